Background: an optimization exercise with open tools, aiming at small area. Do not read the settings as production practice.
RTL that was checked went through simulation tests only; none was proved equivalent to the original.
The runs stand in the order in which they began. Some may have run side by side, so a run need not build on the results above it, and the first need not be the original design.
Some runs may be left out. An edit can pass the tests and still lose a function that they never use.
For runs 1, 3 and 4, only the layout was checked, not whether the RTL still works.
Power and IR drop assume default switching activity.

[design/flow/run.sh]
#!/bin/bash
# synth_recipe.tcl (not shown) runs the flow's synth.tcl, then flattens the netlist and writes it again
# the make line also repeats each setting of config.mk as NAME=value (left out here)
make -C /OpenROAD-flow-scripts/flow DESIGN_CONFIG=/design/flow/config.mk WORK_HOME=/design/flow/orfs CLKGATE_MAP_FILE= SYNTH_SCRIPT=/design/flow/synth_recipe.tcl finish
[design/flow/config.mk]
export PLATFORM = sky130hd
export DESIGN_NAME = queue_non_fsm
export DESIGN_NICKNAME = queue_non_fsm
export VERILOG_FILES = /design/flow/design.v
export SDC_FILE = /design/flow/constraint.sdc
export NUM_CORES = 4
export LEC_CHECK = 0
export CAP_MARGIN = 20
export CORE_MARGIN = 2
export CORE_UTILIZATION = 40
export SLEW_MARGIN = 20
[design/flow/constraint.sdc]
create_clock -name core_clock -period 5.0 [get_ports {clk}]
set_input_delay 1.0000 -clock core_clock [delete_from_list [all_inputs] [get_ports {clk}]]
set_output_delay 1.0000 -clock core_clock [all_outputs]
set_load 0.01 [all_outputs]
[design/flow/design.v]
`timescale 1ns / 1ps
module queue_non_fsm(
    clk,              
    reset,            
    data_in,          
    write_to_stack,   
    read_from_stack,  
    stack_full,       
    stack_empty,      
    data_out          
    );
    parameter num_of_words  = 32;  
    parameter word_length   = 8;   
    parameter pointer_width = 5;   
    input [word_length - 1:0] data_in;
    input       clk,
                reset,
                write_to_stack,
                read_from_stack;
    output stack_full,
           stack_empty;
    output [word_length - 1:0] data_out;
    reg    [word_length - 1:0] data_out;
    reg [word_length - 1:0] queue_8_32 [0:num_of_words - 1];  
    reg [pointer_width:0]     pointer_difference;
    reg [pointer_width - 1:0] read_pointer,
                              write_pointer;
    assign stack_full  = pointer_difference == num_of_words;
    assign stack_empty = pointer_difference == 0;
    integer i;
    always @ (posedge clk or 
              posedge reset
              ) begin
        if (reset) begin
           for (i = 0; i < num_of_words; i = i + 1) queue_8_32[i] <= 8'b0000_0000;           
           data_out           <= 8'b0000_0000;
           pointer_difference <= 0;
           read_pointer       <= 0; 
           write_pointer      <= 0;
        end        
        else if (write_to_stack && (!stack_full)) begin
            queue_8_32[write_pointer] <= data_in;
            write_pointer             <= write_pointer + 1;
            pointer_difference        <= pointer_difference + 1;
        end
        else if (read_from_stack && (!stack_empty)) begin
            data_out           <= queue_8_32[read_pointer];
            read_pointer       = read_pointer + 1;
            pointer_difference <= pointer_difference - 1;
        end        
    end
endmodule
==> flow_summary.toml, run 1 <==
[finish]
fill_cells = 3108
final_area_um2 = 14900
num-nets-final = 1093
syn_to_final_growth_pct = 11.4
diodes = 0
drive_gt1_share_pct = 33.9

[clock_network]
clock-sinks = 280
clkSlewWorstSetupHoldPaths_ns = 0.06
root_buffer = "clkbuf_16"
cts_tree = "yes"
cts_resized = 0
htree_num_levels = 1
cts.path.max_buffers = 3
cts_inserted_buffers = 30
insertion_delay_ns = 0.55
cts_setup_buffers = 0
cts_hold_buf = 0

[setup_path]
r2r_start = "read_pointer[4]"
cp-start-kind = "flop"
cp-end-kind = "flop"
critical_path_class = "reg -> reg"
crit_start = "read_pointer[4]"
worstPathRequired_ns = 5.40
critical_path_arrival_ns = 3.90
cp_max_fo = 34

[floorplan]
rows = 67
initial_core_util_pct = 40.2
die_w_um = 187
ios = 22
dieArea_um2 = 35000
fp.coreArea_um2 = 33300
die_h_um = 187

[pwr]
p_per_area_nw_per_um2 = 638
combPwrFrac_pct = 36.5
power_mw = 9.53
sw_frac_of_total_pct = 36.6
switching_power_mw = 3.48
internal-power_mw = 6.04
p_clk_share_pct = 22.4
p_seq_share_pct = 41.2
cellLeakagePower_nw = 6.57
max-vdd-ir-drop_uv = 332

[logic_synthesis]
netlist_area_um2 = 13400
yosysUniqueCellTypes = 70
avgSynthCellArea_um2 = 12.5
netlist_instances = 1068
postSynth.asyncResetShare_pct = 100
ys_warn_count = 2
ys_ff_latch = 280
synth_flop_cell = "dfrtp_1"
ys_seq_area_share_pct = 52.3
synth-edff-count = 0

[grt]
first_global_vias = 9230
antenna_found_initial = 0
grt_start_max_net_pins = 84
grt_use_total_pct = 23.1
grt_pass1_wl_mm = 61.2
overflow = 0

[sta]
slew_headroom_pct = 21.2
max_freq_ghz = 0.286
setup_viol = 0
clock_skew_ns = 0.00617
tns_ns = 0
fin_ws_ns = 1.51
period_share_pct = 69.9
rsz0062_at_grt = "false"
drv_slew = 0
period_needed_ns = 3.49
tightestPinTransition_ns = 1.18
hold_viol_final = 0

[routing]
wire_per_inst_um = 26.2
routed_wl_mm = 40.1
drc_errors = 0
vias_per_cell = 5.96
route.antenna.remaining_nets = 0
dr.pass1.iters = 5
vias = 9113
drt-initial-drc-count = 1012

[placement]
hpwlAfterDp_mm = 26.4
numPortBuffers = 21
gp_congestion = 0.888
place_area_um2 = 14000
detailedPlace.worstSlack_ns = 1.52

[min_path]
min_from = "data_out[3]"
min_path_type = "reg -> reg"

[status]
outcome = "timing/DRC/antenna clean"

[run]
timing.max_cap.violations = 0
==> flip-flops by register name, summed over array words and instances, names as in the netlist <==
register	flops
write_pointer	5
read_pointer	5
data_out	8
queue_8_32	256
pointer_difference	6
==> power by group through the flow <==
| stage | registers (mW) | logic [mW] | clock network (mW) |
|---|---|---|---|
| floorplan | 3.65 | 2.53 | 0 |
| finish | 3.92 | 3.47 | 2.13 |
| global route | 4.05 | 3.71 | 2.24 |
| detailed placement | 3.94 | 3.43 | 0 |
| global placement | 3.91 | 3.38 | 0 |
| CTS | 3.90 | 3.44 | 2.15 |
==> cells in the mapped netlist (5+ instances only) <==
library cell | number | area, um2
mux2_2 | 265 | 2980
a22oi_1 | 37 | 278
inv_1 | 12 | 45.0
a211oi_1 | 7 | 52.6
nand2_1 | 59 | 221
a21oi_1 | 16 | 80.1
buf_2 | 22 | 110
a32oi_1 | 5 | 43.8
nor3_1 | 6 | 30.0
a22o_1 | 10 | 87.6
a32o_1 | 9 | 90.1
nor2_1 | 37 | 139
dfrtp_1 | 280 | 7010
nand3_1 | 26 | 130
a221oi_1 | 8 | 70.1
mux2_4 | 8 | 120
mux2i_1 | 23 | 230
and3_1 | 5 | 31.3
nand4_1 | 14 | 87.6
nor2b_1 | 14 | 87.6
ha_1 | 16 | 200
buf_1 | 5 | 18.8
nor2_2 | 11 | 68.8
o22ai_1 | 9 | 56.3
o21ai_0 | 19 | 95.1
nand2b_1 | 7 | 43.8
or3_1 | 6 | 37.5
xnor2_1 | 9 | 78.8
clkbuf_1 | 44 | 165
o2111ai_1 | 5 | 43.8
==> metrics by stage <==
stage | instances | util (%) | hold slack (ns)
6_report | 1528 | 44.9 | 0.476
5_1_grt | 1528 | 44.9 | 0.493
4_1_cts | 1528 | 44.8 | 0.486
3_5_place_dp | 1480 | 42.1 | 0.473
3_3_place_gp | 1480 | 42.1 | 0.466
2_1_floorplan | 1068 | - | 0.471
==> final timing paths <==
kind | end | cells after the start | slack [ns]
max | data_out[7] | 7 | 1.51
min reg2reg | data_out[3] | 2 | 0.48
min in group asynchronous | queue_8_32[22][2] | 2 | 0.90
max in group asynchronous | queue_8_32[21][1] | 3 | 3.13
max reg2reg | data_out[7] | 7 | 1.51
min | data_out[3] | 2 | 0.48
==> final cells by class <==
cell class / instances / area [um2] / area share (%)
inverters: 13 / 52.6 / 0.352
well taps: 448 / 561 / 3.75
repair buffers: 43 / 393 / 2.63
multi-input cells: 696 / 5990 / 40.1
clock buffers: 45 / 908 / 6.08
clock inverters: 3 / 15.0 / 0.101
flip-flops and latches: 280 / 7010 / 47.0
==> cell families (layout without fill, tap and decap cells) <==
logic type	after synthesis	count (layout)	synth area share (%)
muxes	297	297	25.1
DFF	280	280	52.3
and+or+nand+nor	214	214	8.41
AOI/OAI and AO/OA	157	157	8.79
buffers and inverters	92	104	3.07
adders and majority gates	17	17	1.64
xor gates and xnor gates	11	11	0.719
==> layer usage <==
metal / part of all wire, % / up-vias / routed length, um / track usage [%]
li1: - / 3905 / - / -
met1: 46 / 4781 / 18300 / 34.0
met2: 44 / 353 / 17700 / 35.0
met3: 7.1 / 74 / 2850 / 4.05
met4: 3.1 / 0 / 1260 / 6.78
met5: 0 / - / 0 / 0
==> layout by cell type, fill, tap and decap left out, types with 6 or more instances in the layout <==
cell type and n:
o21ai_0 19, or3_1 6, clkdlybuf4s50_1 17, buf_4 19
clkbuf_16 31, a221oi_1 8, mux2_4 8, nand3_1 26
nand2_1 59, a32o_1 9, nor2_2 12, a21oi_1 16
mux2_2 265, dfrtp_1 277, o22ai_1 9, nor2_1 36
nand4_1 14, clkbuf_1 6, nand2b_1 7, mux2i_1 23
nor2b_1 14, nor3_1 6, inv_1 11, a22oi_1 37
a211oi_1 7, xnor2_1 9, a22o_1 10, clkbuf_8 8
ha_1 16
==> critical path, stage by stage, from the launching register on <==
cell      delay [ns]
dfrtp_2         0.74
buf_4           0.52
nor2_2          0.35
a22oi_1         0.57
o22ai_1         0.21
a2111o_1        0.39
nor4_1          0.40
o31ai_1         0.12
==> inputs of run 2 (changes only) <==
==> design/flow/design.v (replaced) <==
`timescale 1ns / 1ps
module queue_non_fsm(
    clk,
    reset,
    data_in,
    write_to_stack,
    read_from_stack,
    stack_full,
    stack_empty,
    data_out
    );
    input  [7:0] data_in;
    input        clk,
                 reset,
                 write_to_stack,
                 read_from_stack;
    output       stack_full,
                 stack_empty;
    output [7:0] data_out;
    reg    [7:0] data_out;
    reg [7:0] mem [0:31];
    reg [5:0] c;
    assign stack_empty = c[5];
    assign stack_full  = ~c[5] & (&c[4:0]);
    wire wr = write_to_stack & ~stack_full;
    wire rd = read_from_stack & ~stack_empty & ~wr;
    integer i;
    always @(posedge clk) begin
        if (wr) begin
            mem[0] <= data_in;
            for (i = 1; i < 32; i = i + 1) mem[i] <= mem[i-1];
        end
    end
    always @(posedge clk or posedge reset) begin
        if (reset) begin
            c        <= 6'b111111;
            data_out <= 8'b0;
        end else begin
            if (wr)      c <= c + 6'd1;
            else if (rd) c <= c - 6'd1;
            if (rd) data_out <= mem[c[4:0]];
        end
    end
endmodule
==> run 2 against run 1 <==
Largest cell class unchanged; area after synthesis is 19% lower; sequential cell count is 10 lower; synthesized cell count is 37% lower; register-to-register slack better by 0.06 ns; clock power is 8% lower; critical endpoint is now stack_full; via count is 26% lower; still clean.
==> flow_summary.toml, run 2 <==
[finish]
syn_to_final_growth_pct = 12.8
regMostFlops = "mem"
num-nets-final = 722
diodes = 0
drive_gt1_share_pct = 10.8
final_area_um2 = 12200
largestRegisters = "mem (256), data_out (8), c (6)"
fin_cells = 1066
layout_common_cells = "edfxtp_1 (256), nor2_1 (42), a22oi_1 (36)"
largest_reg_flops = 256
final_common_cell = "edfxtp_1"

[setup_path]
cp_max_fo = 38
r2r_start = "c[1]"
worstPathRequired_ns = 4.00
cp-end-kind = "primary output"
rrSetupSlack_ns = 1.57
critical_path_class = "reg -> out"
r2r-end = "data_out[5]"
r2r_cells = 6
cp-start-kind = "flop"
critical_path_arrival_ns = 2.73
crit_path_end = "stack_full"
crit_start = "c[1]"

[routing]
vias_per_cell = 6.29
routed_wl_mm = 29.3
wire_per_inst_um = 27.5
route.antenna.remaining_nets = 0
dr.pass1.iters = 6
vias = 6706
drc_errors = 0
drt-initial-drc-count = 1022

[pwr]
p_per_area_nw_per_um2 = 572
cellLeakagePower_nw = 4.11
max-vdd-ir-drop_uv = 400

[grt]
antenna_found_initial = 0
grt_pass1_wl_mm = 43.2
grt_start_max_net_pins = 75
grt_use_total_pct = 20.4
first_global_vias = 6621
overflow = 0

[sta]
rsz0062_at_grt = "false"
period_needed_ns = 3.73
tns_ns = 0
fin_ws_ns = 1.27
slew_headroom_pct = 29.0
period_share_pct = 74.6
hold_viol_final = 0
drv_slew = 0
tightestPinTransition_ns = 1.06
max_freq_ghz = 0.268
clock_skew_ns = 0.0127
setup_viol = 0

[floorplan]
die_w_um = 168
fp.coreArea_um2 = 26700
dieArea_um2 = 28400
ios = 22
die_h_um = 168
initial_core_util_pct = 40.5
rows = 60

[logic_synthesis]
netlist_area_um2 = 10800
synth-edff-count = 256
synthTopCellsByArea = "edfxtp_1 (71%), a22oi_1 (2.5%), dfrtp_1 (1.9%), dfstp_2 (1.5%), nor2_1 (1.5%)"
yosys.area.top_type = "edfxtp_1"
ys_warn_count = 2
synth_top_cell_area_share_pct = 71.1
postSynth.asyncResetShare_pct = 5.19
yosysUniqueCellTypes = 75
post-synth-top-count-cell = "edfxtp_1"
synthTopCellsByCount = "edfxtp_1 (256), nor2_1 (42), a22oi_1 (36)"
ys_seq_area_share_pct = 74.4
avgSynthCellArea_um2 = 16.0
netlist_instances = 678
ys_ff_latch = 270
synth_flop_cell = "edfxtp_1"

[status]
outcome = "timing/DRC/antenna clean"

[clock_network]
clock-sinks = 270
cts.path.max_buffers = 3
htree_num_levels = 1
cts_inserted_buffers = 27
root_buffer = "clkbuf_16"
cts_hold_buf = 0
cts_tree = "yes"
clkSlewWorstSetupHoldPaths_ns = 0.07
cts_resized = 0
cts_setup_buffers = 0
insertion_delay_ns = 0.54

[placement]
detailedPlace.worstSlack_ns = 1.38
dp_cells = 1017
place_area_um2 = 11400
hpwlAfterDp_mm = 19.0
numPortBuffers = 21
gp_congestion = 0.912

[run]
timing.max_cap.violations = 0

[min_path]
min_path_type = "reg -> reg"
==> run 2: final cells by class <==
cell class / count / area (um2)
fill: 2334 / 14500
sequential: 270 / 8050
multi-input combinational: 364 / 2540
clock buffer: 31 / 691
tap: 341 / 427
timing repair buffer: 34 / 308
clock inverter: 18 / 156
inverter: 8 / 33.8
==> run 2: where the power goes <==
part | switching, mW | total [mW] | internal [mW]
clock network | 0.837 | 1.97 | 1.14
logic | 1.15 | 1.79 | 0.641
registers | 0.383 | 3.22 | 2.83
total | 2.37 | 6.98 | 4.61
==> run 2: worst min-delay path by stage <==
stage | startpoint | endpoint | slack, ns | cells after the start
after floorplan | mem[16][6] | mem[17][6] | 0.42 | 0
after global placement | mem[27][1] | mem[28][1] | 0.43 | 0
after detailed placement | mem[26][0] | mem[27][0] | 0.43 | 0
after CTS | mem[1][3] | mem[2][3] | 0.45 | 0
after global routing | mem[10][7] | mem[11][7] | 0.45 | 0
final | mem[27][5] | mem[28][5] | 0.44 | 0
==> run 2: cell families (layout without fill, tap and decap cells) <==
group	count (synthesis)	in the layout	synth area share [%]
AOI/OAI and AO/OA	156	156	11.2
xor gates and xnor gates	4	4	0.324
adders and majority gates	5	5	0.648
buffers and inverters	44	91	2.37
DFF	270	270	74.4
muxes	26	26	2.57
and+or+nand+nor	173	173	8.55
==> run 2: critical path, cell delays in order, from the launching register on <==
cell and delay (ns):
dfstp_2 1.15, and2_0 0.32, nand2_4 0.08, nor2_1 0.09
clkdlybuf4s50_1 0.54
==> run 2: metrics by stage <==
stage	util (%)	hold slack (ns)	power (mW)
floorplan	-	0.417	4.32
global placement	42.5	0.428	4.97
detailed placement	42.5	0.430	5.00
CTS	45.7	0.447	6.95
global route	45.7	0.454	7.20
finish	45.7	0.442	6.98
==> run 2: per-layer routing <==
metal / track usage (%) / vias up / share of wire [%]
li1: - / 2807 / -
met1: 27.8 / 3373 / 39
met2: 33.2 / 455 / 47
met3: 3.65 / 71 / 9.9
met4: 7.50 / 0 / 3.4
met5: 0 / - / 0
==> inputs of run 3 (changes only) <==
--- a/design/flow/design.v
+++ b/design/flow/design.v
@@ -24,6 +24,32 @@
     assign stack_full  = ~c[5] & (&c[4:0]);
     wire wr = write_to_stack & ~stack_full;
     wire rd = read_from_stack & ~stack_empty & ~wr;
+    wire [32:0] sel;
+    genvar g;
+    generate for (g = 0; g < 32; g = g + 1) begin : dec
+        assign sel[g] = rd & (c[4:0] == g);
+    end endgenerate
+    assign sel[32] = ~rd;
+    wire [7:0] rd_next;
+    generate for (g = 0; g < 8; g = g + 1) begin : rbit
+        wire [32:0] d;
+        genvar k;
+        for (k = 0; k < 32; k = k + 1) begin : dk
+            assign d[k] = mem[k][g];
+        end
+        assign d[32] = data_out[g];
+        wire [10:0] y;
+        for (k = 0; k < 11; k = k + 1) begin : t
+            aoi222 u (.a1(sel[3*k]),   .a2(d[3*k]),
+                      .b1(sel[3*k+1]), .b2(d[3*k+1]),
+                      .c1(sel[3*k+2]), .c2(d[3*k+2]), .y(y[k]));
+        end
+        wire p0, p1, p2;
+        nand4 n0 (.a(y[0]), .b(y[1]), .c(y[2]),  .d(y[3]), .y(p0));
+        nand4 n1 (.a(y[4]), .b(y[5]), .c(y[6]),  .d(y[7]), .y(p1));
+        nand3 n2 (.a(y[8]), .b(y[9]), .c(y[10]),            .y(p2));
+        assign rd_next[g] = p0 | p1 | p2;
+    end endgenerate
     integer i;
     always @(posedge clk) begin
         if (wr) begin
@@ -38,7 +64,16 @@
         end else begin
             if (wr)      c <= c + 6'd1;
             else if (rd) c <= c - 6'd1;
-            if (rd) data_out <= mem[c[4:0]];
+            data_out <= rd_next;
         end
     end
 endmodule
+module aoi222(input a1, a2, b1, b2, c1, c2, output y);
+    assign y = ~((a1 & a2) | (b1 & b2) | (c1 & c2));
+endmodule
+module nand4(input a, b, c, d, output y);
+    assign y = ~(a & b & c & d);
+endmodule
+module nand3(input a, b, c, output y);
+    assign y = ~(a & b & c);
+endmodule
--- a/design/flow/config.mk
+++ b/design/flow/config.mk
@@ -9,3 +9,5 @@
 export CORE_MARGIN = 2
 export CORE_UTILIZATION = 40
 export SLEW_MARGIN = 20
+export SYNTH_HIERARCHICAL = 1
+export SYNTH_MINIMUM_KEEP_SIZE = 0
==> run 3 against run 2 <==
Still clean on timing, DRC and antenna; worst hold slack better by 0.0053 ns; combinational power is 67% lower; clock power is 3% higher; core utilization is 1.9 points higher; clock-buffer cell count is 3 higher; global-route usage is 4.1 points lower; critical path type is now in -> reg.
==> flow_summary.toml, run 3 <==
[status]
outcome = "timing/DRC/antenna clean"

[grt]
gr-usage-met2_pct = 26.1
grt_pass1_wl_mm = 32.2
antenna_found_initial = 1
met1_usage_pct = 21.8
grt_start_max_net_pins = 200
grt.busiest_layer = "met2"
grt.met3_usage_pct = 3.65
overflow = 0
grt_use_total_pct = 16.3
first_global_vias = 5262

[floorplan]
die_h_um = 159
rows = 56
initial_core_util_pct = 41.0
ios = 22
fp.coreArea_um2 = 23500
die_w_um = 159
dieArea_um2 = 25400

[sta]
tightestPinTransition_ns = 1.07
setup_viol = 0
slew_headroom_pct = 28.6
period_share_pct = 64.5
rsz0062_at_grt = "false"
max_freq_ghz = 0.310
hold_viol_final = 0
clock_skew_ns = 0.0133
tns_ns = 0
drv_slew = 0
period_needed_ns = 3.22

[placement]
hpwlAfterDp_mm = 13.5
gp_congestion = 0.818
numPortBuffers = 21

[setup_path]
cp_max_fo = 8
cp-start-kind = "input port"
critical_path_arrival_ns = 3.70
cp-end-kind = "flop"
critical_path_class = "in -> reg"
worstPathRequired_ns = 5.47

[routing]
routed_wl_mm = 21.2
dr.pass1.iters = 10
vias = 5351
drc_errors = 0
vias_per_cell = 6.12
route.antenna.remaining_nets = 0
drt-initial-drc-count = 1106
wire_per_inst_um = 24.3

[clock_network]
cts.path.max_buffers = 3
clock-sinks = 270
htree_num_levels = 1
root_buffer = "clkbuf_16"
cts_inserted_buffers = 27
cts_tree = "yes"
cts_setup_buffers = 0
insertion_delay_ns = 0.53
clkSlewWorstSetupHoldPaths_ns = 0.06
cts_hold_buf = 0
cts_resized = 0

[finish]
largest_reg_flops = 256
regMostFlops = "mem"
drive_gt1_share_pct = 9.91
syn_to_final_growth_pct = 15.9
num-nets-final = 552
diodes = 0
largestRegisters = "mem (256), data_out (8), c (6)"
register_area_um2 = 8050
layout_common_cells = "edfxtp_1 (256), a222oi_1 (88), nor2_1 (32)"
fin_util_pct = 47.5
multi_input_area_um2 = 1580
fill_cells = 1990
final_common_cell = "edfxtp_1"

[logic_synthesis]
ys_seq_area_share_pct = 83.4
synth-edff-count = 256
yosys.area.top_type = "edfxtp_1"
post-synth-top-count-cell = "edfxtp_1"
synthTopCellsByCount = "edfxtp_1 (256), a222oi_1 (88), nor2_1 (32)"
ys_ff_latch = 270
yosysUniqueCellTypes = 33
netlist_instances = 483
synthTopCellsByArea = "edfxtp_1 (80%), a222oi_1 (9.1%), dfrtp_1 (2.1%), dfstp_2 (1.6%), nor2_1 (1.2%)"
netlist_area_um2 = 9650
synth_top_cell_area_share_pct = 79.7
synth_flop_cell = "edfxtp_1"
ys_warn_count = 8
postSynth.asyncResetShare_pct = 5.19
avgSynthCellArea_um2 = 20.0

[pwr]
cellLeakagePower_nw = 3.67
max-vdd-ir-drop_uv = 209
p_per_area_nw_per_um2 = 498

[run]
timing.max_cap.violations = 0

[min_path]
min_path_type = "reg -> reg"
## run 3: cell families (layout without fill, tap and decap cells)
group | count (synthesis) | in the layout | share of synthesized area, %
AND/OR/NAND/NOR | 95 | 95 | 4.97
XOR/XNOR | 3 | 3 | 0.272
adder cells (fa/ha/maj) | 6 | 6 | 0.856
AO/OA/AOI/OAI | 102 | 102 | 10.2
flip-flops | 270 | 270 | 83.4
buffers and inverters | 7 | 79 | 0.272
## run 3: worst max-delay path, cell delays in order
cell	delay, ns
clkdlybuf4s50_1	0.52
nand2b_1	0.20
nor3b_1	0.40
nand2_1	0.21
nor2_1	0.74
a222oi_1	0.23
nand4_1	0.23
or3_1	0.15
## run 3: area by class of cell
type | count | area share, %
Clock buffer | 34 | 6.28
Timing Repair Buffer | 23 | 2.13
Multi-Input combinational cell | 206 | 14.1
Sequential cell | 270 | 71.9
Inverter | 6 | 0.235
Clock inverter | 16 | 1.73
Tap cell | 319 | 3.57
## run 3: path summary, 6_finish.rpt
kind,from,cells past startpoint,slack [ns],endpoint
setup / recovery,read_from_stack,8,1.78,data_out[0]
hold / removal,mem[4][1],0,0.45,mem[5][1]
setup reg to reg,c[0],6,1.98,data_out[7]
hold reg to reg,mem[4][1],0,0.45,mem[5][1]
max in group asynchronous,reset,2,3.74,data_out[1]
min in group asynchronous,reset,2,0.85,data_out[0]
## run 3: stage by stage
stage          power, mW  hold slack (ns)  cell area [um2]  std cells  worst slack, ns
3_3_place_gp        3.55            0.429            10300        824             1.35
5_1_grt             5.77            0.452            11200        874             1.63
2_1_floorplan       3.27            0.425             9660        483            -1.57
4_1_cts             5.60            0.448            11200        874             1.84
3_5_place_dp        3.57            0.433            10300        824             1.29
6_report            5.57            0.447            11200        874             1.78
## run 3: where the power goes
group / total, mW / internal, mW / switching (mW)
Sequential: 2.95 / 2.76 / 0.186
Combinational: 0.590 / 0.226 / 0.364
Clock: 2.03 / 1.21 / 0.825
## run 3: per-module statistics from Yosys (local to each module, per instance)
module	cells inside	times used	flip-flops and latches	cell area [um2]
nand4	1	16	0	6.26
aoi222	1	88	0	10.0
queue_non_fsm	371	1	270	8630
nand3	1	8	0	5.00
## run 3: per-layer routing
| metal | part of all wire [%] | wire length, um |
|---|---|---|
| met3 | 9.8 | 2080 |
| met5 | 0.061 | 13 |
| met1 | 39 | 8380 |
| met4 | 3.6 | 767 |
| met2 | 47 | 9990 |
==> inputs of run 4 (changes only) <==
--- a/design/flow/config.mk
+++ b/design/flow/config.mk
@@ -7,7 +7,8 @@
 export LEC_CHECK = 0
 export CAP_MARGIN = 20
 export CORE_MARGIN = 2
-export CORE_UTILIZATION = 40
+export CORE_UTILIZATION = 65
+export CTS_BUF_LIST = sky130_fd_sc_hd__clkbuf_4
 export SLEW_MARGIN = 20
 export SYNTH_HIERARCHICAL = 1
 export SYNTH_MINIMUM_KEEP_SIZE = 0
==> run 4 against run 3 <==
Global-route usage grew 12 points; routed wire length grew 0.74%; via count is 5.3% higher; highest routed layer is now met4; worst hold slack got worse by 0.025 ns; area after synthesis is the same; still clean.
==> flow_summary.toml, run 4 <==
[status]
outcome = "timing/DRC/antenna clean"

[pwr]
p_seq_share_pct = 55.6
max-vdd-ir-drop_uv = 313
internal-power_mw = 3.92
sw_frac_of_total_pct = 26.2
switching_power_mw = 1.39
cellLeakagePower_nw = 3.74
combPwrFrac_pct = 10.7
power_mw = 5.31
p_per_area_nw_per_um2 = 484
p_clk_share_pct = 33.7

[finish]
fin_cells = 804
syn_to_final_growth_pct = 13.6
largestRegisters = "mem (256), data_out (8), c (6)"
register_area_um2 = 8050
fill_cells = 882
regMostFlops = "mem"
fin_util_pct = 75.4
final_common_cell = "edfxtp_1"
final_area_um2 = 11000
layout_common_cells = "edfxtp_1 (256), clkbuf_4 (96), a222oi_1 (88)"
drive_gt1_share_pct = 18.9
largest_reg_flops = 256
num-nets-final = 593
multi_input_area_um2 = 1580

[setup_path]
slowest_delay_ns = 0.76
worstPathRequired_ns = 5.60
critical-path-top-delay-family = "simple AND/OR/NAND/NOR gates"
cp-end-kind = "flop"
critical_path_arrival_ns = 3.86
critical_path_class = "in -> reg"
cp-start-kind = "input port"
worst_path_max_delay_cell = "nor2_1"
critical_path.cell_chain = "clkdlybuf4s50_1 > nand2b_1 > nor3b_1 > nand2_1 > nor2_1 > a222oi_1 > nand4_1 > or3_1"
cp_max_fo = 8
path_buf_inv = 1

[sta]
tightestPinTransition_ns = 0.946
period_needed_ns = 3.26
slew_headroom_pct = 36.7
fin_ws_ns = 1.74
setup_viol = 0
holdWs_ns = 0.421
tns_ns = 0
max_freq_ghz = 0.307
drv_slew = 0
clock_skew_ns = 0.0460
rsz0062_at_grt = "false"
period_share_pct = 65.2
hold_viol_final = 0

[logic_synthesis]
synth-edff-count = 256
netlist_area_um2 = 9650
avgSynthCellArea_um2 = 20.0
synthTopCellsByCount = "edfxtp_1 (256), a222oi_1 (88), nor2_1 (32)"
post-synth-top-count-cell = "edfxtp_1"
synth_flop_cell = "edfxtp_1"
synth_top_cell_area_share_pct = 79.7
ys_seq_area_share_pct = 83.4
synthTopCellsByArea = "edfxtp_1 (80%), a222oi_1 (9.1%), dfrtp_1 (2.1%), dfstp_2 (1.6%), nor2_1 (1.2%)"
postSynth.asyncResetShare_pct = 5.19
ys_ff_latch = 270
yosysUniqueCellTypes = 33
yosys.area.top_type = "edfxtp_1"
netlist_instances = 483
ys_warn_count = 8

[placement]
dp_cells = 689
detailedPlace.worstSlack_ns = 1.27
numPortBuffers = 21
hpwlAfterDp_mm = 12.8
place_area_um2 = 10100
gp_congestion = 0.817

[run]
timing.max_cap.violations = 0

[clock_network]
htree_num_levels = 3
cts_setup_buffers = 0
insertion_delay_ns = 0.66
clock-sinks = 270
cts_resized = 0
cts_hold_buf = 0
cts_inserted_buffers = 67
cts_tree = "yes"
clkSlewWorstSetupHoldPaths_ns = 0.07
cts.path.max_buffers = 3
root_buffer = "clkbuf_4"

[floorplan]
initial_core_util_pct = 66.4
ios = 22
die_w_um = 126
fp.coreArea_um2 = 14500
rows = 44
dieArea_um2 = 15800
die_h_um = 126

[routing]
routed_wl_mm = 21.4
dr.pass1.iters = 9
wire_per_inst_um = 26.6
drt-initial-drc-count = 1158
route.antenna.remaining_nets = 0
drc_errors = 0
vias = 5636
vias_per_cell = 7.01

[min_path]
min_path_type = "reg -> reg"

[grt]
overflow = 0
grt_start_max_net_pins = 220
grt_use_total_pct = 27.9
grt_pass1_wl_mm = 32.9
first_global_vias = 5502
antenna_found_initial = 1
## run 4: area by class of cell
type / instances / area share (%)
repair buffers: 24 / 2.42
clock inverters: 16 / 0.822
inverters: 6 / 0.240
diodes: 2 / 0.0456
multi-input cells: 206 / 14.4
well taps: 184 / 2.10
clock buffers: 96 / 6.57
flip-flops and latches: 270 / 73.4
## run 4: cells by family after synthesis
kind of cell | after synthesis | synth area share [%]
AOI/OAI and AO/OA | 102 | 10.2
and+or+nand+nor | 95 | 4.97
buffers and inverters | 7 | 0.272
adders and majority gates | 6 | 0.856
xor gates and xnor gates | 3 | 0.272
DFF | 270 | 83.4
## run 4: per-layer routing
metal  track usage, %  wire [um]  vias to the layer above
li1                 -          -                     2395
met1             41.7       8410                     2778
met2             41.2      10000                      408
met3             6.80       2400                       55
met4             10.1        536                        0
met5                0          0                        -
## run 4: per-module statistics from Yosys, one instance, submodules excluded
module	flip-flops and latches	times used
aoi222	0	88
nand4	0	16
queue_non_fsm	270	1
nand3	0	8
## run 4: power by group through the flow
stage          Combinational (mW)  Clock [mW]  Sequential (mW)
2_1_floorplan               0.330           0             2.94
3_3_place_gp                0.549           0             2.98
3_5_place_dp                0.562           0             2.99
4_1_cts                     0.564        1.83             2.95
5_1_grt                     0.623        1.96             2.98
6_report                    0.569        1.79             2.95
## run 4: final timing paths
path	slack, ns	endpoint	depth (start not counted)	from
setup / recovery	1.74	data_out[7]	8	read_from_stack
hold / removal	0.42	mem[28][0]	0	mem[27][0]
setup reg to reg	2.06	data_out[6]	6	c[0]
hold reg to reg	0.42	mem[28][0]	0	mem[27][0]
max in group asynchronous	3.83	data_out[3]	2	reset
min in group asynchronous	0.72	data_out[7]	2	reset
==> inputs of run 5 (changes only) <==
--- a/design/flow/design.v
+++ b/design/flow/design.v
@@ -19,7 +19,8 @@
     output [7:0] data_out;
     reg    [7:0] data_out;
     reg [7:0] mem [0:31];
-    reg [5:0] c;
+    reg  [5:0] cn;
+    wire [5:0] c = ~cn;
     assign stack_empty = c[5];
     assign stack_full  = ~c[5] & (&c[4:0]);
     wire wr = write_to_stack & ~stack_full;
@@ -59,11 +60,11 @@
     end
     always @(posedge clk or posedge reset) begin
         if (reset) begin
-            c        <= 6'b111111;
+            cn       <= 6'b000000;
             data_out <= 8'b0;
         end else begin
-            if (wr)      c <= c + 6'd1;
-            else if (rd) c <= c - 6'd1;
+            if (wr)      cn <= cn - 6'd1;
+            else if (rd) cn <= cn + 6'd1;
             data_out <= rd_next;
         end
     end
==> design/flow/flow/run.sh (new file) <==
#!/bin/bash
# The standard ORFS layout (standard.sh, unchanged synthesis), with three
# changes to what it builds around the design:
#  - port buffers are the smallest buffer, buf_1;
#  - clock tree synthesis uses small clock buffers and inserts no dummy
#    loads (the tree is still built by CTS; no register gets a skew of
#    its own);
# Each tool's full output is in the ORFS logs under orfs/logs, and make's
# own output in flow_make.log.
set -euo pipefail
export BUFFER_PORTS_ARGS="-buffer_cell sky130_fd_sc_hd__buf_1"
export CTS_ARGS="-sink_clustering_enable -repair_clock_nets -dont_use_dummy_load -buf_list sky130_fd_sc_hd__clkbuf_8 -sink_clustering_size 20 -sink_clustering_max_diameter 50"
bash standard.sh > flow_make.log 2>&1
==> design/flow/standard.sh (new file) <==
#!/bin/bash
# synth_recipe.tcl (not shown) runs the flow's synth.tcl, then flattens the netlist and writes it again
# the make line also repeats each setting of config.mk as NAME=value (left out here)
make -C /OpenROAD-flow-scripts/flow DESIGN_CONFIG=/design/flow/config.mk WORK_HOME=/design/flow/orfs CLKGATE_MAP_FILE= SYNTH_SCRIPT=/design/flow/synth_recipe.tcl "${@:-finish}"
--- a/design/flow/config.mk
+++ b/design/flow/config.mk
@@ -7,8 +7,7 @@
 export LEC_CHECK = 0
 export CAP_MARGIN = 20
 export CORE_MARGIN = 2
-export CORE_UTILIZATION = 65
-export CTS_BUF_LIST = sky130_fd_sc_hd__clkbuf_4
+export CORE_UTILIZATION = 40
 export SLEW_MARGIN = 20
 export SYNTH_HIERARCHICAL = 1
 export SYNTH_MINIMUM_KEEP_SIZE = 0
removed: design/flow/run.sh
==> run 5 against run 4 <==
Worst setup slack improved by 0.35 ns; clock-buffer cell count fell by 74; worst hold slack got worse by 0.027 ns; largest power group unchanged.
==> flow_summary.toml, run 5 <==
[clock_network]
htree_num_levels = 1
root_buffer = "clkbuf_8"
cts_hold_buf = 0
clkSlewWorstSetupHoldPaths_ns = 0.11
clock-sinks = 270
cts_inserted_buffers = 22
cts_tree = "yes"
insertion_delay_ns = 0.54
cts_resized = 0
cts.path.max_buffers = 3
cts_setup_buffers = 0

[routing]
drc_errors = 0
routed_wl_mm = 18.6
dr.pass1.iters = 8
wire_per_inst_um = 22.1
vias = 5117
route.antenna.remaining_nets = 0
vias_per_cell = 6.06
drt-initial-drc-count = 1128

[min_path]
min_path_type = "reg -> reg"

[pwr]
max-vdd-ir-drop_uv = 241
p_per_area_nw_per_um2 = 445
cellLeakagePower_nw = 3.38
power_mw = 4.65

[finish]
num-nets-final = 544
largestRegisters = "mem (256), data_out (8), cn (6)"
register_area_um2 = 8040
final_common_cell = "edfxtp_1"
layout_common_cells = "edfxtp_1 (256), a222oi_1 (88), nor2_1 (33)"
diodes = 0
drive_gt1_share_pct = 6.29
regMostFlops = "mem"
fin_cells = 844
largest_reg_flops = 256
fill_cells = 2063
syn_to_final_growth_pct = 8.34
multi_input_area_um2 = 1580

[floorplan]
die_w_um = 159
fp.coreArea_um2 = 23500
ios = 22
initial_core_util_pct = 40.9
die_h_um = 159
dieArea_um2 = 25300
rows = 56

[logic_synthesis]
netlist_instances = 480
avgSynthCellArea_um2 = 20.1
yosys.area.top_type = "edfxtp_1"
ys_warn_count = 8
postSynth.asyncResetShare_pct = 5.19
synthTopCellsByArea = "edfxtp_1 (80%), a222oi_1 (9.1%), dfrtp_1 (3.6%), nor2_1 (1.3%), nand4_1 (1.1%)"
netlist_area_um2 = 9640
synth_top_cell_area_share_pct = 79.8
synth-edff-count = 256
synth_flop_cell = "edfxtp_1"
post-synth-top-count-cell = "edfxtp_1"
synthTopCellsByCount = "edfxtp_1 (256), a222oi_1 (88), nor2_1 (33)"
ys_ff_latch = 270
ys_seq_area_share_pct = 83.4
yosysUniqueCellTypes = 35

[sta]
tightestPinTransition_ns = 1.11
holdWs_ns = 0.394
max_freq_ghz = 0.344
clock_skew_ns = 0.0625
period_share_pct = 58.2
drv_slew = 0
tns_ns = 0
period_needed_ns = 2.91
slew_headroom_pct = 26.2
rsz0062_at_grt = "false"
setup_viol = 0
hold_viol_final = 0
fin_ws_ns = 2.09

[setup_path]
critical_path.cell_chain = "buf_1 > inv_1 > a31o_4 > inv_8 > buf_4"
critical-path-top-delay-family = "buffers and inverters"
path_buf_inv = 4
slowest_delay_ns = 0.90
cp-end-kind = "flop"
critical_path_arrival_ns = 3.02
cp-start-kind = "input port"
critical_path_class = "in -> reg"
worstPathRequired_ns = 5.11
cp_max_fo = 88
worst_path_max_delay_cell = "buf_4"

[grt]
grt_start_max_net_pins = 89
antenna_found_initial = 1
grt_use_total_pct = 14.3
overflow = 0
first_global_vias = 4952
grt_pass1_wl_mm = 29.1

[placement]
numPortBuffers = 21
hpwlAfterDp_mm = 12.2
detailedPlace.worstSlack_ns = 1.54
gp_congestion = 0.823
dp_cells = 822

[status]
outcome = "timing/DRC/antenna clean"

[run]
timing.max_cap.violations = 0
## run 5: cell count changes in the layout (fill, tap and decap cells not counted), moves of 3 or more
cell | previous run | this run
buf_1 | 0 | 21
clkbuf_4 | 96 | 0
clkbuf_8 | 0 | 22
clkdlybuf4s50_1 | 21 | 0
clkinv_1 | 11 | 0
dfrtp_1 | 8 | 14
dfstp_2 | 6 | 0
inv_2 | 3 | 0
## run 5: per-layer routing
metal | GRT usage (%) | wire length, um | vias up
met5 | 0 | 0 | -
met4 | 3.06 | 320 | 0
met3 | 2.53 | 1160 | 26
met2 | 22.7 | 8640 | 188
met1 | 21.0 | 8490 | 2679
li1 | - | - | 2224
## run 5: cells by family after synthesis
kind of cell	after synthesis	synth area share (%)
adders and majority gates	5	0.727
muxes	2	0.221
AOI/OAI and AO/OA	99	10.1
and+or+nand+nor	95	5.04
xor gates and xnor gates	3	0.273
buffers and inverters	6	0.234
DFF	270	83.4
## run 5: path summary, 6_finish.rpt
check / cells past startpoint / slack (ns) / startpoint / to
max in group asynchronous: 2 / 4.04 / reset / cn[2]
max reg2reg: 4 / 2.22 / cn[0] / mem[17][0]
min in group asynchronous: 2 / 0.49 / reset / data_out[6]
max: 5 / 2.09 / write_to_stack / mem[17][0]
min reg2reg: 0 / 0.39 / mem[17][0] / mem[18][0]
min: 0 / 0.39 / mem[17][0] / mem[18][0]
## run 5: worst reg2reg max path: cells and delay by family, from the launching register on
family	cells	cell delay, ns
compound gates	1	0.30
buf+inv	2	1.41
flops	1	0.47
simple gates	1	0.11
## run 5: layout make-up
| type | instances | area share (%) |
|---|---|---|
| Clock buffer | 22 | 2.90 |
| Inverter | 6 | 0.288 |
| Multi-Input combinational cell | 204 | 15.1 |
| Sequential cell | 270 | 77.0 |
| Tap cell | 319 | 3.82 |
| Timing Repair Buffer | 23 | 0.899 |
## run 5: per-module statistics from Yosys, one instance, submodules excluded
module | copies in the design | cell area (um2) | cells
queue_non_fsm | 1 | 8620 | 368
aoi222 | 88 | 10.0 | 1
nand4 | 16 | 6.26 | 1
nand3 | 8 | 5.00 | 1
## run 5: stage by stage
stage	util [%]	cell area, um2
after floorplan	-	9640
after global placement	43.1	10100
after detailed placement	43.1	10100
after CTS	44.3	10400
after global routing	44.3	10400
final	44.3	10400
## run 5: report_power, final
group / switching [mW] / internal [mW] / total (mW) / leakage, nW
sequential: 0.183 / 2.86 / 3.04 / 2.67
clock: 0.638 / 0.396 / 1.03 / 0.158
combinational: 0.375 / 0.199 / 0.574 / 0.545
==> inputs of run 6 (changes only) <==
==> design/flow/run.sh (new file) <==
#!/bin/bash
# synth_recipe.tcl (not shown) runs the flow's synth.tcl, then flattens the netlist and writes it again
# the make line also repeats each setting of config.mk as NAME=value (left out here)
make -C /OpenROAD-flow-scripts/flow DESIGN_CONFIG=/design/flow/config.mk WORK_HOME=/design/flow/orfs CLKGATE_MAP_FILE= SYNTH_SCRIPT=/design/flow/synth_recipe.tcl finish
--- a/design/flow/config.mk
+++ b/design/flow/config.mk
@@ -7,7 +7,10 @@
 export LEC_CHECK = 0
 export CAP_MARGIN = 20
 export CORE_MARGIN = 2
-export CORE_UTILIZATION = 40
+export CORE_UTILIZATION = 60
+export CTS_BUF_LIST = sky130_fd_sc_hd__clkbuf_8
+export CTS_CLUSTER_DIAMETER = 50
+export CTS_CLUSTER_SIZE = 20
 export SLEW_MARGIN = 20
 export SYNTH_HIERARCHICAL = 1
 export SYNTH_MINIMUM_KEEP_SIZE = 0
removed: design/flow/flow/run.sh
removed: design/flow/standard.sh
==> run 6 against run 5 <==
Area after synthesis unchanged; non-clock buffer count unchanged; critical path depth decreased by 2; clock power increased by 27%; sequential power about the same; worst hold slack improved by 0.040 ns; synthesized cell count unchanged; fmax decreased by 6.0%; design area increased by 2.2%; sequential share of layout area decreased by 1.7 points; worst setup slack got worse by 0.19 ns; critical endpoint is now stack_full.
==> flow_summary.toml, run 6 <==
[logic_synthesis]
synth_top_family_by_area = "compound AO/OA/AOI/OAI gates"
ys_seq_area_share_pct = 83.4
synth-compound-area-share_pct = 10.1
synthTopCellsByArea = "edfxtp_1 (80%), a222oi_1 (9.1%), dfrtp_1 (3.6%), nor2_1 (1.3%), nand4_1 (1.1%)"
synth_mux_area_share_pct = 0.221
synth_fa_ha_area_share_pct = 0.727
synth_top_cell_area_share_pct = 79.8
synth_flop_cell = "edfxtp_1"
postSynth.asyncResetShare_pct = 5.19
synthTopCellsByCount = "edfxtp_1 (256), a222oi_1 (88), nor2_1 (33)"
yosysUniqueCellTypes = 35
ys_warn_count = 8
yosys.area_share.simple_pct = 5.04
netlist_instances = 480
synth_xor_area_share_pct = 0.273
yosys.area.top_type = "edfxtp_1"
post-synth-top-count-cell = "edfxtp_1"
ys_ff_latch = 270
netlist_area_um2 = 9640
synth-edff-count = 256
avgSynthCellArea_um2 = 20.1

[routing]
drt-initial-drc-count = 825
vias_per_cell = 6.81
wire_per_inst_um = 25.0
vias = 5185
route.antenna.remaining_nets = 0
dr.pass1.iters = 9
drc_errors = 0
routed_wl_mm = 19.0

[pwr]
max-vdd-ir-drop_uv = 293
p_per_area_nw_per_um2 = 469
cellLeakagePower_nw = 3.53

[grt]
overflow = 0
grt.met3_usage_pct = 5.09
first_global_vias = 4892
grt_start_max_net_pins = 231
met1_usage_pct = 33.4
antenna_found_initial = 2
grt_use_total_pct = 22.3
gr-usage-met2_pct = 34.5
grt_pass1_wl_mm = 28.3
grt.busiest_layer = "met2"

[floorplan]
ios = 22
rows = 46
die_w_um = 131
fp.coreArea_um2 = 15800
dieArea_um2 = 17100
initial_core_util_pct = 61.1
die_h_um = 131

[setup_path]
cp-start-kind = "flop"
r2r_cells = 7
cp-end-kind = "primary output"
worst_path_max_delay_cell = "clkdlybuf4s50_1"
slowest_delay_ns = 0.53
cp_max_fo = 8
critical_path.cell_chain = "nor3_2 > and3_1 > clkdlybuf4s50_1"
worstPathRequired_ns = 4.00
critical_path_class = "reg -> out"
critical_path_arrival_ns = 2.09

[sta]
period_share_pct = 61.9
fin_ws_ns = 1.91
tns_ns = 0
hold_viol_final = 0
tightestPinTransition_ns = 0.935
slew_headroom_pct = 37.4
max_freq_ghz = 0.323
drv_slew = 0
period_needed_ns = 3.09
rsz0062_at_grt = "false"
clock_skew_ns = 0.0305
setup_viol = 0

[min_path]
whs_path_depth = 0
min_path_type = "reg -> reg"

[clock_network]
root_buffer = "clkbuf_8"
htree_num_levels = 1
cts_resized = 0
cts_inserted_buffers = 23
cts_setup_buffers = 0
insertion_delay_ns = 0.56
cts_tree = "yes"
cts_hold_buf = 0
cts.path.max_buffers = 3
clkSlewWorstSetupHoldPaths_ns = 0.12
clock-sinks = 270

[placement]
hpwlAfterDp_mm = 12.2
detailedPlace.worstSlack_ns = 1.47
gp_congestion = 0.844
place_area_um2 = 10100
numPortBuffers = 21

[finish]
final_area_um2 = 10700
syn_to_final_growth_pct = 10.7
largestRegisters = "mem (256), data_out (8), cn (6)"
num-nets-final = 545
layout_common_cells = "edfxtp_1 (256), a222oi_1 (88), nor2_1 (33)"
regMostFlops = "mem"
diodes = 0
drive_gt1_share_pct = 9.54
final_common_cell = "edfxtp_1"
largest_reg_flops = 256

[status]
outcome = "timing/DRC/antenna clean"

[run]
timing.max_cap.violations = 0
## run 6: cells by family after synthesis
logic type	Yosys count
XOR/XNOR	3
flip-flops	270
AO/OA/AOI/OAI	99
adder cells (fa/ha/maj)	5
buffers and inverters	6
AND/OR/NAND/NOR	95
multiplexers	2
## run 6: metal layers
layer | share of wire [%] | up-vias
li1 | - | 2249
met1 | 43 | 2652
met2 | 47 | 262
met3 | 8.6 | 20
met4 | 1.1 | 2
met5 | 0.042 | -
## run 6: per-stage QoR
step	total power [mW]	util, %	hold WS (ns)	std cells
2_1_floorplan	3.43	-	0.425	480
3_3_place_gp	3.71	64.3	0.429	718
3_5_place_dp	3.73	64.3	0.433	718
4_1_cts	5.02	67.5	0.426	760
5_1_grt	5.20	67.7	0.450	761
6_report	5.00	67.7	0.435	761
## run 6: power by group
group / switching, mW / leakage [nW] / total [mW] / internal (mW)
clock network: 0.781 / 0.249 / 1.31 / 0.532
logic: 0.378 / 0.613 / 0.629 / 0.251
registers: 0.209 / 2.67 / 3.06 / 2.85
total: 1.37 / 3.53 / 5.00 / 3.63
## run 6: worst paths after layout
| path | startpoint | endpoint | slack (ns) |
|---|---|---|---|
| worst max-delay path | cn[3] | stack_full | 1.91 |
| worst min-delay path | mem[28][7] | mem[29][7] | 0.43 |
| worst max register to register | cn[3] | cn[5] | 2.37 |
| worst min register to register | mem[28][7] | mem[29][7] | 0.43 |
| max in group asynchronous | reset | cn[1] | 3.72 |
| min in group asynchronous | reset | cn[3] | 0.83 |
## run 6: cell type report
| type | count | area [um2] |
|---|---|---|
| clock buffers | 23 | 317 |
| clock inverters | 19 | 181 |
| fillers | 1102 | 5100 |
| inverters | 6 | 30.0 |
| multi-input cells | 204 | 1580 |
| flip-flops and latches | 270 | 8040 |
| well taps | 216 | 270 |
| repair buffers | 23 | 258 |
## run 6: critical path, delay by kind of cell (launching register included)
kind | cells | cell delay [ns]
buffers and inverters | 1 | 0.53
AND/OR/NAND/NOR | 2 | 0.50
flip-flops | 1 | 0.50
## run 6: Yosys stat by module, one instance, submodules excluded
module / cell area, um2 / times used
queue_non_fsm: 8620 / 1
nand3: 5.00 / 8
nand4: 6.26 / 16
aoi222: 10.0 / 88
==> inputs of run 7 (changes only) <==
==> design/flow/flow/run.sh (new file) <==
#!/bin/bash
# The standard ORFS layout (standard.sh, with its synthesis unchanged), with
# two changes to what it builds around the design:
#  - the port buffers are the smallest buffer, buf_1;
#  - clock tree synthesis uses clkbuf_8 only, clusters of up to 20 sinks,
#    and inserts no dummy loads. The tree is still built by CTS; no
#    register is given a skew of its own.
# Each tool's full output is in the ORFS logs under orfs/logs; make's own
# output is in flow_make.log.
set -euo pipefail
export BUFFER_PORTS_ARGS="-buffer_cell sky130_fd_sc_hd__buf_1"
export CTS_ARGS="-sink_clustering_enable -repair_clock_nets -dont_use_dummy_load -buf_list sky130_fd_sc_hd__clkbuf_8 -sink_clustering_size 20 -sink_clustering_max_diameter 50"
bash standard.sh > flow_make.log 2>&1
==> design/flow/standard.sh (new file) <==
#!/bin/bash
# synth_recipe.tcl (not shown) runs the flow's synth.tcl, then flattens the netlist and writes it again
# the make line also repeats each setting of config.mk as NAME=value (left out here)
make -C /OpenROAD-flow-scripts/flow DESIGN_CONFIG=/design/flow/config.mk WORK_HOME=/design/flow/orfs CLKGATE_MAP_FILE= SYNTH_SCRIPT=/design/flow/synth_recipe.tcl "${@:-finish}"
--- a/design/flow/config.mk
+++ b/design/flow/config.mk
@@ -8,9 +8,6 @@
 export CAP_MARGIN = 20
 export CORE_MARGIN = 2
 export CORE_UTILIZATION = 60
-export CTS_BUF_LIST = sky130_fd_sc_hd__clkbuf_8
-export CTS_CLUSTER_DIAMETER = 50
-export CTS_CLUSTER_SIZE = 20
 export SLEW_MARGIN = 20
 export SYNTH_HIERARCHICAL = 1
 export SYNTH_MINIMUM_KEEP_SIZE = 0
removed: design/flow/run.sh
==> run 7 against run 6 <==
Synthesized cell count did not move; die area did not move; final cell count fell by 2.5%; via count fell by 3.8%; first-iteration DRC count fell by 11%; routed wire length fell by 6.2%; clock skew rose by 0.019 ns; sequential cell count did not move; core utilization fell by 2.0 points; worst hold slack got worse by 0.0014 ns; combinational power fell by 7.6%; critical path depth rose by 5.
==> flow_summary.toml, run 7 <==
[pwr]
max-vdd-ir-drop_uv = 267
combPwrFrac_pct = 12.4
p_per_area_nw_per_um2 = 451
p_clk_share_pct = 22.3
cellLeakagePower_nw = 3.40
power_mw = 4.67
internal-power_mw = 3.47
sw_frac_of_total_pct = 25.7
switching_power_mw = 1.20
p_seq_share_pct = 65.3

[setup_path]
cp_max_fo = 54
critical_path_class = "in -> reg"
cp-start-kind = "input port"
critical_path_arrival_ns = 3.13
worstPathRequired_ns = 5.40
cp-end-kind = "flop"

[clock_network]
htree_num_levels = 1
cts_tree = "yes"
cts_resized = 0
cts_inserted_buffers = 23
clock-sinks = 270
root_buffer = "clkbuf_8"
cts_hold_buf = 0
cts_setup_buffers = 0
clkSlewWorstSetupHoldPaths_ns = 0.09
insertion_delay_ns = 0.53
cts.path.max_buffers = 3

[routing]
dr.pass1.iters = 6
routed_wl_mm = 17.8
vias = 4986
vias_per_cell = 6.72
drc_errors = 0
drt-initial-drc-count = 731
route.antenna.remaining_nets = 0
wire_per_inst_um = 24.0

[finish]
layout_common_cells = "edfxtp_1 (256), a222oi_1 (88), nor2_1 (33)"
final_common_cell = "edfxtp_1"
regMostFlops = "mem"
largest_reg_flops = 256
syn_to_final_growth_pct = 7.48
num-nets-final = 545
largestRegisters = "mem (256), data_out (8), cn (6)"
fin_cells = 742
fill_cells = 1100
drive_gt1_share_pct = 6.46
diodes = 0

[logic_synthesis]
avgSynthCellArea_um2 = 20.1
yosys.area.top_type = "edfxtp_1"
synthTopCellsByCount = "edfxtp_1 (256), a222oi_1 (88), nor2_1 (33)"
synth_top_cell_area_share_pct = 79.8
post-synth-top-count-cell = "edfxtp_1"
ys_ff_latch = 270
synth_flop_cell = "edfxtp_1"
synth-edff-count = 256
synthTopCellsByArea = "edfxtp_1 (80%), a222oi_1 (9.1%), dfrtp_1 (3.6%), nor2_1 (1.3%), nand4_1 (1.1%)"
netlist_instances = 480
netlist_area_um2 = 9640
ys_seq_area_share_pct = 83.4
yosysUniqueCellTypes = 35
postSynth.asyncResetShare_pct = 5.19
ys_warn_count = 8

[status]
outcome = "timing/DRC/antenna clean"

[placement]
numPortBuffers = 21
hpwlAfterDp_mm = 11.6
detailedPlace.worstSlack_ns = 1.75
dp_cells = 718
gp_congestion = 0.777

[sta]
period_needed_ns = 2.73
drv_slew = 0
rsz0062_at_grt = "false"
clock_skew_ns = 0.0491
slew_headroom_pct = 44.0
period_share_pct = 54.7
setup_viol = 0
tns_ns = 0
hold_viol_final = 0
max_freq_ghz = 0.366
holdWs_ns = 0.433
tightestPinTransition_ns = 0.840
fin_ws_ns = 2.27

[floorplan]
fp.coreArea_um2 = 15800
die_h_um = 131
initial_core_util_pct = 61.1
ios = 22
rows = 46
dieArea_um2 = 17100
die_w_um = 131

[min_path]
min_path_type = "reg -> reg"

[grt]
grt_use_total_pct = 21.4
antenna_found_initial = 0
overflow = 0
grt_start_max_net_pins = 209
grt_pass1_wl_mm = 27.5
first_global_vias = 4873

[run]
timing.max_cap.violations = 0
-- run 7: cell type report --
type                            instances  area, um2  area share, %
Clock buffer                           23        317           3.06
Inverter                                6       30.0          0.290
Multi-Input combinational cell        204       1580           15.2
Sequential cell                       270       8040           77.6
Tap cell                              216        270           2.61
Timing Repair Buffer                   23        126           1.22
-- run 7: power by group through the flow --
stage,registers (mW),clock network [mW],logic (mW)
2_1_floorplan,3.04,0,0.382
3_3_place_gp,3.08,0,0.547
6_report,3.05,1.04,0.581
5_1_grt,3.08,1.16,0.642
3_5_place_dp,3.09,0,0.573
4_1_cts,3.05,1.09,0.574
-- run 7: cells by family after synthesis --
family	synth area share [%]
simple gates	5.04
mux	0.221
fa+ha+maj	0.727
flops	83.4
compound gates	10.1
xor+xnor	0.273
buf+inv	0.234
-- run 7: path summary, 6_finish.rpt --
check	from	to	slack (ns)	cells past startpoint
setup / recovery	write_to_stack	cn[5]	2.27	8
hold / removal	mem[30][5]	mem[31][5]	0.43	0
setup reg to reg	cn[3]	cn[5]	2.33	7
hold reg to reg	mem[30][5]	mem[31][5]	0.43	0
max in group asynchronous	reset	data_out[4]	4.03	2
min in group asynchronous	reset	data_out[5]	0.52	2
-- run 7: per-stage QoR --
step                      utilization (%)  cell area, um2
after floorplan                         -            9640
after global placement               63.5           10000
after detailed placement             63.5           10000
after CTS                            65.5           10300
after global routing                 65.7           10400
final                                65.7           10400
-- run 7: Yosys stat by module (local to each module, per instance) --
module / cells / copies in the design
queue_non_fsm: 368 / 1
aoi222: 1 / 88
nand4: 1 / 16
nand3: 1 / 8
-- run 7: critical path: stages --
cell and delay [ns]:
buf_1 0.14, inv_1 0.11, a31o_4 0.27, inv_8 0.30, ha_1 0.36, and3_4 0.20
a2111o_1 0.44, o311a_1 0.29
-- run 7: per-layer routing --
layer,wire [um],track usage [%],share of wire [%]
met1,7640,31.2,43
met3,1160,3.50,6.5
met5,0,0,0
met2,8730,34.7,49
met4,286,5.07,1.6
==> inputs of run 8 (changes only) <==
--- a/design/flow/design.v
+++ b/design/flow/design.v
@@ -52,11 +52,17 @@
         assign rd_next[g] = p0 | p1 | p2;
     end endgenerate
     integer i;
+    wire wrn = ~wr;
+    wire [7:0] mem_d [0:31];
+    generate for (g = 0; g < 32; g = g + 1) begin : word
+        genvar b;
+        for (b = 0; b < 8; b = b + 1) begin : bits
+            ao22 u (.a1(wr),  .a2(g == 0 ? data_in[b] : mem[g == 0 ? 0 : g-1][b]),
+                    .b1(wrn), .b2(mem[g][b]), .y(mem_d[g][b]));
+        end
+    end endgenerate
     always @(posedge clk) begin
-        if (wr) begin
-            mem[0] <= data_in;
-            for (i = 1; i < 32; i = i + 1) mem[i] <= mem[i-1];
-        end
+        for (i = 0; i < 32; i = i + 1) mem[i] <= mem_d[i];
     end
     always @(posedge clk or posedge reset) begin
         if (reset) begin
@@ -72,6 +78,9 @@
 module aoi222(input a1, a2, b1, b2, c1, c2, output y);
     assign y = ~((a1 & a2) | (b1 & b2) | (c1 & c2));
 endmodule
+module ao22(input a1, a2, b1, b2, output y);
+    assign y = (a1 & a2) | (b1 & b2);
+endmodule
 module nand4(input a, b, c, d, output y);
     assign y = ~(a & b & c & d);
 endmodule
==> run 8 against run 7 <==
Highest routed layer unchanged; still clean; clock-buffer cell count fell by 2; sequential cell count is the same; clock skew fell by 0.0045 ns; die area fell by 3.1%; sequential power increased by 16%; first-iteration DRC count grew 49%.
==> flow_summary.toml, run 8 <==
[grt]
grt_pass1_wl_mm = 35.5
grt_use_total_pct = 26.9
antenna_found_initial = 0
grt_start_max_net_pins = 113
overflow = 0
first_global_vias = 6526

[placement]
dp_cells = 950
hpwlAfterDp_mm = 14.1
gp_congestion = 0.859
numPortBuffers = 21

[sta]
tightestPinTransition_ns = 1.07
drv_slew = 0
setup_viol = 0
slew_headroom_pct = 28.6
period_needed_ns = 3.40
tns_ns = 0
max_freq_ghz = 0.294
rsz0062_at_grt = "false"
clock_skew_ns = 0.0446
hold_viol_final = 0
period_share_pct = 68.1

[logic_synthesis]
ys_seq_area_share_pct = 58.7
avgSynthCellArea_um2 = 12.6
synth_top_cell_area_share_pct = 54.9
synth-edff-count = 0
postSynth.asyncResetShare_pct = 5.19
yosysUniqueCellTypes = 33
netlist_instances = 738
ys_ff_latch = 270
synth_flop_cell = "dfxtp_1"
synthTopCellsByArea = "dfxtp_1 (55%), a22o_1 (24%), a222oi_1 (9.4%), dfrtp_1 (3.8%), nor2_1 (1.3%)"
netlist_area_um2 = 9330
synthTopCellsByCount = "a22o_1 (256), dfxtp_1 (256), a222oi_1 (88)"
ys_warn_count = 9
yosys.area.top_type = "dfxtp_1"

[floorplan]
die_w_um = 129
ios = 22
rows = 45
die_h_um = 129
fp.coreArea_um2 = 15200
dieArea_um2 = 16600
initial_core_util_pct = 61.4

[routing]
vias = 7252
route.antenna.remaining_nets = 0
drt-initial-drc-count = 1091
wire_per_inst_um = 23.5
vias_per_cell = 7.47
routed_wl_mm = 22.8
dr.pass1.iters = 6
drc_errors = 0

[status]
outcome = "timing/DRC/antenna clean"

[clock_network]
cts_hold_buf = 0
cts.path.max_buffers = 3
root_buffer = "clkbuf_8"
htree_num_levels = 1
cts_tree = "yes"
clkSlewWorstSetupHoldPaths_ns = 0.11
cts_setup_buffers = 0
clock-sinks = 270
insertion_delay_ns = 0.55
cts_inserted_buffers = 21
cts_resized = 0

[min_path]
whs_path_depth = 1
min_path_type = "reg -> reg"

[setup_path]
cp-end-kind = "flop"
cp_max_fo = 66
r2r_cells = 7
critical_path_arrival_ns = 3.81
critical_path_class = "reg -> reg"
cp-start-kind = "flop"
worstPathRequired_ns = 5.40

[finish]
register_area_um2 = 5480
diodes = 0
largestRegisters = "mem (256), data_out (8), cn (6)"
largest_reg_flops = 256
syn_to_final_growth_pct = 7.08
fin_cells = 971
multi_input_area_um2 = 3830
num-nets-final = 802
regMostFlops = "mem"
layout_common_cells = "a22o_1 (256), dfxtp_1 (256), a222oi_1 (88)"
fill_cells = 1178
drive_gt1_share_pct = 4.73

[run]
timing.max_cap.violations = 0

[pwr]
cellLeakagePower_nw = 3.85
max-vdd-ir-drop_uv = 352
p_per_area_nw_per_um2 = 581
power_mw = 5.80
[run 8: cell types whose count changed after synthesis, sizes merged, moves of 2 or more]
cell | previous run | this run
a22o | 0 | 256
and2b | 0 | 2
buf | 0 | 2
edfxtp | 256 | 0
nor2b | 3 | 1
dfxtp | 0 | 256
[run 8: cells by family after synthesis]
family	count (synthesis)	synth area share, %
fa+ha+maj	5	0.751
mux	1	0.107
compound gates	355	34.5
xor+xnor	3	0.282
simple gates	96	5.20
flops	270	58.7
buf+inv	8	0.483
[run 8: area by class of cell]
type                    instances  area share, %
well taps                     188           2.35
flip-flops and latches        270           54.8
clock buffers                  21           2.89
inverters                       6          0.388
multi-input cells             460           38.4
repair buffers                 26           1.20
[run 8: critical path, cell delays in order (launching register included)]
cell	delay, ns
dfrtp_1	0.49
nor3_2	0.26
a31o_4	0.70
clkinvlp_4	0.37
ha_1	0.42
and3_1	0.21
a2111o_1	0.45
o311a_4	0.38
[run 8: Yosys stat by module, one instance, submodules excluded]
module | cell area, um2 | flops+latches | copies in the design
ao22 | 8.76 | 0 | 256
aoi222 | 10.0 | 0 | 88
nand3 | 5.00 | 0 | 8
nand4 | 6.26 | 0 | 16
queue_non_fsm | 6070 | 270 | 1
[run 8: where the power goes]
group	internal [mW]	switching [mW]
logic	0.673	0.568
clock network	0.378	0.631
registers	2.91	0.645
[run 8: worst paths after layout]
kind	from	end	slack (ns)
max	cn[3]	cn[5]	1.60
min	mem[10][0]	mem[11][0]	0.47
min in group asynchronous	reset	data_out[3]	0.51
max reg2reg	cn[3]	cn[5]	1.60
min reg2reg	mem[10][0]	mem[11][0]	0.47
max in group asynchronous	reset	data_out[0]	4.05
[run 8: per-layer routing]
layer / track usage, % / part of all wire [%] / vias to the layer above
met5: 0 / 0 / -
met4: 10.5 / 3.4 / 0
met3: 3.99 / 6.8 / 48
met2: 40.0 / 46 / 277
met1: 39.8 / 44 / 3654
li1: - / - / 3273
[run 8: through the flow]
| stage | util (%) | instance area, um2 | hold WS (ns) | worst slack [ns] |
|---|---|---|---|---|
| after floorplan | - | 9390 | 0.440 | -1.29 |
| after global placement | 63.8 | 9700 | 0.455 | 1.33 |
| after detailed placement | 63.8 | 9700 | 0.460 | 1.18 |
| final | 65.7 | 9990 | 0.467 | 1.60 |
| after global routing | 65.7 | 9990 | 0.514 | 1.40 |
| after CTS | 65.7 | 9990 | 0.470 | 1.62 |
==> inputs of run 9 (changes only) <==
==> design/flow/flow/run.sh (replaced) <==
#!/bin/bash
# The standard ORFS layout (standard.sh, with its synthesis unchanged), with
# these changes to what it builds around the design:
#  - the port buffers are the smallest buffer, buf_1;
#  - clock tree synthesis drives the registers from clkbuf_4 in clusters of
#    up to 10 sinks, with clkbuf_2 above them in the tree, and inserts no
#    dummy loads. The tree is still built by CTS; no register is given a
#    skew of its own;
#  - the buffers ABC inserted are removed at floorplan (repair_design then
#    buffers what needs it), and after global routing repair_timing
#    downsizes gates on paths with slack to spare (RECOVER_POWER).
# Each tool's full output is in the ORFS logs under orfs/logs; make's own
# output is in flow_make.log.
set -euo pipefail
export BUFFER_PORTS_ARGS="-buffer_cell sky130_fd_sc_hd__buf_1"
export CTS_ARGS="-sink_clustering_enable -repair_clock_nets -dont_use_dummy_load -buf_list sky130_fd_sc_hd__clkbuf_4 -root_buf sky130_fd_sc_hd__clkbuf_2 -tree_buf sky130_fd_sc_hd__clkbuf_2 -sink_clustering_size 10 -sink_clustering_max_diameter 40"
export REMOVE_ABC_BUFFERS=1
export RECOVER_POWER=100
bash standard.sh > flow_make.log 2>&1
==> run 9 against run 8 <==
Worst hold slack got worse by 0.21 ns; non-clock buffer count fell by 1; design area fell by 0.70%; via count down 0.14%; worst setup slack got worse by 0.59 ns; core utilization shrank 0.46 points; clock-buffer cell count up 15; clock skew increased by 0.058 ns; critical path type unchanged; critical endpoint unchanged.
==> flow_summary.toml, run 9 <==
[status]
outcome = "timing/DRC/antenna clean"

[logic_synthesis]
netlist_area_um2 = 9330
synth_top_family_by_area = "compound AO/OA/AOI/OAI gates"
ys_ff_latch = 270
yosys.area.top_type = "dfxtp_1"
synthTopCellsByCount = "a22o_1 (256), dfxtp_1 (256), a222oi_1 (88)"
synth-compound-area-share_pct = 34.5
ys_seq_area_share_pct = 58.7
netlist_instances = 738
synth_xor_area_share_pct = 0.282
synth-edff-count = 0
yosysUniqueCellTypes = 33
synthTopCellsByArea = "dfxtp_1 (55%), a22o_1 (24%), a222oi_1 (9.4%), dfrtp_1 (3.8%), nor2_1 (1.3%)"
synth_top_cell_area_share_pct = 54.9
yosys.area_share.simple_pct = 5.20
synth_fa_ha_area_share_pct = 0.751
synth_flop_cell = "dfxtp_1"
ys_warn_count = 9
postSynth.asyncResetShare_pct = 5.19
synth_mux_area_share_pct = 0.107
avgSynthCellArea_um2 = 12.6

[grt]
grt_start_max_net_pins = 125
grt_use_total_pct = 28.4
grt_pass1_wl_mm = 37.3
first_global_vias = 6954
overflow = 0
antenna_found_initial = 1

[pwr]
p_seq_share_pct = 62.1
switching_power_mw = 1.88
p_clk_share_pct = 16.8
combPwrFrac_pct = 21.1
cellLeakagePower_nw = 3.86
power_mw = 5.76
max-vdd-ir-drop_uv = 323
internal-power_mw = 3.88
p_per_area_nw_per_um2 = 580
sw_frac_of_total_pct = 32.7

[finish]
regMostFlops = "mem"
largestRegisters = "mem (256), data_out (8), cn (6)"
fill_cells = 1179
syn_to_final_growth_pct = 6.33
drive_gt1_share_pct = 5.90
num-nets-final = 816
layout_common_cells = "a22o_1 (256), dfxtp_1 (256), a222oi_1 (88)"
largest_reg_flops = 256

[placement]
hpwlAfterDp_mm = 14.6
gp_congestion = 0.795
numPortBuffers = 21

[clock_network]
cts.path.max_buffers = 3
clkSlewWorstSetupHoldPaths_ns = 0.10
root_buffer = "clkbuf_2"
cts_hold_buf = 0
insertion_delay_ns = 0.77
cts_tree = "yes"
cts_resized = 0
htree_num_levels = 2
cts_setup_buffers = 0
clock-sinks = 270
cts_inserted_buffers = 36

[routing]
wl_met2_mm = 11.2
route.antenna.remaining_nets = 0
vias_per_cell = 7.34
met3WireLength_mm = 1.54
highest_layer = "met4"
vias = 7242
drt-initial-drc-count = 989
wire_per_inst_um = 23.4
routed_wl_mm = 23.0
wl_met1_mm = 9.88
dr.pass1.iters = 9
drc_errors = 0

[sta]
max_freq_ghz = 0.251
tns_ns = 0
setup_viol = 0
clock_skew_ns = 0.103
hold_viol_final = 0
rsz0062_at_grt = "false"
period_needed_ns = 3.99
tightestPinTransition_ns = 1.26
drv_slew = 0
period_share_pct = 79.8
slew_headroom_pct = 15.8

[run]
timing.max_cap.violations = 0

[setup_path]
r2r_start = "cn[3]"
r2r_cells = 7
cp-start-kind = "flop"
r2r-end = "cn[5]"
worstPathRequired_ns = 5.55
critical_path_class = "reg -> reg"
cp_max_fo = 112
rrSetupSlack_ns = 1.01
critical_path_arrival_ns = 4.55
cp-end-kind = "flop"

[floorplan]
dieArea_um2 = 16600
die_h_um = 129
initial_core_util_pct = 61.4
rows = 45
fp.coreArea_um2 = 15200
die_w_um = 129
ios = 22

[min_path]
min_path_type = "in -> async"
## run 9: routing by layer
metal | global-route usage (%) | up-vias
met5 | 0 | -
met4 | 8.38 | 0
met3 | 4.70 | 39
met2 | 46.4 | 267
met1 | 39.1 | 3612
li1 | - | 3324
## run 9: per-stage QoR
| stage | util [%] | setup slack [ns] | hold WS [ns] | std cells | area (um2) |
|---|---|---|---|---|---|
| after global routing | 65.3 | 0.762 | 0.225 | 986 | 9920 |
| final | 65.3 | 1.01 | 0.259 | 986 | 9920 |
| after CTS | 65.3 | 1.76 | 0.211 | 985 | 9930 |
| after floorplan | - | -9.11 | 0.440 | 736 | 9310 |
| after global placement | 63.6 | 1.49 | 0.455 | 949 | 9670 |
| after detailed placement | 63.6 | 1.41 | 0.453 | 949 | 9670 |
## run 9: how the worst max path moves through the flow
| stage | start | end | slack (ns) | cells past startpoint |
|---|---|---|---|---|
| 6_report | cn[3] | cn[5] | 1.01 | 7 |
| 5_1_grt | cn[3] | cn[5] | 0.76 | 8 |
| 4_1_cts | cn[3] | cn[4] | 1.76 | 8 |
| 3_5_place_dp | write_to_stack | cn[5] | 1.41 | 8 |
| 3_3_place_gp | write_to_stack | cn[4] | 1.49 | 9 |
| 2_1_floorplan | write_to_stack | cn[5] | -9.11 | 7 |
## run 9: cell families after synthesis
group           Yosys count
simple gates             96
compound gates          355
fa+ha+maj                 5
buf+inv                   8
xor+xnor                  3
flops                   270
mux                       1
## run 9: power groups by stage
| stage | sequential (mW) | clock, mW | combinational [mW] |
|---|---|---|---|
| after floorplan | 3.39 | 0 | 0.967 |
| after global placement | 3.57 | 0 | 1.17 |
| after detailed placement | 3.60 | 0 | 1.22 |
| after CTS | 3.56 | 0.996 | 1.22 |
| after global routing | 3.67 | 1.09 | 1.34 |
| final | 3.57 | 0.967 | 1.22 |
## run 9: critical path, cell delays in order (launching register included)
cell and delay (ns):
dfrtp_1 0.50, nor3_2 0.27, a31o_1 1.03, inv_8 0.47, ha_1 0.50, and3_1 0.21, a2111o_1 0.47, o311a_2 0.35
## run 9: modules after synthesis (local to each module, per instance)
module	times used	flip-flops and latches	area, um2	cells
nand3	8	0	5.00	1
aoi222	88	0	10.0	1
ao22	256	0	8.76	1
queue_non_fsm	1	270	6070	370
nand4	16	0	6.26	1
## run 9: cell type report
class / instances / area, um2 / area share [%]
multi-input combinational: 460 / 3810 / 38.4
timing repair buffer: 25 / 113 / 1.14
tap: 188 / 235 / 2.37
sequential: 270 / 5480 / 55.2
clock buffer: 36 / 258 / 2.60
inverter: 6 / 30.0 / 0.303
antenna: 1 / 2.50 / 0.0252
==> inputs of run 10 (changes only) <==
==> design/flow/run.sh (new file) <==
#!/bin/bash
# synth_recipe.tcl (not shown) runs the flow's synth.tcl, then flattens the netlist and writes it again
# the make line also repeats each setting of config.mk as NAME=value (left out here)
make -C /OpenROAD-flow-scripts/flow DESIGN_CONFIG=/design/flow/config.mk WORK_HOME=/design/flow/orfs CLKGATE_MAP_FILE= SYNTH_SCRIPT=/design/flow/synth_recipe.tcl finish
--- a/design/flow/config.mk
+++ b/design/flow/config.mk
@@ -8,6 +8,9 @@
 export CAP_MARGIN = 20
 export CORE_MARGIN = 2
 export CORE_UTILIZATION = 60
+export CTS_BUF_LIST = sky130_fd_sc_hd__clkbuf_8
+export CTS_CLUSTER_DIAMETER = 50
+export CTS_CLUSTER_SIZE = 20
 export SLEW_MARGIN = 20
 export SYNTH_HIERARCHICAL = 1
 export SYNTH_MINIMUM_KEEP_SIZE = 0
removed: design/flow/flow/run.sh
removed: design/flow/standard.sh
==> run 10 against run 9 <==
Still clean; largest cell class unchanged; non-clock buffer count unchanged; worst hold slack improved by 0.23 ns; sequential cell count is the same; critical path type is now in -> reg; die area stayed put; clock skew shrank 0.080 ns; power up 8.1%; clock-buffer cell count fell by 12; final cell count rose by 0.10%; design area is 4.5% higher; fmax grew 11%.
==> flow_summary.toml, run 10 <==
[status]
outcome = "timing/DRC/antenna clean"

[floorplan]
rows = 45
die_w_um = 129
fp.coreArea_um2 = 15200
die_h_um = 129
initial_core_util_pct = 61.4
dieArea_um2 = 16600
ios = 22

[logic_synthesis]
synth-edff-count = 0
synth_flop_cell = "dfxtp_1"
synthTopCellsByArea = "dfxtp_1 (55%), a22o_1 (24%), a222oi_1 (9.4%), dfrtp_1 (3.8%), nor2_1 (1.3%)"
synth_fa_ha_area_share_pct = 0.751
ys_seq_area_share_pct = 58.7
synth_top_family_by_area = "compound AO/OA/AOI/OAI gates"
ys_warn_count = 9
yosys.area.top_type = "dfxtp_1"
ys_ff_latch = 270
postSynth.asyncResetShare_pct = 5.19
netlist_area_um2 = 9330
synth-compound-area-share_pct = 34.5
avgSynthCellArea_um2 = 12.6
synthTopCellsByCount = "a22o_1 (256), dfxtp_1 (256), a222oi_1 (88)"
synth_xor_area_share_pct = 0.282
yosysUniqueCellTypes = 33
yosys.area_share.simple_pct = 5.20
netlist_instances = 738
synth_mux_area_share_pct = 0.107
synth_top_cell_area_share_pct = 54.9

[grt]
grt_start_max_net_pins = 221
grt_use_total_pct = 27.3
antenna_found_initial = 0
grt_pass1_wl_mm = 36.4
first_global_vias = 6731
overflow = 0

[routing]
route.antenna.remaining_nets = 0
wire_per_inst_um = 23.0
drc_errors = 0
vias = 7233
vias_per_cell = 7.33
dr.pass1.iters = 9
routed_wl_mm = 22.7
drt-initial-drc-count = 1133

[sta]
period_needed_ns = 3.59
period_share_pct = 71.8
clock_skew_ns = 0.0228
setup_viol = 0
drv_slew = 0
max_freq_ghz = 0.279
tightestPinTransition_ns = 0.961
rsz0062_at_grt = "false"
slew_headroom_pct = 35.9
hold_viol_final = 0

[setup_path]
worstPathRequired_ns = 5.44
critical_path_arrival_ns = 4.03
cp_max_fo = 46
critical_path_class = "in -> reg"
cp-end-kind = "flop"
cp-start-kind = "input port"

[min_path]
min_path_type = "reg -> reg"

[finish]
regMostFlops = "mem"
largestRegisters = "mem (256), data_out (8), cn (6)"
syn_to_final_growth_pct = 11.1
register_area_um2 = 5480
fin_util_pct = 68.2
diodes = 0
fill_cells = 1163
largest_reg_flops = 256
multi_input_area_um2 = 3830
drive_gt1_share_pct = 6.38
final_area_um2 = 10400
num-nets-final = 801
layout_common_cells = "a22o_1 (256), dfxtp_1 (256), a222oi_1 (88)"
fin_cells = 987

[placement]
hpwlAfterDp_mm = 14.2
gp_congestion = 0.924
dp_cells = 949
place_area_um2 = 9830
numPortBuffers = 21

[clock_network]
insertion_delay_ns = 0.55
clock-sinks = 270
cts_resized = 0
cts_setup_buffers = 0
cts_hold_buf = 0
htree_num_levels = 1
cts_tree = "yes"
cts.path.max_buffers = 3
cts_inserted_buffers = 21
clkSlewWorstSetupHoldPaths_ns = 0.12
root_buffer = "clkbuf_8"

[pwr]
max-vdd-ir-drop_uv = 366
cellLeakagePower_nw = 4.03
p_per_area_nw_per_um2 = 601
power_mw = 6.22

[run]
timing.max_cap.violations = 0
-- run 10: cell counts after synthesis --
No cell type changed its count.
-- run 10: per-module statistics from Yosys (local to each module, per instance) --
module,times used,flops+latches
queue_non_fsm,1,270
aoi222,88,0
ao22,256,0
nand4,16,0
nand3,8,0
-- run 10: where the power goes --
part | switching [mW] | internal (mW)
clock network | 0.754 | 0.633
logic | 0.558 | 0.727
registers | 0.646 | 2.91
total | 1.96 | 4.27
-- run 10: critical path, stage by stage --
cell	delay, ns
clkdlybuf4s50_1	0.58
inv_12	0.12
a31o_4	0.44
clkinvlp_4	0.42
ha_1	0.44
and3_1	0.20
a2111o_1	0.44
o311a_4	0.39
-- run 10: cell type report --
| class | count | area share [%] |
|---|---|---|
| clock buffer | 24 | 3.19 |
| clock inverter | 14 | 1.90 |
| inverter | 6 | 0.374 |
| multi-input combinational | 460 | 37.0 |
| sequential | 270 | 52.8 |
| tap | 188 | 2.27 |
| timing repair buffer | 25 | 2.47 |
-- run 10: layer usage --
| metal | track usage (%) | routed length (um) | up-vias |
|---|---|---|---|
| met5 | 0 | 0 | - |
| met4 | 8.82 | 679 | 0 |
| met3 | 3.62 | 1450 | 47 |
| met2 | 42.6 | 10500 | 267 |
| met1 | 39.4 | 10100 | 3625 |
| li1 | - | - | 3294 |
-- run 10: cell families (layout without fill, tap and decap cells) --
kind of cell | Yosys count | after routing
compound gates | 355 | 355
flops | 270 | 270
xor+xnor | 3 | 3
buf+inv | 8 | 69
fa+ha+maj | 5 | 5
mux | 1 | 1
simple gates | 96 | 96
-- run 10: through the flow --
step | hold WS (ns) | setup WS, ns | TNS (ns)
4_1_cts | 0.488 | 1.44 | 0
5_1_grt | 0.513 | 1.29 | 0
6_report | 0.487 | 1.41 | 0
2_1_floorplan | 0.440 | -1.29 | -20.08
3_5_place_dp | 0.459 | 0.863 | 0
3_3_place_gp | 0.453 | 0.986 | 0
-- run 10: final timing paths --
path	from	end	slack (ns)	cells after the start
max	write_to_stack	cn[5]	1.41	8
min	mem[31][2]	mem[31][2]	0.49	1
max reg2reg	cn[3]	cn[5]	1.70	7
min reg2reg	mem[31][2]	mem[31][2]	0.49	1
max in group asynchronous	reset	data_out[4]	3.73	2
min in group asynchronous	reset	cn[5]	0.85	2
==> inputs of run 11 (changes only) <==
==> design/flow/flow/run.sh (new file) <==
#!/bin/bash
# The standard ORFS layout (standard.sh, with its synthesis unchanged), with
# these changes to what it builds around the design:
#  - the port buffers are the smallest buffer, buf_1;
#  - clock tree synthesis drives the registers from clkbuf_4 in clusters of
#    up to 10 sinks, with clkbuf_2 above them in the tree, and inserts no
#    dummy loads. The tree is still built by CTS; no register is given a
#    skew of its own;
#  - the buffers ABC inserted are removed at floorplan (repair_design then
#    buffers what needs it), and after global routing repair_timing
#    downsizes gates on paths with slack to spare (RECOVER_POWER).
# Each tool's full output is in the ORFS logs under orfs/logs; make's own
# output is in flow_make.log.
set -euo pipefail
export BUFFER_PORTS_ARGS="-buffer_cell sky130_fd_sc_hd__buf_1"
export CTS_ARGS="-sink_clustering_enable -repair_clock_nets -dont_use_dummy_load -buf_list sky130_fd_sc_hd__clkbuf_4 -root_buf sky130_fd_sc_hd__clkbuf_2 -tree_buf sky130_fd_sc_hd__clkbuf_2 -sink_clustering_size 10 -sink_clustering_max_diameter 40"
export REMOVE_ABC_BUFFERS=1
export RECOVER_POWER=100
bash standard.sh > flow_make.log 2>&1
==> design/flow/standard.sh (new file) <==
#!/bin/bash
# synth_recipe.tcl (not shown) runs the flow's synth.tcl, then flattens the netlist and writes it again
# the make line also repeats each setting of config.mk as NAME=value (left out here)
make -C /OpenROAD-flow-scripts/flow DESIGN_CONFIG=/design/flow/config.mk WORK_HOME=/design/flow/orfs CLKGATE_MAP_FILE= SYNTH_SCRIPT=/design/flow/synth_recipe.tcl "${@:-finish}"
==> design/flow/config.mk (replaced) <==
export PLATFORM = sky130hd
export DESIGN_NAME = queue_non_fsm
export DESIGN_NICKNAME = queue_non_fsm
export VERILOG_FILES = /design/flow/design.v
export SDC_FILE = /design/flow/constraint.sdc
export NUM_CORES = 4
export LEC_CHECK = 0
export CAP_MARGIN = 20
export CORE_MARGIN = 2
export CORE_UTILIZATION = 70
export PLACE_DENSITY = 0.85
export SLEW_MARGIN = 20
export SYNTH_HIERARCHICAL = 1
export SYNTH_MINIMUM_KEEP_SIZE = 0
removed: design/flow/run.sh
==> run 11 against run 10 <==
Non-clock buffer count fell by 1; largest cell class unchanged; critical endpoint is now data_out[1]; now fails the layout checks on max-capacitance violations, max-slew violations; combinational power fell by 5%; sequential power barely moved; core utilization rose by 6.9 points; final cell count fell by 2.0%; worst setup slack improved by 0.20 ns; power fell by 8.5%; critical path depth fell by 1; sequential share of layout area rose by 2.7 points; via count rose by 2.2%.
==> flow_summary.toml, run 11 <==
[status]
outcome = "complete, but fails checks"
violations = "max-capacitance violations, max-slew violations"

[logic_synthesis]
synth_flop_cell = "dfxtp_1"
synth_mux_area_share_pct = 0.107
synth_top_cell_area_share_pct = 54.9
netlist_instances = 738
yosysUniqueCellTypes = 33
synth_fa_ha_area_share_pct = 0.751
synthTopCellsByCount = "a22o_1 (256), dfxtp_1 (256), a222oi_1 (88)"
synthTopCellsByArea = "dfxtp_1 (55%), a22o_1 (24%), a222oi_1 (9.4%), dfrtp_1 (3.8%), nor2_1 (1.3%)"
ys_warn_count = 9
synth_top_family_by_area = "compound AO/OA/AOI/OAI gates"
ys_ff_latch = 270
ys_seq_area_share_pct = 58.7
synth-edff-count = 0
synth_xor_area_share_pct = 0.282
yosys.area_share.simple_pct = 5.20
yosys.area.top_type = "dfxtp_1"
netlist_area_um2 = 9330
synth-compound-area-share_pct = 34.5
postSynth.asyncResetShare_pct = 5.19
avgSynthCellArea_um2 = 12.6

[sta]
max_freq_ghz = 0.295
clock_skew_ns = 0.0265
tightestPinTransition_ns = 1.89
setup_viol = 0
hold_viol_final = 0
holdWs_ns = 0.200
period_needed_ns = 3.39
rsz0062_at_grt = "false"
period_share_pct = 67.8
slew_headroom_pct = -26.1
drv_slew = 185
fin_ws_ns = 1.61

[finish]
num-nets-final = 810
drive_gt1_share_pct = 5.18
regMostFlops = "mem"
final_area_um2 = 9870
largestRegisters = "mem (256), data_out (8), cn (6)"
largest_reg_flops = 256
syn_to_final_growth_pct = 5.77
fin_util_pct = 75.1
layout_common_cells = "a22o_1 (256), dfxtp_1 (256), a222oi_1 (88)"
diodes = 0

[clock_network]
cts_setup_buffers = 0
cts_tree = "yes"
cts_inserted_buffers = 31
cts_resized = 0
clock-sinks = 270
insertion_delay_ns = 0.82
root_buffer = "clkbuf_2"
cts.path.max_buffers = 3
htree_num_levels = 1
cts_hold_buf = 0
clkSlewWorstSetupHoldPaths_ns = 0.11

[routing]
drc_errors = 0
dr.pass1.iters = 6
vias = 7389
drt-initial-drc-count = 1161
route.antenna.remaining_nets = 0
routed_wl_mm = 22.5
wire_per_inst_um = 23.2
vias_per_cell = 7.64

[pwr]
p_per_area_nw_per_um2 = 577
max-vdd-ir-drop_uv = 317
cellLeakagePower_nw = 3.83

[placement]
gp_congestion = 0.877
detailedPlace.worstSlack_ns = 1.35
numPortBuffers = 21
place_area_um2 = 9660
hpwlAfterDp_mm = 14.2

[floorplan]
ios = 22
fp.coreArea_um2 = 13100
die_h_um = 119
initial_core_util_pct = 71.0
rows = 42
dieArea_um2 = 14300
die_w_um = 119

[grt]
grt_use_total_pct = 30.8
grt_start_max_net_pins = 265
overflow = 0
antenna_found_initial = 0
first_global_vias = 6822
grt_pass1_wl_mm = 35.6

[setup_path]
worstPathRequired_ns = 5.71
path_common_cell = "nand3_1"
slowest_delay_ns = 0.69
cp_max_fo = 264
worst_path_max_delay_cell = "buf_12"
cp-end-kind = "flop"
critical_path_class = "reg -> reg"
cp-start-kind = "flop"
critical_path_arrival_ns = 4.10
critical_path.cell_chain = "nor3_1 > a31o_4 > buf_12 > nand3_1 > a222oi_1 > nand3_1 > or3_1"

[min_path]
min_path_type = "in -> async"

[run]
timing.max_cap.violations = 2
-- run 11: cell types whose count changed in the layout (fill, tap and decap cells not counted), sizes merged --
cell and delta:
clkinvlp -2, bufinv -3, buf +18, clkinv -5
clkbuf +9, clkdlybuf4s50 -21, inv -4
-- run 11: worst max-delay path: cells and delay by family, from the launching register on --
family	cells	cell delay, ns
flip-flops	1	0.49
AO/OA/AOI/OAI	2	0.74
AND/OR/NAND/NOR	4	1.38
buffers and inverters	1	0.69
-- run 11: routing by layer --
metal	vias up	routed length (um)	global-route usage, %	part of all wire, %
li1	3309	-	-	-
met1	3651	9170	42.0	41
met2	371	10800	49.0	48
met3	58	1650	4.84	7.3
met4	0	880	13.2	3.9
met5	-	0	0	0
-- run 11: where the power goes --
part,internal (mW),leakage [nW],switching [mW]
Combinational,0.663,1.41,0.565
Sequential,2.91,2.28,0.654
Clock,0.270,0.141,0.638
-- run 11: path summary, 6_finish.rpt --
check	start	end	slack [ns]	cells past startpoint
setup / recovery	cn[3]	data_out[1]	1.61	7
hold / removal	reset	data_out[6]	0.20	2
setup reg to reg	cn[3]	data_out[1]	1.61	7
hold reg to reg	mem[31][7]	mem[31][7]	0.49	1
max in group asynchronous	reset	data_out[4]	4.38	2
min in group core_clock	data_in[4]	mem[0][4]	0.39	2
-- run 11: logic make-up (layout without fill, tap and decap cells) --
family          after synthesis  count (layout)
simple gates                 96              96
fa+ha+maj                     5               5
compound gates              355             355
xor+xnor                      3               3
buf+inv                       8              61
mux                           1               1
flops                       270             270
-- run 11: per-stage QoR --
step                      setup TNS (ns)  power, mW  cells
after floorplan                 -2100.82       4.36    736
after global placement                 0       4.68    936
after detailed placement               0       4.80    936
after CTS                              0       5.69    967
after global routing                   0       5.99    967
final                                  0       5.70    967
-- run 11: cell type report --
class                           count  area [um2]
Fill cell                         917        3270
Multi-Input combinational cell    460        3810
Inverter                            6        27.5
Clock buffer                       31         225
Sequential cell                   270        5480
Timing Repair Buffer               24         109
Tap cell                          176         220
-- run 11: per-module statistics from Yosys (local to each module, per instance) --
module | cells inside | cell area [um2] | flops+latches | copies in the design
nand3 | 1 | 5.00 | 0 | 8
nand4 | 1 | 6.26 | 0 | 16
queue_non_fsm | 370 | 6070 | 270 | 1
ao22 | 1 | 8.76 | 0 | 256
aoi222 | 1 | 10.0 | 0 | 88
==> inputs of run 12 (changes only) <==
--- a/design/flow/design.v
+++ b/design/flow/design.v
@@ -26,9 +26,18 @@
     wire wr = write_to_stack & ~stack_full;
     wire rd = read_from_stack & ~stack_empty & ~wr;
     wire [32:0] sel;
+    wire [4:0]  ci = ~c[4:0];
+    wire [3:0]  lo_n;
+    wire [7:0]  hi_n;
     genvar g;
-    generate for (g = 0; g < 32; g = g + 1) begin : dec
-        assign sel[g] = rd & (c[4:0] == g);
+    generate for (g = 0; g < 4; g = g + 1) begin : plo
+        nand3 u (.a(rd), .b(g & 1 ? c[0] : ci[0]), .c(g & 2 ? c[1] : ci[1]), .y(lo_n[g]));
+    end
+    for (g = 0; g < 8; g = g + 1) begin : phi
+        nand3 u (.a(g & 1 ? c[2] : ci[2]), .b(g & 2 ? c[3] : ci[3]), .c(g & 4 ? c[4] : ci[4]), .y(hi_n[g]));
+    end
+    for (g = 0; g < 32; g = g + 1) begin : dec
+        nor2 u (.a(lo_n[g % 4]), .b(hi_n[g / 4]), .y(sel[g]));
     end endgenerate
     assign sel[32] = ~rd;
     wire [7:0] rd_next;
@@ -87,3 +96,6 @@
 module nand3(input a, b, c, output y);
     assign y = ~(a & b & c);
 endmodule
+module nor2(input a, b, output y);
+    assign y = ~(a | b);
+endmodule
==> design/flow/flow/run.sh (replaced) <==
#!/bin/bash
# The standard ORFS layout (standard.sh, with its synthesis unchanged), with
# these changes to what it builds around the design:
#  - the port buffers are the smallest buffer, buf_1;
#  - clock tree synthesis drives the registers from clkbuf_4 in clusters of
#    up to 10 sinks, with clkbuf_2 above them in the tree, and inserts no
#    dummy loads. The tree is still built by CTS; no register is given a
#    skew of its own;
#  - the buffers ABC inserted are removed at floorplan; repair_design then
#    buffers what needs it.
# Each tool's full output is in the ORFS logs under orfs/logs; make's own
# output is in flow_make.log.
set -euo pipefail
export BUFFER_PORTS_ARGS="-buffer_cell sky130_fd_sc_hd__buf_1"
export CTS_ARGS="-sink_clustering_enable -repair_clock_nets -dont_use_dummy_load -buf_list sky130_fd_sc_hd__clkbuf_4 -root_buf sky130_fd_sc_hd__clkbuf_2 -tree_buf sky130_fd_sc_hd__clkbuf_2 -sink_clustering_size 10 -sink_clustering_max_diameter 60"
export REMOVE_ABC_BUFFERS=1
bash standard.sh > flow_make.log 2>&1
--- a/design/flow/config.mk
+++ b/design/flow/config.mk
@@ -7,8 +7,7 @@
 export LEC_CHECK = 0
 export CAP_MARGIN = 20
 export CORE_MARGIN = 2
-export CORE_UTILIZATION = 70
-export PLACE_DENSITY = 0.85
+export CORE_UTILIZATION = 60
 export SLEW_MARGIN = 20
 export SYNTH_HIERARCHICAL = 1
 export SYNTH_MINIMUM_KEEP_SIZE = 0
==> run 12 against run 11 <==
Register-to-register slack got worse by 0.35 ns; clock skew grew 0.041 ns; combinational power shrank 12%; now clean on timing, DRC and antenna; via count is essentially flat; clock-buffer cell count is 1 lower; largest power group unchanged; critical path type unchanged.
==> flow_summary.toml, run 12 <==
[setup_path]
cp-end-kind = "flop"
worstPathRequired_ns = 5.76
r2r_cells = 9
worst_path_max_delay_cell = "nor2_1"
path_common_cell = "nand3_1"
critical_path_arrival_ns = 4.50
path_buf_inv = 1
r2r_start = "cn[4]"
critical-path-top-delay-family = "simple AND/OR/NAND/NOR gates"
cp_max_fo = 9
r2r-end = "data_out[4]"
slowest_delay_ns = 0.72
rrSetupSlack_ns = 1.26
critical_path.cell_chain = "or4b_4 > o31ai_4 > nand3_1 > inv_1 > nand3_1 > nor2_1 > a222oi_1 > nand4_1 > or3_1"
cp-start-kind = "flop"
critical_path_class = "reg -> reg"

[logic_synthesis]
post-synth-top-count-cell = "a22o_1"
ys_ff_latch = 270
ys_warn_count = 9
yosys.area.top_type = "dfxtp_1"
synth_top_cell_area_share_pct = 55.1
netlist_instances = 734
netlist_area_um2 = 9300
synthTopCellsByCount = "a22o_1 (257), dfxtp_1 (256), a222oi_1 (88)"
synth-edff-count = 0
postSynth.asyncResetShare_pct = 5.19
ys_seq_area_share_pct = 58.9
avgSynthCellArea_um2 = 12.7
yosysUniqueCellTypes = 29
synthTopCellsByArea = "dfxtp_1 (55%), a22o_1 (24%), a222oi_1 (9.5%), dfrtp_1 (3.8%), nor2_1 (1.3%)"
synth_flop_cell = "dfxtp_1"

[pwr]
p_per_area_nw_per_um2 = 551
power_mw = 5.45
max-vdd-ir-drop_uv = 296
cellLeakagePower_nw = 3.83

[routing]
wire_per_inst_um = 24.2
vias = 7390
routed_wl_mm = 23.7
route.antenna.remaining_nets = 0
vias_per_cell = 7.55
drc_errors = 0
drt-initial-drc-count = 1382
dr.pass1.iters = 6

[sta]
slew_headroom_pct = 30.1
setup_viol = 0
period_needed_ns = 3.74
period_share_pct = 74.8
clock_skew_ns = 0.0674
tns_ns = 0
tightestPinTransition_ns = 1.05
max_freq_ghz = 0.267
hold_viol_final = 0
rsz0062_at_grt = "false"
drv_slew = 0

[grt]
first_global_vias = 6799
grt_start_max_net_pins = 158
grt_use_total_pct = 28.4
antenna_found_initial = 1
grt_pass1_wl_mm = 37.6
overflow = 0

[clock_network]
root_buffer = "clkbuf_2"
cts_tree = "yes"
htree_num_levels = 1
cts.path.max_buffers = 3
clock-sinks = 270
insertion_delay_ns = 0.86
clkSlewWorstSetupHoldPaths_ns = 0.12
cts_resized = 0
cts_setup_buffers = 0
cts_inserted_buffers = 30
cts_hold_buf = 0

[floorplan]
die_h_um = 128
ios = 22
fp.coreArea_um2 = 15100
die_w_um = 128
rows = 45
dieArea_um2 = 16500
initial_core_util_pct = 61.4

[finish]
final_common_cell = "a22o_1"
syn_to_final_growth_pct = 6.45
regMostFlops = "mem"
drive_gt1_share_pct = 5.06
largest_reg_flops = 256
largestRegisters = "mem (256), data_out (8), cn (6)"
num-nets-final = 809
layout_common_cells = "a22o_1 (257), dfxtp_1 (256), a222oi_1 (88)"
fill_cells = 1171

[placement]
gp_congestion = 0.836
numPortBuffers = 21
hpwlAfterDp_mm = 14.6

[min_path]
min_path_type = "in -> async"

[run]
timing.max_cap.violations = 0

[status]
outcome = "timing/DRC/antenna clean"
-- run 12: kinds of logic after synthesis --
group | after synthesis | share of synthesized area, %
buffers and inverters | 11 | 0.444
adder cells (fa/ha/maj) | 5 | 0.754
AO/OA/AOI/OAI | 355 | 34.6
multiplexers | 2 | 0.215
AND/OR/NAND/NOR | 88 | 4.84
XOR/XNOR | 3 | 0.283
flip-flops | 270 | 58.9
-- run 12: area by class of cell --
type	instances	area, um2	share of cell area, %
antenna	1	2.50	0.0253
clock buffer	30	218	2.20
sequential	270	5480	55.3
timing repair buffer	26	136	1.38
inverter	11	48.8	0.493
multi-input combinational	453	3780	38.2
tap	188	235	2.38
-- run 12: modules after synthesis, one instance, submodules excluded --
module,cells inside,copies in the design,area (um2)
queue_non_fsm,322,1,5860
nand4,1,16,6.26
nand3,1,20,5.00
nor2,1,32,3.75
aoi222,1,88,10.0
ao22,1,256,8.76
-- run 12: through the flow --
step           worst slack (ns)  utilization, %  cell area [um2]  cells  hold WS, ns
3_3_place_gp               1.33            63.7             9650    947        0.454
6_report                   1.26            65.4             9900    979        0.213
2_1_floorplan             -9.52               -             9300    734        0.440
5_1_grt                   0.986            65.4             9900    979        0.219
3_5_place_dp               1.29            63.7             9650    947        0.457
4_1_cts                    1.35            65.2             9870    977        0.140
-- run 12: how the worst max path moves through the flow --
stage | from | to | slack (ns) | cells past startpoint
floorplan | cn[1] | cn[5] | -9.52 | 8
global placement | write_to_stack | data_out[3] | 1.33 | 9
detailed placement | write_to_stack | data_out[3] | 1.29 | 9
CTS | cn[4] | data_out[1] | 1.35 | 9
global route | cn[4] | data_out[4] | 0.99 | 9
finish | cn[4] | data_out[4] | 1.26 | 9
-- run 12: power breakdown --
group          internal [mW]  switching (mW)  leakage, nW
logic                  0.590           0.495         1.41
registers               2.83           0.636         2.28
clock network          0.261           0.645        0.137
total                   3.68            1.78         3.83
-- run 12: layer usage --
| metal | wire (um) | track usage (%) |
|---|---|---|
| met5 | 0 | 0 |
| met4 | 743 | 10.4 |
| met3 | 2200 | 5.65 |
| met2 | 10300 | 39.6 |
| met1 | 10500 | 43.8 |
==> inputs of run 13 (changes only) <==
--- a/design/flow/design.v
+++ b/design/flow/design.v
@@ -23,8 +23,11 @@
     wire [5:0] c = ~cn;
     assign stack_empty = c[5];
     assign stack_full  = ~c[5] & (&c[4:0]);
-    wire wr = write_to_stack & ~stack_full;
-    wire rd = read_from_stack & ~stack_empty & ~wr;
+    wire wr, wrn, rd, rdn;
+    nand2b g_wrn (.an(stack_full), .b(write_to_stack), .y(wrn));
+    inv    g_wr  (.a(wrn), .y(wr));
+    and3   g_rd  (.a(read_from_stack), .b(~c[5]), .c(wrn), .y(rd));
+    nand3  g_rdn (.a(read_from_stack), .b(~c[5]), .c(wrn), .y(rdn));
     wire [32:0] sel;
     wire [4:0]  ci = ~c[4:0];
     wire [3:0]  lo_n;
@@ -39,7 +42,7 @@
     for (g = 0; g < 32; g = g + 1) begin : dec
         nor2 u (.a(lo_n[g % 4]), .b(hi_n[g / 4]), .y(sel[g]));
     end endgenerate
-    assign sel[32] = ~rd;
+    assign sel[32] = rdn;
     wire [7:0] rd_next;
     generate for (g = 0; g < 8; g = g + 1) begin : rbit
         wire [32:0] d;
@@ -61,7 +64,6 @@
         assign rd_next[g] = p0 | p1 | p2;
     end endgenerate
     integer i;
-    wire wrn = ~wr;
     wire [7:0] mem_d [0:31];
     generate for (g = 0; g < 32; g = g + 1) begin : word
         genvar b;
@@ -99,3 +101,12 @@
 module nor2(input a, b, output y);
     assign y = ~(a | b);
 endmodule
+module nand2b(input an, b, output y);
+    assign y = ~(~an & b);
+endmodule
+module inv(input a, output y);
+    assign y = ~a;
+endmodule
+module and3(input a, b, c, output y);
+    assign y = a & b & c;
+endmodule
==> run 13 against run 12 <==
Still clean on timing, DRC and antenna; largest cell class unchanged; clock-buffer cell count stayed put; global-route usage shrank 0.26 points; routed wire length is 0.73% lower; critical path type unchanged.
==> flow_summary.toml, run 13 <==
[status]
outcome = "timing/DRC/antenna clean"

[floorplan]
initial_core_util_pct = 61.2
die_w_um = 128
dieArea_um2 = 16500
rows = 45
ios = 22
fp.coreArea_um2 = 15100
die_h_um = 128

[clock_network]
clkSlewWorstSetupHoldPaths_ns = 0.11
cts_hold_buf = 0
cts.path.max_buffers = 3
cts_inserted_buffers = 30
cts_resized = 0
root_buffer = "clkbuf_2"
insertion_delay_ns = 0.85
cts_tree = "yes"
cts_setup_buffers = 0
clock-sinks = 270
htree_num_levels = 1

[setup_path]
worst_path_max_delay_cell = "buf_12"
cp-end-kind = "flop"
cp-start-kind = "flop"
critical_path.cell_chain = "inv_1 > nand4_1 > nor3_1 > nand2b_4 > buf_12 > nand3_1 > a222oi_1 > nand3_1 > or3_1"
crit_start = "cn[4]"
rrSetupSlack_ns = 1.31
r2r-end = "data_out[4]"
r2r_cells = 9
worstPathRequired_ns = 5.67
cp_max_fo = 257
slowest_delay_ns = 0.66
critical_path_class = "reg -> reg"
critical_path_arrival_ns = 4.36
path_common_cell = "nand3_1"
r2r_start = "cn[4]"

[routing]
dr.pass1.iters = 9
drt-initial-drc-count = 1092
vias_per_cell = 7.40
vias = 7238
route.antenna.remaining_nets = 0
wire_per_inst_um = 24.0
drc_errors = 0
routed_wl_mm = 23.5

[finish]
syn_to_final_growth_pct = 6.25
drive_gt1_share_pct = 4.70
fill_cells = 1163
largestRegisters = "mem (256), data_out (8), cn (6)"
regMostFlops = "mem"
layout_common_cells = "a22o_1 (256), dfxtp_1 (256), a222oi_1 (88)"
largest_reg_flops = 256
fin_cells = 978
num-nets-final = 807

[logic_synthesis]
synthTopCellsByArea = "dfxtp_1 (55%), a22o_1 (24%), a222oi_1 (9.5%), dfrtp_1 (3.8%), nor2_1 (1.3%)"
yosysUniqueCellTypes = 29
synth_top_cell_area_share_pct = 55.3
synth_fa_ha_area_share_pct = 0.756
synth_flop_cell = "dfxtp_1"
ys_seq_area_share_pct = 59.1
ys_ff_latch = 270
synthTopCellsByCount = "a22o_1 (256), dfxtp_1 (256), a222oi_1 (88)"
synth_top_family_by_area = "compound AO/OA/AOI/OAI gates"
synth_mux_area_share_pct = 0.108
synth-edff-count = 0
avgSynthCellArea_um2 = 12.6
yosys.area.top_type = "dfxtp_1"
netlist_instances = 735
synth-compound-area-share_pct = 34.6
postSynth.asyncResetShare_pct = 5.19
ys_warn_count = 9
yosys.area_share.simple_pct = 4.74
netlist_area_um2 = 9270
synth_xor_area_share_pct = 0.378

[placement]
numPortBuffers = 21
hpwlAfterDp_mm = 14.8
detailedPlace.worstSlack_ns = 1.28
gp_congestion = 0.842
dp_cells = 946

[grt]
overflow = 0
grt_pass1_wl_mm = 37.2
grt_use_total_pct = 28.2
first_global_vias = 6825
grt_start_max_net_pins = 258
antenna_found_initial = 1

[sta]
rsz0062_at_grt = "false"
fin_ws_ns = 1.31
slew_headroom_pct = 25.4
max_freq_ghz = 0.271
period_share_pct = 73.8
holdWs_ns = 0.203
setup_viol = 0
tightestPinTransition_ns = 1.12
clock_skew_ns = 0.0737
drv_slew = 0
period_needed_ns = 3.69
hold_viol_final = 0

[pwr]
switching_power_mw = 1.61
sw_frac_of_total_pct = 31.3
power_mw = 5.15
p_per_area_nw_per_um2 = 523
combPwrFrac_pct = 18.5
p_seq_share_pct = 64.1
internal-power_mw = 3.53
p_clk_share_pct = 17.4
max-vdd-ir-drop_uv = 291
cellLeakagePower_nw = 3.79

[min_path]
min_path_type = "in -> async"

[run]
timing.max_cap.violations = 0
[run 13: cell types whose count changed in the layout (fill, tap and decap cells not counted), moves of 2 or more]
cell,previous run,this run
a21oi_1,2,4
buf_4,4,1
nand3_1,23,21
o21ai_0,1,4
xnor2_1,1,3
[run 13: Yosys stat by module, one instance, submodules excluded]
module / cells / flip-flops and latches / copies in the design / area (um2)
queue_non_fsm: 319 / 270 / 1 / 5810
aoi222: 1 / 0 / 88 / 10.0
ao22: 1 / 0 / 256 / 8.76
and3: 1 / 0 / 1 / 6.26
nand2b: 1 / 0 / 1 / 6.26
nand4: 1 / 0 / 16 / 6.26
nand3: 1 / 0 / 21 / 5.00
inv: 1 / 0 / 1 / 3.75
nor2: 1 / 0 / 32 / 3.75
[run 13: worst max-delay path by stage]
| stage | endpoint | slack (ns) |
|---|---|---|
| 6_report | data_out[4] | 1.31 |
| 5_1_grt | data_out[4] | 1.04 |
| 4_1_cts | data_out[4] | 1.20 |
| 3_5_place_dp | data_out[1] | 1.28 |
| 3_3_place_gp | data_out[1] | 1.37 |
| 2_1_floorplan | cn[5] | -9.22 |
[run 13: layer usage]
metal | global-route usage, % | vias to the layer above | part of all wire (%)
li1 | - | 3300 | -
met1 | 39.5 | 3587 | 43
met2 | 44.8 | 293 | 48
met4 | 10.2 | 0 | 3.4
met3 | 4.05 | 58 | 6.3
met5 | 0 | - | 0
[run 13: critical path, delay by kind of cell (launching register included)]
| family | cells | cell delay, ns |
|---|---|---|
| simple gates | 6 | 1.73 |
| buf+inv | 2 | 0.85 |
| flops | 1 | 0.46 |
| compound gates | 1 | 0.46 |
[run 13: power by group through the flow]
stage | Sequential (mW) | Clock [mW] | Combinational (mW)
6_report | 3.30 | 0.894 | 0.955
2_1_floorplan | 3.15 | 0 | 0.782
3_5_place_dp | 3.33 | 0 | 0.948
4_1_cts | 3.29 | 0.922 | 0.951
3_3_place_gp | 3.30 | 0 | 0.904
5_1_grt | 3.37 | 1.01 | 1.06
[run 13: layout make-up]
type / instances / area, um2 / area share [%]
diodes: 2 / 5.00 / 0.0508
clock buffers: 30 / 218 / 2.21
inverters: 10 / 45.0 / 0.457
multi-input cells: 455 / 3770 / 38.2
flip-flops and latches: 270 / 5480 / 55.6
well taps: 188 / 235 / 2.39
repair buffers: 23 / 106 / 1.08
[run 13: kinds of logic (layout without fill, tap and decap cells)]
logic type                 count (synthesis)  count (layout)
xor gates and xnor gates                   4               4
muxes                                      1               1
DFF                                      270             270
and+or+nand+nor                           88              88
adders and majority gates                  5               5
AOI/OAI and AO/OA                        357             357
other                                      0               2
buffers and inverters                     10              63
[run 13: metrics by stage]
| step | util [%] | setup TNS [ns] | area (um2) |
|---|---|---|---|
| 2_1_floorplan | - | -2233.42 | 9270 |
| 3_3_place_gp | 63.6 | 0 | 9630 |
| 3_5_place_dp | 63.6 | 0 | 9630 |
| 4_1_cts | 65.0 | 0 | 9850 |
| 5_1_grt | 65.0 | 0 | 9850 |
| 6_report | 65.0 | 0 | 9850 |
==> inputs of run 14 (changes only) <==
--- a/design/flow/design.v
+++ b/design/flow/design.v
@@ -21,8 +21,20 @@
     reg [7:0] mem [0:31];
     reg  [5:0] cn;
     wire [5:0] c = ~cn;
+    genvar g;
+    wire [5:1] a, z;
+    assign a[1] = c[0];
+    assign z[1] = cn[0];
+    nor2  g_a2 (.a(cn[0]), .b(cn[1]), .y(a[2]));
+    nor2  g_z2 (.a(c[0]),  .b(c[1]),  .y(z[2]));
+    and3  g_a3 (.a(c[0]),  .b(c[1]),  .c(c[2]),  .y(a[3]));
+    and3  g_z3 (.a(cn[0]), .b(cn[1]), .c(cn[2]), .y(z[3]));
+    and4  g_a4 (.a(c[0]),  .b(c[1]),  .c(c[2]),  .d(c[3]),  .y(a[4]));
+    and4  g_z4 (.a(cn[0]), .b(cn[1]), .c(cn[2]), .d(cn[3]), .y(z[4]));
+    and2  g_a5 (.a(a[4]), .b(c[4]),  .y(a[5]));
+    and2  g_z5 (.a(z[4]), .b(cn[4]), .y(z[5]));
     assign stack_empty = c[5];
-    assign stack_full  = ~c[5] & (&c[4:0]);
+    and2  g_full (.a(cn[5]), .b(a[5]), .y(stack_full));
     wire wr, wrn, rd, rdn;
     nand2b g_wrn (.an(stack_full), .b(write_to_stack), .y(wrn));
     inv    g_wr  (.a(wrn), .y(wr));
@@ -32,12 +44,11 @@
     wire [4:0]  ci = ~c[4:0];
     wire [3:0]  lo_n;
     wire [7:0]  hi_n;
-    genvar g;
     generate for (g = 0; g < 4; g = g + 1) begin : plo
-        nand3 u (.a(rd), .b(g & 1 ? c[0] : ci[0]), .c(g & 2 ? c[1] : ci[1]), .y(lo_n[g]));
+        nand3 u (.a(rd), .b(((g & 1) != 0) ? c[0] : ci[0]), .c(((g & 2) != 0) ? c[1] : ci[1]), .y(lo_n[g]));
     end
     for (g = 0; g < 8; g = g + 1) begin : phi
-        nand3 u (.a(g & 1 ? c[2] : ci[2]), .b(g & 2 ? c[3] : ci[3]), .c(g & 4 ? c[4] : ci[4]), .y(hi_n[g]));
+        nand3 u (.a(((g & 1) != 0) ? c[2] : ci[2]), .b(((g & 2) != 0) ? c[3] : ci[3]), .c(((g & 4) != 0) ? c[4] : ci[4]), .y(hi_n[g]));
     end
     for (g = 0; g < 32; g = g + 1) begin : dec
         nor2 u (.a(lo_n[g % 4]), .b(hi_n[g / 4]), .y(sel[g]));
@@ -63,6 +74,14 @@
         nand3 n2 (.a(y[8]), .b(y[9]), .c(y[10]),            .y(p2));
         assign rd_next[g] = p0 | p1 | p2;
     end endgenerate
+    wire [5:0] t, cn_next;
+    or2   g_t0 (.a(wr), .b(rd), .y(t[0]));
+    generate for (g = 1; g < 6; g = g + 1) begin : cnt
+        ao22 u (.a1(wr), .a2(a[g]), .b1(rd), .b2(z[g]), .y(t[g]));
+    end
+    for (g = 0; g < 6; g = g + 1) begin : cnx
+        xor2 u (.a(cn[g]), .b(t[g]), .y(cn_next[g]));
+    end endgenerate
     integer i;
     wire [7:0] mem_d [0:31];
     generate for (g = 0; g < 32; g = g + 1) begin : word
@@ -80,8 +99,7 @@
             cn       <= 6'b000000;
             data_out <= 8'b0;
         end else begin
-            if (wr)      cn <= cn - 6'd1;
-            else if (rd) cn <= cn + 6'd1;
+            cn       <= cn_next;
             data_out <= rd_next;
         end
     end
@@ -110,3 +128,15 @@
 module and3(input a, b, c, output y);
     assign y = a & b & c;
 endmodule
+module and4(input a, b, c, d, output y);
+    assign y = a & b & c & d;
+endmodule
+module and2(input a, b, output y);
+    assign y = a & b;
+endmodule
+module or2(input a, b, output y);
+    assign y = a | b;
+endmodule
+module xor2(input a, b, output y);
+    assign y = a ^ b;
+endmodule
==> run 14 against run 13 <==
Clock-buffer cell count unchanged; first-iteration DRC count increased by 2.2%; still clean; register-to-register slack got worse by 0.15 ns; core utilization decreased by 0.38 points; highest routed layer unchanged; design area decreased by 0.95%; clock power increased by 0.8%; critical path depth increased by 2; global-route usage decreased by 1.5 points; sequential share of layout area increased by 0.53 points.
==> flow_summary.toml, run 14 <==
[setup_path]
r2r_cells = 11
rrSetupSlack_ns = 1.16
r2r_start = "cn[2]"
cp_max_fo = 10
path_common_cell = "and2_1"
critical_path_class = "reg -> reg"
worstPathRequired_ns = 5.70
critical_path_arrival_ns = 4.54
critical-path-top-delay-family = "simple AND/OR/NAND/NOR gates"
critical_path.cell_chain = "inv_1 > and4_1 > and2_1 > and2_1 > nand2b_4 > and3_1 > nand3_1 > nor2_1 > a222oi_1 > nand4_1 > or3_1"
r2r-end = "data_out[7]"
path_buf_inv = 1
cp-end-kind = "flop"
slowest_delay_ns = 0.72
cp-start-kind = "flop"
worst_path_max_delay_cell = "a222oi_1"

[pwr]
max-vdd-ir-drop_uv = 267
power_mw = 5.20
cellLeakagePower_nw = 3.78
p_per_area_nw_per_um2 = 533

[grt]
first_global_vias = 6547
antenna_found_initial = 0
overflow = 0
grt_pass1_wl_mm = 35.3
grt_start_max_net_pins = 259
grt_use_total_pct = 26.7

[floorplan]
initial_core_util_pct = 60.8
fp.coreArea_um2 = 15100
dieArea_um2 = 16300
die_w_um = 128
die_h_um = 128
rows = 45
ios = 22

[sta]
slew_headroom_pct = 28.3
drv_slew = 0
setup_viol = 0
holdWs_ns = 0.183
rsz0062_at_grt = "false"
clock_skew_ns = 0.0387
tightestPinTransition_ns = 1.08
period_needed_ns = 3.84
hold_viol_final = 0
max_freq_ghz = 0.261
period_share_pct = 76.8

[logic_synthesis]
synthTopCellsByCount = "a22o_1 (261), dfxtp_1 (256), a222oi_1 (88)"
post-synth-top-count-cell = "a22o_1"
ys_seq_area_share_pct = 59.7
synth-edff-count = 0
netlist_instances = 722
ys_warn_count = 9
ys_ff_latch = 270
yosys.area.top_type = "dfxtp_1"
avgSynthCellArea_um2 = 12.7
yosysUniqueCellTypes = 15
postSynth.asyncResetShare_pct = 5.19
synth_top_cell_area_share_pct = 55.9
netlist_area_um2 = 9180
synthTopCellsByArea = "dfxtp_1 (56%), a22o_1 (25%), a222oi_1 (9.6%), dfrtp_1 (3.8%), nor2_1 (1.4%)"
synth_flop_cell = "dfxtp_1"

[run]
timing.max_cap.violations = 0

[clock_network]
cts_inserted_buffers = 30
cts_setup_buffers = 0
root_buffer = "clkbuf_2"
cts_resized = 0
cts_hold_buf = 0
insertion_delay_ns = 0.84
cts_tree = "yes"
clock-sinks = 270
cts.path.max_buffers = 3
clkSlewWorstSetupHoldPaths_ns = 0.12
htree_num_levels = 1

[finish]
diodes = 0
drive_gt1_share_pct = 4.51
fin_cells = 964
largest_reg_flops = 256
regMostFlops = "mem"
fill_cells = 1205
final_area_um2 = 9760
largestRegisters = "mem (256), data_out (8), cn (6)"
syn_to_final_growth_pct = 6.34
layout_common_cells = "a22o_1 (261), dfxtp_1 (256), a222oi_1 (88)"
fin_util_pct = 64.7
num-nets-final = 790
final_common_cell = "a22o_1"

[routing]
route.antenna.remaining_nets = 0
vias = 7147
routed_wl_mm = 22.4
wire_per_inst_um = 23.3
drt-initial-drc-count = 1116
vias_per_cell = 7.41
dr.pass1.iters = 6
drc_errors = 0

[status]
outcome = "timing/DRC/antenna clean"

[min_path]
min_path_type = "in -> async"

[placement]
hpwlAfterDp_mm = 13.6
place_area_um2 = 9540
numPortBuffers = 21
gp_congestion = 0.803
dp_cells = 934
## run 14: cell types whose count changed after synthesis, moves of 2 or more
| cell | delta |
|---|---|
| and4_1 | +2 |
| xnor2_1 | -3 |
| xor2_1 | +5 |
| and3_1 | +2 |
| inv_1 | -2 |
| ha_1 | -4 |
| o21ai_0 | -4 |
| and2_1 | +3 |
| a22o_1 | +5 |
| a21oi_1 | -4 |
| nand2_1 | -2 |
## run 14: layout make-up
type | instances | area [um2] | area share [%]
clock buffer | 30 | 218 | 2.23
inverter | 8 | 37.5 | 0.385
multi-input combinational | 444 | 3680 | 37.7
sequential | 270 | 5480 | 56.1
tap | 188 | 235 | 2.41
timing repair buffer | 24 | 114 | 1.17
## run 14: layer usage
layer	GRT usage (%)	wire length, um
met5	0	0
met4	9.37	764
met3	4.51	1550
met2	39.5	9960
met1	39.6	10100
## run 14: worst reg2reg max path: stages (launching register included)
cell and delay (ns):
dfrtp_1 0.49, inv_1 0.15, and4_1 0.25, and2_1 0.17, and2_1 0.15, nand2b_4 0.15, and3_1 0.29, nand3_1 0.40
nor2_1 0.27, a222oi_1 0.72, nand4_1 0.26, or3_1 0.42
## run 14: power breakdown
group / switching (mW) / leakage, nW / total (mW) / internal [mW]
logic: 0.418 / 1.36 / 0.941 / 0.523
clock network: 0.640 / 0.137 / 0.901 / 0.261
registers: 0.559 / 2.28 / 3.36 / 2.80
## run 14: through the flow
step | setup slack (ns) | TNS [ns]
floorplan | -8.68 | -2254.06
global placement | 1.36 | 0
detailed placement | 1.31 | 0
CTS | 1.26 | 0
global route | 1.04 | 0
finish | 1.16 | 0
## run 14: kinds of logic (layout without fill, tap and decap cells)
group | Yosys count | in the layout | synth area share [%]
AND/OR/NAND/NOR | 89 | 89 | 4.91
flip-flops | 270 | 270 | 59.7
buffers and inverters | 8 | 62 | 0.327
XOR/XNOR | 6 | 6 | 0.573
AO/OA/AOI/OAI | 349 | 349 | 34.5
## run 14: worst max path at each step
stage / slack (ns) / start / cells past startpoint / end
after CTS: 1.26 / cn[0] / 11 / data_out[7]
after floorplan: -8.68 / cn[2] / 8 / cn[0]
after global placement: 1.36 / cn[2] / 11 / data_out[7]
final: 1.16 / cn[2] / 11 / data_out[7]
after global routing: 1.04 / cn[2] / 10 / data_out[6]
after detailed placement: 1.31 / cn[2] / 11 / data_out[7]
## run 14: per-module statistics from Yosys (local to each module, per instance), a selection
module / flip-flops and latches / cells / cell area (um2)
aoi222: 0 / 1 / 10.0
and2: 0 / 1 / 6.26
nor2: 0 / 1 / 3.75
nand2b: 0 / 1 / 6.26
and4: 0 / 1 / 8.76
or2: 0 / 1 / 6.26
queue_non_fsm: 270 / 285 / 5550
==> inputs of run 15 (changes only) <==
--- a/design/flow/design.v
+++ b/design/flow/design.v
@@ -31,10 +31,10 @@
     and3  g_z3 (.a(cn[0]), .b(cn[1]), .c(cn[2]), .y(z[3]));
     and4  g_a4 (.a(c[0]),  .b(c[1]),  .c(c[2]),  .d(c[3]),  .y(a[4]));
     and4  g_z4 (.a(cn[0]), .b(cn[1]), .c(cn[2]), .d(cn[3]), .y(z[4]));
-    and2  g_a5 (.a(a[4]), .b(c[4]),  .y(a[5]));
     and2  g_z5 (.a(z[4]), .b(cn[4]), .y(z[5]));
+    assign a[5] = c[5];
     assign stack_empty = c[5];
-    and2  g_full (.a(cn[5]), .b(a[5]), .y(stack_full));
+    and3  g_full (.a(cn[5]), .b(a[4]), .c(c[4]), .y(stack_full));
     wire wr, wrn, rd, rdn;
     nand2b g_wrn (.an(stack_full), .b(write_to_stack), .y(wrn));
     inv    g_wr  (.a(wrn), .y(wr));
@@ -74,13 +74,14 @@
         nand3 n2 (.a(y[8]), .b(y[9]), .c(y[10]),            .y(p2));
         assign rd_next[g] = p0 | p1 | p2;
     end endgenerate
-    wire [5:0] t, cn_next;
-    or2   g_t0 (.a(wr), .b(rd), .y(t[0]));
+    wire [5:1] t;
+    wire [5:0] cn_next;
+    wire       tn0;
+    nor2  g_t0 (.a(wr), .b(rd), .y(tn0));
+    xnor2 g_x0 (.a(cn[0]), .b(tn0), .y(cn_next[0]));
     generate for (g = 1; g < 6; g = g + 1) begin : cnt
         ao22 u (.a1(wr), .a2(a[g]), .b1(rd), .b2(z[g]), .y(t[g]));
-    end
-    for (g = 0; g < 6; g = g + 1) begin : cnx
-        xor2 u (.a(cn[g]), .b(t[g]), .y(cn_next[g]));
+        xor2 x (.a(cn[g]), .b(t[g]), .y(cn_next[g]));
     end endgenerate
     integer i;
     wire [7:0] mem_d [0:31];
@@ -134,8 +135,8 @@
 module and2(input a, b, output y);
     assign y = a & b;
 endmodule
-module or2(input a, b, output y);
-    assign y = a | b;
+module xnor2(input a, b, output y);
+    assign y = ~(a ^ b);
 endmodule
 module xor2(input a, b, output y);
     assign y = a ^ b;
==> run 15 against run 14 <==
Combinational power rose by 8%; still clean on timing, DRC and antenna; highest routed layer unchanged; register-to-register slack better by 0.22 ns; clock skew fell by 0.019 ns; sequential share of layout area about the same; area after synthesis about the same.
==> flow_summary.toml, run 15 <==
[setup_path]
critical_path_class = "reg -> reg"
worstPathRequired_ns = 5.71
cp_max_fo = 258
rrSetupSlack_ns = 1.38
worst_path_max_delay_cell = "buf_12"
critical_path.cell_chain = "inv_1 > and4_1 > and3_1 > nand2b_4 > buf_12 > inv_8 > buf_4 > a22o_1"
critical_path_arrival_ns = 4.33
cp-start-kind = "flop"
slowest_delay_ns = 0.63
cp-end-kind = "flop"

[finish]
syn_to_final_growth_pct = 6.37
largestRegisters = "mem (256), data_out (8), cn (6)"
largest_reg_flops = 256
fill_cells = 1187
multi_input_area_um2 = 3670
layout_common_cells = "a22o_1 (261), dfxtp_1 (256), a222oi_1 (88)"
final_area_um2 = 9750
final_common_cell = "a22o_1"
register_area_um2 = 5480
drive_gt1_share_pct = 4.52
regMostFlops = "mem"
num-nets-final = 789

[logic_synthesis]
synth_top_cell_area_share_pct = 55.9
synthTopCellsByCount = "a22o_1 (261), dfxtp_1 (256), a222oi_1 (88)"
ys_warn_count = 9
ys_ff_latch = 270
postSynth.asyncResetShare_pct = 5.19
netlist_area_um2 = 9170
ys_seq_area_share_pct = 59.7
avgSynthCellArea_um2 = 12.7
post-synth-top-count-cell = "a22o_1"
netlist_instances = 721
synthTopCellsByArea = "dfxtp_1 (56%), a22o_1 (25%), a222oi_1 (9.6%), dfrtp_1 (3.8%), nor2_1 (1.4%)"
synth-edff-count = 0
synth_flop_cell = "dfxtp_1"
yosysUniqueCellTypes = 15
yosys.area.top_type = "dfxtp_1"

[clock_network]
cts.path.max_buffers = 3
cts_hold_buf = 0
cts_resized = 0
cts_tree = "yes"
clock-sinks = 270
insertion_delay_ns = 0.83
cts_setup_buffers = 0
root_buffer = "clkbuf_2"
cts_inserted_buffers = 30
clkSlewWorstSetupHoldPaths_ns = 0.12
htree_num_levels = 1

[floorplan]
die_h_um = 128
initial_core_util_pct = 60.7
die_w_um = 128
rows = 45
fp.coreArea_um2 = 15100
dieArea_um2 = 16300
ios = 22

[routing]
route.antenna.remaining_nets = 0
wire_per_inst_um = 24.4
drc_errors = 0
vias_per_cell = 7.48
routed_wl_mm = 23.5
dr.pass1.iters = 8
vias = 7208
drt-initial-drc-count = 1136

[grt]
grt_start_max_net_pins = 259
overflow = 0
first_global_vias = 6643
grt_pass1_wl_mm = 36.9
antenna_found_initial = 1
grt_use_total_pct = 28.3

[sta]
period_needed_ns = 3.62
holdWs_ns = 0.205
tns_ns = 0
max_freq_ghz = 0.276
slew_headroom_pct = 21.5
setup_viol = 0
drv_slew = 0
fin_ws_ns = 1.38
tightestPinTransition_ns = 1.18
clock_skew_ns = 0.0196
rsz0062_at_grt = "false"
period_share_pct = 72.4
hold_viol_final = 0

[placement]
numPortBuffers = 21
hpwlAfterDp_mm = 14.9
place_area_um2 = 9530
detailedPlace.worstSlack_ns = 1.48
gp_congestion = 0.957

[min_path]
min_path_type = "in -> async"

[pwr]
p_per_area_nw_per_um2 = 559
max-vdd-ir-drop_uv = 295
power_mw = 5.45
cellLeakagePower_nw = 3.77

[run]
timing.max_cap.violations = 0

[status]
outcome = "timing/DRC/antenna clean"
-- run 15: cell count changes after synthesis, sizes merged --
cell | before | now
and3 | 3 | 4
and2 | 3 | 1
nor2 | 34 | 35
xor2 | 6 | 5
or2 | 1 | 0
xnor2 | 0 | 1
-- run 15: logic make-up (layout without fill, tap and decap cells) --
family	after synthesis	count (layout)	share of synthesized area, %
AO/OA/AOI/OAI	349	349	34.5
AND/OR/NAND/NOR	88	88	4.82
other	0	1	0
XOR/XNOR	6	6	0.573
flip-flops	270	270	59.7
buffers and inverters	8	62	0.328
-- run 15: path summary, 6_finish.rpt --
| path | startpoint | depth (start not counted) | end |
|---|---|---|---|
| max | cn[2] | 8 | mem[4][1] |
| min | reset | 2 | cn[0] |
| max reg2reg | cn[2] | 8 | mem[4][1] |
| min reg2reg | mem[31][1] | 1 | mem[31][1] |
| max in group asynchronous | reset | 2 | cn[4] |
| min in group core_clock | data_in[0] | 2 | mem[0][0] |
-- run 15: worst max-delay path, delay by kind of cell, from the launching register on --
| kind | cells | cell delay [ns] |
|---|---|---|
| buffers and inverters | 4 | 1.83 |
| DFF | 1 | 0.48 |
| and+or+nand+nor | 3 | 0.55 |
| AOI/OAI and AO/OA | 1 | 0.28 |
-- run 15: metrics by stage --
stage	util [%]	std cells
3_5_place_dp	63.2	933
3_3_place_gp	63.2	933
2_1_floorplan	-	721
5_1_grt	64.6	964
4_1_cts	64.6	963
6_report	64.6	964
-- run 15: area by class of cell --
| cell class | count | area share, % |
|---|---|---|
| antenna | 1 | 0.0257 |
| tap | 188 | 2.41 |
| sequential | 270 | 56.2 |
| inverter | 8 | 0.385 |
| multi-input combinational | 443 | 37.6 |
| clock buffer | 30 | 2.23 |
| timing repair buffer | 24 | 1.17 |
-- run 15: per-layer routing --
layer / up-vias / global-route usage, % / part of all wire (%)
met4: 0 / 10.2 / 3.5
met2: 351 / 44.4 / 46
li1: 3245 / - / -
met5: - / 0 / 0
met1: 3550 / 39.6 / 42
met3: 62 / 5.15 / 8.2
-- run 15: per-module statistics from Yosys (local to each module, per instance), a selection --
module / flops+latches / cell area (um2)
nand2b: 0 / 6.26
and3: 0 / 6.26
nor2: 0 / 3.75
xnor2: 0 / 8.76
and4: 0 / 8.76
ao22: 0 / 8.76
and2: 0 / 6.26
xor2: 0 / 8.76
-- run 15: power breakdown --
group / switching (mW) / internal (mW) / leakage (nW) / total (mW)
Clock: 0.649 / 0.261 / 0.137 / 0.910
Sequential: 0.656 / 2.86 / 2.28 / 3.52
Combinational: 0.449 / 0.569 / 1.36 / 1.02
Total: 1.75 / 3.69 / 3.77 / 5.45

## what the ideal ports hide
The results above use ideal ports. As a check the final layouts listed here were re-extracted and re-timed, cells and wires unchanged. Step 1 (the two cells are an assumption about what drives the block):
set clk [get_ports {clk}]
set_driving_cell -lib_cell sky130_fd_sc_hd__clkbuf_16 $clk
set_driving_cell -lib_cell sky130_fd_sc_hd__buf_2 [delete_from_list [all_inputs] $clk]
Step 2 times the ports against the registers' clock, not the clock port: input delays grow and output delays shrink by t, the midpoint of the rising clock arrivals with the driver on. a / b / c = ideal ports / drivers / drivers and shift; a / b = the first two.
run | shift t [ns] | slack for setup (ns) | worst setup path at the end | slew at the worst register clock pin (ns) | worst data-port slew with drivers (ns)
run 1 | 0.601 | 1.507 / 1.507 / 1.467 | input to register | 0.06 / 0.06 | 0.03
run 2 | 0.585 | 1.272 / 1.225 / 1.378 | input to register | 0.07 / 0.07 | 0.06
run 3 | 0.564 | 1.776 / 1.787 / 1.223 | input to register | 0.07 / 0.07 | 0.03
run 4 | 0.675 | 1.739 / 1.752 / 1.076 | input to register | 0.07 / 0.07 | 0.03
run 5 | 0.550 | 2.091 / 2.103 / 1.553 | input to register | 0.11 / 0.11 | 0.03
run 6 | 0.584 | 1.905 / 1.865 / 1.350 | input to register | 0.12 / 0.12 | 0.04
run 7 | 0.549 | 2.267 / 2.276 / 1.727 | input to register | 0.11 / 0.11 | 0.03
run 8 | 0.561 | 1.596 / 1.596 / 1.153 | input to register | 0.11 / 0.11 | 0.03
run 9 | 0.758 | 1.009 / 1.009 / 0.660 | input to register | 0.10 / 0.10 | 0.04
run 10 | 0.579 | 1.412 / 1.428 / 0.848 | input to register | 0.12 / 0.12 | 0.03
run 11 | 0.847 | 1.608 / 1.608 / 1.214 | input to register | 0.11 / 0.11 | 0.04
run 12 | 0.861 | 1.259 / 1.259 / 1.219 | input to register | 0.12 / 0.12 | 0.04
run 13 | 0.846 | 1.311 / 1.311 / 1.311 | register to register | 0.11 / 0.11 | 0.03
run 14 | 0.857 | 1.162 / 1.162 / 1.162 | register to register | 0.12 / 0.12 | 0.03
run 15 | 0.859 | 1.378 / 1.378 / 1.378 | register to register | 0.12 / 0.12 | 0.03
For run 4, which loses most, drivers alone change the setup slack by +0.013 ns; drivers and shift together by -0.663 ns.
